Background: an optimization exercise with open tools, aiming at small area, a short achievable clock period and few clock cycles per item. Do not read the settings as production practice.
The RTL was checked by simulation tests, not by an equivalence proof against the original design.
Order is by start time. A run may have started before the one above it ended, and the first run may already hold edits.
The series may have gaps, and a smaller design here may also do less where the tests do not look.

**flow/config.mk**
```make
export PLATFORM = sky130hd
export DESIGN_NAME = hanoivm_fsm
export DESIGN_NICKNAME = hanoivm_fsm
export VERILOG_FILES = /design/flow/design.v
export SDC_FILE = /design/flow/constraint.sdc
export NUM_CORES = 4
export LEC_CHECK = 0
export CAP_MARGIN = 20
export CORE_MARGIN = 2
export CORE_UTILIZATION = 30
export PLACE_DENSITY = 0.5
export SLEW_MARGIN = 20
```
**flow/constraint.sdc**
```tcl
create_clock -name core_clock -period 9.0 [get_ports {clk}]
set_input_delay 1.8000 -clock core_clock [delete_from_list [all_inputs] [get_ports {clk}]]
set_output_delay 1.8000 -clock core_clock [all_outputs]
set_load 0.01 [all_outputs]
```
**flow/design.v**
```verilog
module hanoivm_fsm(
    input clk,
    input rst,
    input [7:0] opcode_in,
    input [80:0] operand_in,
    input valid,
    output ready,
    output [80:0] result_out,
    output reg done
);
    localparam D = 15;
    reg [80:0] s [0:D-1];
    reg [80:0] last_top;
    reg [3:0]  sp;
    reg        sel_top;    
    reg        sel_last;   
    assign ready = 1'b1;
    wire is_push = valid && opcode_in == 8'h01;
    wire is_pop  = valid && opcode_in == 8'h02 && sp != 4'd0;
    wire is_add  = valid && opcode_in == 8'h03 && sp[3:1] != 3'd0;
    wire down    = is_pop || is_add;
    wire [80:0] sum = s[0] + s[1];
    always @(posedge clk or posedge rst) begin
        if (rst) begin
            sp <= 4'd0;
            done <= 1'b0;
        end else begin
            done <= valid;
            if (is_push)
                sp <= sp + 4'd1;
            else if (down)
                sp <= sp - 4'd1;
        end
    end
    always @(posedge clk) begin
        sel_top  <= is_push || is_add;
        sel_last <= is_pop;
        last_top <= s[0];
    end
    always @(posedge clk) begin
        if (is_push)
            s[0] <= operand_in;
        else if (is_add)
            s[0] <= sum;
        else if (is_pop)
            s[0] <= s[1];
    end
    genvar i;
    generate
        for (i = 1; i < D; i = i + 1) begin : g_shift
            always @(posedge clk) begin
                if (is_push)
                    s[i] <= s[i-1];
                else if (down && i < D-1)
                    s[i] <= s[(i < D-1) ? i+1 : i];
            end
        end
    endgenerate
    assign result_out = ({81{sel_top}} & s[0]) | ({81{sel_last}} & last_top);
endmodule
```
**flow/run.sh**
```bash
#!/bin/bash
# synth_recipe.tcl (not shown) runs the flow's synth.tcl, then flattens the netlist and writes it again
# the make line also repeats each setting of config.mk as NAME=value (left out here)
make -C /OpenROAD-flow-scripts/flow DESIGN_CONFIG=/design/flow/config.mk WORK_HOME=/design/flow/orfs CLKGATE_MAP_FILE= SYNTH_SCRIPT=/design/flow/synth_recipe.tcl finish
```
==> impl_metrics.yaml, run 1 <==
hold_path:
  holdCritStartpoint: "s[0][0]$_DFFE_PP_"
  hold_end: "last_top[0]$_DFF_P_"
  holdPathStages: 0
  hold_path.class: "flip-flop to flip-flop"
critical_path:
  r2r_setup_slack_ps: 3980
  worstReg2RegStart: "s[0][4]$_DFFE_PP_"
  path_class: "primary input to flip-flop"
  cp-end-kind: "flip-flop"
  crit_family: "buffers and inverters"
  reg2regPathDepth: 12
  crit_slowest_cell: "inv_2"
  crit_path_frequent_cell: "nor2_4"
  crit_chain: "clkdlybuf4s50_1 -> or4b_4 -> nor4_2 -> nand3b_1 -> inv_8 -> nor2_4 -> buf_4 -> inv_2 -> nor2_4 -> clkinvlp_4 -> buf_12"
  crit_fanout: 166
  crit_arrival_ps: 6870
  critPathRequiredTime_ps: 9390
  worstSetupStartpointType: "primary input"
  max_stage_delay_ps: 690
  path_buf_inv: 6
  r2r-end: "s[0][49]$_DFFE_PP_"
floorplan:
  ios: 175
  initial_core_util: 0.301
  rows: 161
  fp.dieH_um: 443
  fp.coreArea_sq_um: 192000
  die_w_um: 443
  die_area_sq_um: 197000
layout:
  num-nets-final: 5971
  fill_cells: 19500
  finalCoreUtilization: 0.347
  syn_to_final_growth_pct: 15.1
  layout-drive-gt1-share: 0.0471
detailed_routing:
  drtAntennaViolNets: 0
  drtIter0Drc: 3267
  drc: 0
  wire_per_inst_um: 16.2
  firstDrtPassIters: 6
  avgViaCountPerCell: 4.68
  wirelength_mm: 137
  via_count: 39500
placement:
  hpwl_mm: 84.9
  routabilityCongestion: 0.878
  port_buffers: 173
clock_tree:
  cts_buffer_depth: 3
  cts_made_buffers: 143
  clk_pin_slew_worst_paths_ps: 60
  cts_root_buf: "clkbuf_16"
  cts_sinks: 1303
  clk_latency_ps: 790
  cts_tree: "yes"
  post_cts_buffers: 0
  postCtsResizedCells: 0
  htree_levels: 4
  ctsHoldBuffers: 0
timing:
  worst_pin_slew_ps: 1280
  finalCritPeriodShare: 0.720
  setup_viol: 0
  clock.fmax_mhz: 154
  maxSlewHeadroom: 0.147
  min_period_ps: 6480
  worst_hold_slack_ps: 443
  hold_viol_final: 0
  slew_viol_final: 0
  tns_ps: 0
  clock_skew_ps: 31.2
  rsz0062_at_grt: "false"
status:
  outcome: "finished clean"
global_routing:
  grt_overflow: 0
  grt_pass1_wl_mm: 218
  grt_pass1_vias: 38900
  grt_max_degree: 229
  track_usage: 0.137
  antenna_found_initial: 3
synth:
  synth_edf_count: 1215
  synth_most_common_cell: "nand2_1"
  ys_seq_elements: 1303
  avgSynthCellArea_sq_um: 10.1
  yosysUniqueCellTypes: 73
  yosysTopAreaCell: "edfxtp_1"
  synth_top_area_frac: 0.630
  syn_inst: 5742
  ys_async_sr_fraction: 0.00384
  synth_fp_nets: 5918
  synth-main-ff-cell: "edfxtp_1"
  syn_area_sq_um: 57900
  yosys_warnings: 2
  ys_seq_area_frac: 0.661
  yosys-top-cells-area: "edfxtp_1, nand2_1, dfxtp_1"
  ys_top_cells_by_count: "nand2_1, edfxtp_1, clkbuf_1"
job:
  cap_violations: 0
## kinds of logic after synthesis
| family | count (synthesis) | share of synthesized area |
|---|---|---|
| buffers and inverters | 341 | 0.0227 |
| AOI/OAI and AO/OA | 523 | 0.0607 |
| and+or+nand+nor | 3410 | 0.225 |
| muxes | 1 | 0.000194 |
| DFF | 1303 | 0.661 |
| other | 1 | 0.0000647 |
| adders and majority gates | 84 | 0.0184 |
| xor gates and xnor gates | 79 | 0.0119 |
## registers in the layout (all words and copies together) (netlist names)
register / flops
done: 1
s: 1215
sp: 4
sel_last: 1
sel_top: 1
last_top: 81
## placed cells by master (no fill, tap or decap), types with 12 or more instances in the layout
cell type and instances:
nand2_1 3242, edfxtp_1 1215, clkdlybuf4s50_1 173, clkbuf_16 143, a21oi_1 129, o21ai_0 93, ha_1 82, a22o_1 81
dfxtp_1 81, nor2_1 59, a22oi_1 47, xnor2_1 42, a21o_1 40, xor2_1 37, buf_4 34, clkbuf_1 31
o22ai_1 29, clkinv_1 28, nand4_1 26, inv_1 25, o21bai_1 24, nor3_1 21, clkinv_2 19, nand3_1 16
buf_12 12
## per-stage QoR
stage / setup slack (ps) / cells / cell area (sq um)
6_report: 2520 / 8435 / 66700
5_1_grt: 2280 / 8435 / 66700
4_1_cts: 2610 / 8433 / 66700
3_5_place_dp: 1750 / 8175 / 62200
3_3_place_gp: 1770 / 8175 / 62200
2_1_floorplan: -9930 / 5742 / 58000
## worst register-to-register path, cell delays in order, from the launching register on
cell	delay (ps)
edfxtp_1	490
ha_1	420
a21o_1	220
a31o_2	200
o2111ai_1	170
a211oi_1	750
o21bai_1	270
o21ai_1	730
a21boi_0	310
o21ai_0	720
a21oi_1	200
xor2_1	170
o21ai_0	80
## metal layers
| layer | part of all wire | GRT usage |
|---|---|---|
| met1 | 0.47 | 0.188 |
| met2 | 0.46 | 0.217 |
| met3 | 0.035 | 0.0216 |
| met4 | 0.032 | 0.0514 |
| met5 | 0.000088 | 0 |
## worst max-delay path by stage
| stage | depth (start not counted) | endpoint | slack, ps | startpoint |
|---|---|---|---|---|
| 2_1_floorplan | 9 | s[10][0]$_DFFE_PP_ | -9930 | valid |
| 3_3_place_gp | 11 | s[10][76]$_DFFE_PP_ | 1770 | opcode_in[6] |
| 3_5_place_dp | 11 | s[10][76]$_DFFE_PP_ | 1750 | opcode_in[3] |
| 4_1_cts | 11 | s[3][69]$_DFFE_PP_ | 2610 | opcode_in[3] |
| 5_1_grt | 11 | s[12][76]$_DFFE_PP_ | 2280 | valid |
| 6_report | 11 | s[11][76]$_DFFE_PP_ | 2520 | opcode_in[6] |
## cell type report
type	instances	area, sq um	area share
clock buffer	180	3780	0.0566
multi-input combinational	4098	18400	0.276
tap	2526	3160	0.0474
inverter	29	123	0.00184
antenna	1	2.50	0.0000375
clock inverter	78	716	0.0107
sequential	1303	38300	0.574
timing repair buffer	220	2250	0.0338
Testbench counts, summed over its fixed seeds: cycles 2,400, items 2,400.
Power of run 1 is not shown: the default activity estimate is doubtful for this run.
==> inputs of run 2 (changes only) <==
==> flow/design.v (replaced) <==
module hanoivm_fsm(
    input clk,
    input rst,
    input [7:0] opcode_in,
    input [80:0] operand_in,
    input valid,
    output ready,
    output reg [80:0] result_out,
    output reg done
);
    localparam D = 15;
    reg [80:0] s [0:D-1];
    reg [3:0]  sp;
    reg        sp_nz;      
    reg        sp_ge2;     
    reg        v1;
    reg        op_push, op_pop, op_add;
    reg [80:0] operand_r;
    assign ready = 1'b1;
    always @(posedge clk or posedge rst) begin
        if (rst)
            v1 <= 1'b0;
        else
            v1 <= valid;
    end
    always @(posedge clk) begin
        op_push   <= opcode_in == 8'h01;
        op_pop    <= opcode_in == 8'h02;
        op_add    <= opcode_in == 8'h03;
        operand_r <= operand_in;
    end
    wire is_push = v1 && op_push;
    wire is_pop  = v1 && op_pop && sp_nz;
    wire is_add  = v1 && op_add && sp_ge2;
    wire down    = is_pop || is_add;
    wire hold    = !(is_push || down);
    wire [80:0] sum = s[0] + s[1];
    wire [3:0] sp_next = is_push ? sp + 4'd1 : down ? sp - 4'd1 : sp;
    always @(posedge clk or posedge rst) begin
        if (rst) begin
            sp <= 4'd0;
            sp_nz <= 1'b0;
            sp_ge2 <= 1'b0;
            done <= 1'b0;
        end else begin
            sp <= sp_next;
            sp_nz <= sp_next != 4'd0;
            sp_ge2 <= sp_next[3:1] != 3'd0;
            done <= v1;
        end
    end
    always @(posedge clk) begin
        result_out <= ({81{is_push}} & operand_r) | ({81{is_add}} & sum) |
                      ({81{is_pop}} & s[0]);
    end
    always @(posedge clk) begin
        s[0] <= ({81{is_push}} & operand_r) | ({81{is_add}} & sum) |
                ({81{is_pop}} & s[1]) | ({81{hold}} & s[0]);
    end
    genvar i;
    generate
        for (i = 1; i < D; i = i + 1) begin : g_shift
            always @(posedge clk) begin
                if (i < D-1)
                    s[i] <= ({81{is_push}} & s[i-1]) | ({81{down}} & s[(i < D-1) ? i+1 : i]) | ({81{hold}} & s[i]);
                else
                    s[i] <= ({81{is_push}} & s[i-1]) | ({81{!is_push}} & s[i]);
            end
        end
    endgenerate
endmodule
--- a/flow/config.mk
+++ b/flow/config.mk
@@ -8,5 +8,6 @@
 export CAP_MARGIN = 20
 export CORE_MARGIN = 2
-export CORE_UTILIZATION = 30
-export PLACE_DENSITY = 0.5
+export CORE_UTILIZATION = 50
+export PLACE_DENSITY = 0.6
+export SETUP_SLACK_MARGIN = 5
 export SLEW_MARGIN = 20
==> run 2 against run 1 <==
Via count up 9.6%. Utilization is 22 points higher. Critical endpoint is now result_out[66]$_DFF_P_. Final area shrank 8.4%. Register-to-register slack improved by 1200 ps. Clock skew fell by 5.2 ps. Still clean on timing, DRC and antenna. Global-route usage is 10 points higher.
==> impl_metrics.yaml, run 2 <==
status:
  outcome: "finished clean"
synth:
  syn_area_sq_um: 54100
  ys_seq_elements: 1388
  yosys_warnings: 2
  synth_fp_nets: 6374
  yosysUniqueCellTypes: 75
  synth_edf_count: 81
  ys_async_sr_fraction: 0.00576
  synth-main-ff-cell: "dfxtp_1"
  yosysTopAreaCell: "dfxtp_1"
  avgSynthCellArea_sq_um: 8.72
  syn_inst: 6199
  ys_seq_area_frac: 0.530
  yosys-top-cells-area: "dfxtp_1, nand2_1, a22oi_1"
  synth_top_area_frac: 0.481
  ys_top_cells_by_count: "nand2_1, dfxtp_1, a22oi_1"
  synth_most_common_cell: "nand2_1"
detailed_routing:
  wire_per_inst_um: 18.3
  firstDrtPassIters: 8
  drtAntennaViolNets: 0
  drc: 0
  wirelength_mm: 139
  via_count: 43300
  avgViaCountPerCell: 5.68
  drtIter0Drc: 5008
job:
  cap_violations: 0
critical_path:
  startpoint: "s[1][0]$_DFF_P_"
  worstSetupStartpointType: "flip-flop"
  crit_fanout: 5
  path_class: "flip-flop to flip-flop"
  critPathRequiredTime_ps: 9580
  cp-end-kind: "flip-flop"
  crit_arrival_ps: 4440
  reg2regPathDepth: 12
  r2r_setup_slack_ps: 5140
  r2r-end: "result_out[66]$_DFF_P_"
  worstReg2RegStart: "s[1][0]$_DFF_P_"
clock_tree:
  cts_sinks: 1388
  cts_tree: "yes"
  cts_made_buffers: 146
  htree_levels: 4
  clk_pin_slew_worst_paths_ps: 60
  clk_latency_ps: 750
  cts_buffer_depth: 3
  cts_root_buf: "clkbuf_16"
  post_cts_buffers: 0
placement:
  place_area_sq_um: 56200
  routabilityCongestion: 0.939
  hpwl_mm: 89.3
  port_buffers: 173
layout:
  num-nets-final: 6279
  fin_area_sq_um: 61100
  seqCellArea_sq_um: 28600
  syn_to_final_growth_pct: 12.9
  final_common_cell: "nand2_1"
  fill_cells: 9560
  multi_input_area_sq_um: 23600
  layout-drive-gt1-share: 0.0434
  layout_common_cells: "nand2_1, dfxtp_1, a22oi_1"
  reg_top3: "s: 1134 flops, operand_r: 81 flops, result_out: 81 flops"
  largest_register_ffs: 1134
  top_register: "s"
  num_antenna_cells: 0
global_routing:
  grt_overflow: 0
  grt_pass1_vias: 37200
  grt_max_degree: 255
  grt_pass1_wl_mm: 217
  track_usage: 0.239
  antenna_found_initial: 3
timing:
  maxSlewHeadroom: 0.236
  clock_skew_ps: 25.9
  tns_ps: 0
  min_period_ps: 3860
  clock.fmax_mhz: 259
  finalCritPeriodShare: 0.429
  rsz0062_at_grt: "false"
  slew_viol_final: 0
  setup_viol: 0
  hold_viol_final: 0
  worst_pin_slew_ps: 1150
hold_path:
  hold_end: "s[13][23]$_DFF_P_"
  hold_path.class: "flip-flop to flip-flop"
  holdPathStages: 2
floorplan:
  fp.coreArea_sq_um: 107000
  fp.dieH_um: 333
  initial_core_util: 0.504
  die_w_um: 333
  die_area_sq_um: 111000
  rows: 120
  ios: 175
-- run 2: changes by cell type in the layout (fill, tap and decap cells not counted), moves of 28 or more --
cell / delta
dfxtp_1: +1218
edfxtp_1: -1134
a22oi_1: +1041
nand2_1: -951
a22o_1: -60
a221o_1: +47
a222oi_1: +35
inv_1: +28
-- run 2: repair_timing --
item                                   4_1_cts  5_1_grt
hold buffers                                 0        0
setup endpoints to repair                  402      512
gates cloned                                 0        3
resized for setup                            7       13
endpoints found under the hold margin        0        0
-- run 2: cell type report --
type / count / area share
Timing Repair Buffer: 205 / 0.0362
Clock buffer: 226 / 0.0700
Multi-Input combinational cell: 4309 / 0.386
Sequential cell: 1388 / 0.469
Clock inverter: 37 / 0.00660
Tap cell: 1403 / 0.0287
Inverter: 54 / 0.00344
-- run 2: per-layer routing --
layer  vias to the layer above  routed length [um]  GRT usage  share of wire
met2                      1091               52800      0.301           0.38
met4                         2                2570     0.0638          0.018
met5                         -                  13          0       0.000093
met3                       202                8720     0.0382          0.063
li1                      21700                   -          -              -
met1                     20300               75100      0.404           0.54
-- run 2: worst max-delay path by stage --
stage                                   endpoint  slack, ps  cells past startpoint
after floorplan                s[13][76]$_DFF_P_       5040                      7
after global placement                 flip-flop       4590                      5
after detailed placement               flip-flop       4530                      5
after CTS                              flip-flop       5000                      5
after global routing            s[7][21]$_DFF_P_       5010                      7
final                     result_out[66]$_DFF_P_       5140                     12
-- run 2: through the flow --
stage	util	setup WS, ps	hold WS, ps	instances
after CTS	0.569	5000	450	7619
final	0.570	5140	447	7622
after floorplan	-	5040	430	6199
after global placement	0.525	4590	434	7356
after global routing	0.570	5010	466	7622
after detailed placement	0.525	4530	442	7356
-- run 2: critical path: stages, from the launching register on --
cell       delay (ps)
dfxtp_1           410
ha_1              230
inv_1              60
fa_1              400
and2b_1           240
o31ai_2           130
a2111o_1          460
a2111oi_4         480
o21ai_2           200
o21a_1            290
o21bai_2          250
xnor2_1           130
a221o_1           400
-- run 2: logic make-up (layout without fill, tap and decap cells) --
logic type      Yosys count  count (layout)  synth area share
compound gates         1637            1637             0.222
xor+xnor                 71              71            0.0115
fa+ha+maj                83              83            0.0193
buf+inv                 502             522            0.0351
flops                  1388            1388             0.530
mux                       6               6           0.00113
other cells               1               1         0.0000694
simple gates           2511            2511             0.181
Testbench counts for the RTL of run 2, summed over its fixed seeds: cycles 2,406, items 2,400.
Power of run 2 is not shown: the default activity estimate is doubtful for this run.
==> inputs of run 3 (changes only) <==
--- a/flow/config.mk
+++ b/flow/config.mk
@@ -8,6 +8,6 @@
 export CAP_MARGIN = 20
 export CORE_MARGIN = 2
-export CORE_UTILIZATION = 50
-export PLACE_DENSITY = 0.6
+export CORE_UTILIZATION = 30
+export PLACE_DENSITY = 0.5
 export SETUP_SLACK_MARGIN = 5
 export SLEW_MARGIN = 20
==> run 3 against run 2 <==
Maximum frequency barely moved. Non-clock buffer count fell by 2. Sequential share of layout area fell by 1.1 points. Sequential cell count did not move.
==> impl_metrics.yaml, run 3 <==
detailed_routing:
  wirelength_mm: 142
  avgViaCountPerCell: 5.06
  via_count: 43500
  drtIter0Drc: 4484
  wire_per_inst_um: 16.5
  drc: 0
  drtAntennaViolNets: 0
  firstDrtPassIters: 6
layout:
  fill_cells: 18100
  final_common_cell: "nand2_1"
  finalCoreUtilization: 0.350
  top_register: "s"
  layout_common_cells: "nand2_1, dfxtp_1, a22oi_1"
  num-nets-final: 6281
  stdcell_count: 8587
  syn_to_final_growth_pct: 15.7
  multi_input_area_sq_um: 23600
  layout-drive-gt1-share: 0.0469
  largest_register_ffs: 1134
  reg_top3: "s: 1134 flops, operand_r: 81 flops, result_out: 81 flops"
  seqCellArea_sq_um: 28600
floorplan:
  die_w_um: 429
  initial_core_util: 0.302
  die_area_sq_um: 184000
  fp.coreArea_sq_um: 179000
  rows: 155
  ios: 175
  fp.dieH_um: 429
synth:
  yosys-top-cells-area: "dfxtp_1, nand2_1, a22oi_1"
  ys_top_cells_by_count: "nand2_1, dfxtp_1, a22oi_1"
  synth_top_area_frac: 0.481
  syn_inst: 6199
  yosysUniqueCellTypes: 75
  synth_edf_count: 81
  syn_area_sq_um: 54100
  synth-main-ff-cell: "dfxtp_1"
  ys_seq_area_frac: 0.530
  synth_fp_nets: 6374
  ys_seq_elements: 1388
  avgSynthCellArea_sq_um: 8.72
  synth_most_common_cell: "nand2_1"
  yosys_warnings: 2
  yosysTopAreaCell: "dfxtp_1"
  ys_async_sr_fraction: 0.00576
timing:
  worst_pin_slew_ps: 1100
  clock.fmax_mhz: 259
  slew_viol_final: 0
  clock_skew_ps: 32.3
  min_period_ps: 3860
  rsz0062_at_grt: "true"
  finalCritPeriodShare: 0.429
  fin_ws_ps: 5140
  tns_ps: 0
  setup_viol: 0
  hold_viol_final: 0
  maxSlewHeadroom: 0.265
critical_path:
  reg2regPathDepth: 12
  cp-end-kind: "flip-flop"
  r2r_setup_slack_ps: 5140
  worstSetupStartpointType: "flip-flop"
  r2r-end: "result_out[54]$_DFF_P_"
  path_class: "flip-flop to flip-flop"
  critPathRequiredTime_ps: 9670
  crit_arrival_ps: 4530
  crit_fanout: 5
  worstReg2RegStart: "s[0][0]$_DFF_P_"
placement:
  placed_cells: 8308
  routabilityCongestion: 0.870
  hpwl_mm: 89.5
  post-place-ws_ps: 4790
  port_buffers: 173
clock_tree:
  clk_latency_ps: 790
  cts_sinks: 1388
  htree_levels: 4
  cts_buffer_depth: 3
  clk_pin_slew_worst_paths_ps: 60
  cts_root_buf: "clkbuf_16"
  cts_made_buffers: 150
  ctsHoldBuffers: 0
  cts_tree: "yes"
hold_path:
  hold_path.class: "flip-flop to flip-flop"
  hold_end: "s[13][13]$_DFF_P_"
  holdPathStages: 2
global_routing:
  grt_overflow: 0
  grt_pass1_wl_mm: 224
  grt_pass1_vias: 38400
  track_usage: 0.147
  grt_max_degree: 243
  antenna_found_initial: 2
status:
  outcome: "finished clean"
job:
  cap_violations: 0
==> run 3: cell counts after synthesis <==
Identical to the previous run, type by type.
==> run 3: logic make-up (layout without fill, tap and decap cells) <==
logic type,after synthesis,after routing,share of synthesized area
simple gates,2511,2511,0.181
flops,1388,1388,0.530
buf+inv,502,533,0.0351
xor+xnor,71,71,0.0115
compound gates,1637,1637,0.222
fa+ha+maj,83,83,0.0193
other cells,1,3,0.0000694
mux,6,6,0.00113
==> run 3: worst max path at each step <==
stage | startpoint | to | slack (ps) | cells past startpoint
6_report | s[0][0]$_DFF_P_ | result_out[54]$_DFF_P_ | 5140 | 12
5_1_grt | v1$_DFF_PP0_ | result_out[7]$_DFF_P_ | 4860 | 8
4_1_cts | v1$_DFF_PP0_ | s[13][74]$_DFF_P_ | 5010 | 6
3_5_place_dp | v1$_DFF_PP0_ | s[4][4]$_DFF_P_ | 4790 | 6
3_3_place_gp | v1$_DFF_PP0_ | s[1][2]$_DFF_P_ | 4810 | 6
2_1_floorplan | v1$_DFF_PP0_ | s[13][76]$_DFF_P_ | 5040 | 7
==> run 3: worst max-delay path, stage by stage (launching register included) <==
cell,delay (ps)
dfxtp_1,370
ha_1,210
inv_1,60
fa_1,390
and2b_1,230
o31ai_2,130
a2111o_1,490
a2111oi_4,550
o21ai_2,230
o21bai_1,390
a21boi_0,290
mux2i_1,290
nand2_1,90
==> run 3: through the flow <==
stage,cell area (sq um),hold slack (ps)
floorplan,54100,430
global placement,57400,436
detailed placement,57400,444
CTS,62400,447
global route,62500,456
finish,62500,442
==> run 3: metal layers <==
metal,track usage,up-vias,wire [um],share of wire
met2,0.210,837,59200,0.42
met3,0.0238,215,5730,0.040
met1,0.223,20700,73300,0.52
li1,-,21700,-,-
met5,0,-,0,0
met4,0.0472,0,3740,0.026
==> run 3: final cells by class <==
class | instances | area share
clock inverters | 58 | 0.0114
diodes | 2 | 0.0000800
clock buffers | 218 | 0.0683
inverters | 54 | 0.00344
flip-flops and latches | 1388 | 0.458
repair buffers | 203 | 0.0347
well taps | 2355 | 0.0471
multi-input cells | 4309 | 0.377
==> run 3: what timing repair did <==
action                     CTS  global route
cloned                       0             1
setup endpoints to repair  206           761
gates resized for setup      5            17
buffers inserted             0             0
Power of run 3 is not shown: the default activity estimate is doubtful for this run.
==> inputs of run 4 (changes only) <==
==> flow/design.v (replaced) <==
module hanoivm_fsm(
    input clk,
    input rst,
    input [7:0] opcode_in,
    input [80:0] operand_in,
    input valid,
    output ready,
    output reg [80:0] result_out,
    output reg done
);
    localparam D  = 15;
    localparam LO = 41;         
    localparam HI = 81 - LO;    
    reg [LO-1:0] sl [0:D-1];
    reg [HI-1:0] sh [0:D-1];
    reg [3:0]    sp;            
    reg          v2;
    reg          a_push, a_pop, a_add, a_down, a_hold;
    reg [80:0]   operand_r;
    reg          v3;
    reg          b_push, b_pop, b_add, b_down, b_hold;
    reg [HI-1:0] operand_h;
    reg          carry;
    reg [LO-1:0] result_l;
    assign ready = 1'b1;
    wire [3:0] sp_now = a_push ? sp + 4'd1 : a_down ? sp - 4'd1 : sp;
    wire       nz     = sp_now != 4'd0;
    wire       ge2    = sp_now[3:1] != 3'd0;
    wire c_push = valid && opcode_in == 8'h01;
    wire c_pop  = valid && opcode_in == 8'h02 && nz;
    wire c_add  = valid && opcode_in == 8'h03 && ge2;
    always @(posedge clk or posedge rst) begin
        if (rst) begin
            v2     <= 1'b0;
            a_push <= 1'b0;
            a_pop  <= 1'b0;
            a_add  <= 1'b0;
            a_down <= 1'b0;
            a_hold <= 1'b1;
            v3     <= 1'b0;
            b_push <= 1'b0;
            b_pop  <= 1'b0;
            b_add  <= 1'b0;
            b_down <= 1'b0;
            b_hold <= 1'b1;
            sp     <= 4'd0;
            done   <= 1'b0;
        end else begin
            v2     <= valid;
            a_push <= c_push;
            a_pop  <= c_pop;
            a_add  <= c_add;
            a_down <= c_pop || c_add;
            a_hold <= !(c_push || c_pop || c_add);
            v3     <= v2;
            b_push <= a_push;
            b_pop  <= a_pop;
            b_add  <= a_add;
            b_down <= a_down;
            b_hold <= a_hold;
            sp     <= sp_now;
            done   <= v3;
        end
    end
    always @(posedge clk) begin
        operand_r <= operand_in;
        operand_h <= operand_r[80:LO];
    end
    wire [LO:0] sum_l = {1'b0, sl[0]} + {1'b0, sl[1]};
    always @(posedge clk) begin
        carry    <= sum_l[LO];
        result_l <= ({LO{a_push}} & operand_r[LO-1:0]) | ({LO{a_add}} & sum_l[LO-1:0]) |
                    ({LO{a_pop}} & sl[0]);
        sl[0]    <= ({LO{a_push}} & operand_r[LO-1:0]) | ({LO{a_add}} & sum_l[LO-1:0]) |
                    ({LO{a_pop}} & sl[1]) | ({LO{a_hold}} & sl[0]);
    end
    wire [HI:0]   sum_hc = {sh[0], 1'b1} + {sh[1], carry};
    wire [HI-1:0] sum_h  = sum_hc[HI:1];
    always @(posedge clk) begin
        result_out <= {({HI{b_push}} & operand_h) | ({HI{b_add}} & sum_h) |
                       ({HI{b_pop}} & sh[0]),
                       result_l};
        sh[0]      <= ({HI{b_push}} & operand_h) | ({HI{b_add}} & sum_h) |
                      ({HI{b_pop}} & sh[1]) | ({HI{b_hold}} & sh[0]);
    end
    genvar i;
    generate
        for (i = 1; i < D; i = i + 1) begin : g_shift
            always @(posedge clk) begin
                if (i < D-1) begin
                    sl[i] <= ({LO{a_push}} & sl[i-1]) | ({LO{a_down}} & sl[(i < D-1) ? i+1 : i]) |
                             ({LO{a_hold}} & sl[i]);
                    sh[i] <= ({HI{b_push}} & sh[i-1]) | ({HI{b_down}} & sh[(i < D-1) ? i+1 : i]) |
                             ({HI{b_hold}} & sh[i]);
                end else begin
                    sl[i] <= ({LO{a_push}} & sl[i-1]) | ({LO{!a_push}} & sl[i]);
                    sh[i] <= ({HI{b_push}} & sh[i-1]) | ({HI{!b_push}} & sh[i]);
                end
            end
        end
    endgenerate
endmodule
==> flow/flow/run.sh (new file) <==
#!/bin/bash
set -euo pipefail
bash standard.sh SETUP_SLACK_MARGIN=6 TNS_END_PERCENT=30 \
  "BUFFER_PORTS_ARGS=-buffer_cell sky130_fd_sc_hd__buf_2" \
  "CTS_ARGS=-sink_clustering_enable -repair_clock_nets -dont_use_dummy_load -sink_clustering_size 25 -sink_clustering_max_diameter 120" \
  finish > standard.log 2>&1
==> flow/standard.sh (new file) <==
#!/bin/bash
# synth_recipe.tcl (not shown) runs the flow's synth.tcl, then flattens the netlist and writes it again
# the make line also repeats each setting of config.mk as NAME=value (left out here)
make -C /OpenROAD-flow-scripts/flow DESIGN_CONFIG=/design/flow/config.mk WORK_HOME=/design/flow/orfs CLKGATE_MAP_FILE= SYNTH_SCRIPT=/design/flow/synth_recipe.tcl "${@:-finish}"
--- a/flow/config.mk
+++ b/flow/config.mk
@@ -8,6 +8,6 @@
 export CAP_MARGIN = 20
 export CORE_MARGIN = 2
-export CORE_UTILIZATION = 30
-export PLACE_DENSITY = 0.5
+export CORE_UTILIZATION = 40
+export PLACE_DENSITY = 0.55
 export SETUP_SLACK_MARGIN = 5
 export SLEW_MARGIN = 20
removed: flow/run.sh
==> run 4 against run 3 <==
Maximum frequency rose by 23%. Global-route usage increased by 1.9 points. Worst setup slack better by 710 ps. Register-to-register slack better by 710 ps. Hold slack lost 140 ps. Non-clock buffer count is 22 higher. Critical path type unchanged. Largest cell class unchanged.
==> impl_metrics.yaml, run 4 <==
synth:
  synth-main-ff-cell: "dfxtp_1"
  ys_async_sr_fraction: 0.0115
  yosys_warnings: 3
  avgSynthCellArea_sq_um: 10.6
  ys_seq_area_frac: 0.571
  synth-compound-area-share: 0.261
  synth_top_area_frac: 0.518
  yosysUniqueCellTypes: 73
  synth-xor-area-share: 0.0123
  synthAdderAreaFrac: 0.0200
  synth_top_family_by_area: "compound AO/OA/AOI/OAI gates"
  synth_fp_nets: 5198
  ys_top_cells_by_count: "dfxtp_1, inv_1, a222oi_1"
  synth_most_common_cell: "dfxtp_1"
  synth_edf_count: 81
  yosysTopAreaCell: "dfxtp_1"
  syn_inst: 5022
  ys_seq_elements: 1476
  muxShareOfSynthArea: 0.000188
  syn_area_sq_um: 53300
  yosys.area_share.simple: 0.0270
  yosys-top-cells-area: "dfxtp_1, a222oi_1, inv_1"
floorplan:
  ios: 175
  fp.coreArea_sq_um: 132000
  fp.dieH_um: 369
  die_w_um: 369
  rows: 133
  die_area_sq_um: 136000
  initial_core_util: 0.404
timing:
  slew_viol_final: 0
  worst_pin_slew_ps: 1370
  tns_ps: 0
  min_period_ps: 3140
  clock_skew_ps: 69.0
  maxSlewHeadroom: 0.0847
  worst_hold_slack_ps: 298
  finalCritPeriodShare: 0.349
  setup_viol: 0
  hold_viol_final: 0
  clock.fmax_mhz: 318
  rsz0062_at_grt: "true"
detailed_routing:
  firstDrtPassIters: 15
  via_count: 38800
  drtIter0Drc: 7161
  avgViaCountPerCell: 5.83
  drc: 0
  wire_per_inst_um: 18.2
  drtAntennaViolNets: 0
  wirelength_mm: 121
layout:
  reg_top3: "sl: 574 flops, sh: 560 flops"
  largest_register_ffs: 574
  num-nets-final: 5070
  top_register: "sl"
  layout-drive-gt1-share: 0.0758
  num_antenna_cells: 0
  layout_common_cells: "dfxtp_1, inv_1, a222oi_1"
  final_common_cell: "dfxtp_1"
  fin_area_sq_um: 57500
  finalCoreUtilization: 0.436
  syn_to_final_growth_pct: 7.91
clock_tree:
  cts_sinks: 1476
  cts_buffer_depth: 3
  clk_pin_slew_worst_paths_ps: 100
  cts_tree: "yes"
  htree_levels: 3
  clk_latency_ps: 680
  cts_made_buffers: 69
  ctsHoldBuffers: 0
  cts_root_buf: "clkbuf_16"
critical_path:
  worstSetupStartpointType: "flip-flop"
  crit_arrival_ps: 3720
  cp-end-kind: "flip-flop"
  crit_fanout: 3
  path_class: "flip-flop to flip-flop"
  critPathRequiredTime_ps: 9580
placement:
  port_buffers: 173
  routabilityCongestion: 0.872
  hpwl_mm: 72.4
  place_area_sq_um: 55100
global_routing:
  track_usage: 0.166
  grt_pass1_wl_mm: 189
  grt_overflow: 0
  antenna_found_initial: 1
  grt_max_degree: 271
  grt_pass1_vias: 35000
hold_path:
  hold_path.class: "flip-flop to flip-flop"
job:
  cap_violations: 0
status:
  outcome: "finished clean"
==> run 4: changes by cell type in the layout (fill, tap and decap cells not counted), sizes merged, moves of 24 or more <==
cell | before | now
nand4 | 41 | 17
inv | 63 | 1106
clkinv | 37 | 0
clkbuf | 219 | 71
o21ai | 118 | 80
buf | 29 | 221
clkdlybuf4s50 | 173 | 0
a222oi | 35 | 1077
nor2 | 67 | 33
nand2 | 2291 | 195
dfxtp | 1299 | 1378
a22oi | 1088 | 58
==> run 4: cells by family (layout without fill, tap and decap cells) <==
logic type,after synthesis,count (layout)
other,1,1
DFF,1476,1476
AOI/OAI and AO/OA,1531,1531
and+or+nand+nor,324,324
xor gates and xnor gates,75,75
muxes,1,1
adders and majority gates,84,84
buffers and inverters,1530,1400
==> run 4: final cells by class <==
type,count,area (sq um)
fill,12600,74300
inverter,1106,4150
tap,1755,2200
timing repair buffer,225,1510
multi-input combinational,2016,17400
sequential,1476,30500
clock buffer,69,1730
==> run 4: through the flow <==
step / worst slack (ps) / cells
finish: 5860 / 6647
global route: 5790 / 6647
CTS: 5810 / 6635
detailed placement: 5450 / 6551
global placement: 5390 / 6551
floorplan: 6060 / 5022
==> run 4: timing repair <==
item,4_1_cts,5_1_grt
endpoints found under the hold margin,0,0
setup buffers,13,10
pin swaps,19,21
resized for setup,26,58
gates cloned,2,1
endpoints found under the setup margin,600,487
==> run 4: critical path, stage by stage, from the launching register on <==
cell,delay (ps)
dfxtp_4,410
fa_2,400
a21oi_2,120
nor2b_1,70
a311o_2,400
a211o_4,380
a21o_4,250
nand4_1,110
o211ai_1,140
a31oi_1,290
xnor2_1,140
a221o_1,290
==> run 4: worst paths after layout <==
check                                       from                    end  slack, ps  cells past startpoint
max                                carry$_DFF_P_      sh[0][33]$_DFF_P_       5860                     11
min                        operand_r[66]$_DFF_P_  operand_h[25]$_DFF_P_        300                      0
max reg2reg                        carry$_DFF_P_      sh[0][33]$_DFF_P_       5860                     11
min reg2reg                operand_r[66]$_DFF_P_  operand_h[25]$_DFF_P_        300                      0
max in group asynchronous                    rst       b_down$_DFF_PP0_       7080                      2
min in group asynchronous                    rst       a_push$_DFF_PP0_       1270                      2
==> run 4: layer usage <==
metal / share of wire / vias to the layer above / global-route usage
met2: 0.49 / 808 / 0.283
met5: 0.00011 / - / 0
met3: 0.040 / 144 / 0.0243
li1: - / 18800 / -
met4: 0.031 / 2 / 0.0544
met1: 0.44 / 19000 / 0.215
Testbench counts for the RTL of run 4, summed over its fixed seeds: cycles 2,412, items 2,400.
Power of run 4 is not shown: the default activity estimate is doubtful for this run.
==> inputs of run 5 (changes only) <==
==> flow/design.v (replaced) <==
module hanoivm_fsm(
    input clk,
    input rst,
    input [7:0] opcode_in,
    input [80:0] operand_in,
    input valid,
    output ready,
    output reg [80:0] result_out,
    output reg done
);
    localparam D  = 15;
    localparam LO = 41;         
    localparam HI = 81 - LO;    
    reg [LO-1:0] sl [0:D-1];
    reg [HI-1:0] sh [0:D-1];
    reg [3:0]    sp;
    reg          nz;            
    reg          ge2;           
    reg          v2;
    reg          b_push, b_pop, b_add, b_down, b_hold;
    reg [HI-1:0] operand_h;
    reg          carry;
    reg [LO-1:0] result_l;
    assign ready = 1'b1;
    wire a_push = valid && opcode_in == 8'h01;
    wire a_pop  = valid && opcode_in == 8'h02 && nz;
    wire a_add  = valid && opcode_in == 8'h03 && ge2;
    wire a_down = a_pop || a_add;
    wire a_hold = !(a_push || a_down);
    wire [3:0] sp_next = a_push ? sp + 4'd1 : a_down ? sp - 4'd1 : sp;
    always @(posedge clk or posedge rst) begin
        if (rst) begin
            sp     <= 4'd0;
            nz     <= 1'b0;
            ge2    <= 1'b0;
            v2     <= 1'b0;
            b_push <= 1'b0;
            b_pop  <= 1'b0;
            b_add  <= 1'b0;
            b_down <= 1'b0;
            b_hold <= 1'b1;
            done   <= 1'b0;
        end else begin
            sp     <= sp_next;
            nz     <= sp_next != 4'd0;
            ge2    <= sp_next[3:1] != 3'd0;
            v2     <= valid;
            b_push <= a_push;
            b_pop  <= a_pop;
            b_add  <= a_add;
            b_down <= a_down;
            b_hold <= a_hold;
            done   <= v2;
        end
    end
    wire [LO:0] sum_l = {1'b0, sl[0]} + {1'b0, sl[1]};
    always @(posedge clk) begin
        operand_h <= operand_in[80:LO];
        carry     <= sum_l[LO];
        result_l  <= ({LO{a_push}} & operand_in[LO-1:0]) | ({LO{a_add}} & sum_l[LO-1:0]) |
                     ({LO{a_pop}} & sl[0]);
        sl[0]     <= ({LO{a_push}} & operand_in[LO-1:0]) | ({LO{a_add}} & sum_l[LO-1:0]) |
                     ({LO{a_pop}} & sl[1]) | ({LO{a_hold}} & sl[0]);
    end
    wire [HI:0]   sum_hc = {sh[0], 1'b1} + {sh[1], carry};
    wire [HI-1:0] sum_h  = sum_hc[HI:1];
    always @(posedge clk) begin
        result_out <= {({HI{b_push}} & operand_h) | ({HI{b_add}} & sum_h) |
                       ({HI{b_pop}} & sh[0]),
                       result_l};
        sh[0]      <= ({HI{b_push}} & operand_h) | ({HI{b_add}} & sum_h) |
                      ({HI{b_pop}} & sh[1]) | ({HI{b_hold}} & sh[0]);
    end
    genvar i;
    generate
        for (i = 1; i < D; i = i + 1) begin : g_shift
            always @(posedge clk) begin
                if (i < D-1) begin
                    sl[i] <= ({LO{a_push}} & sl[i-1]) | ({LO{a_down}} & sl[(i < D-1) ? i+1 : i]) |
                             ({LO{a_hold}} & sl[i]);
                    sh[i] <= ({HI{b_push}} & sh[i-1]) | ({HI{b_down}} & sh[(i < D-1) ? i+1 : i]) |
                             ({HI{b_hold}} & sh[i]);
                end else begin
                    sl[i] <= ({LO{a_push}} & sl[i-1]) | ({LO{!a_push}} & sl[i]);
                    sh[i] <= ({HI{b_push}} & sh[i-1]) | ({HI{!b_push}} & sh[i]);
                end
            end
        end
    endgenerate
endmodule
--- a/flow/config.mk
+++ b/flow/config.mk
@@ -7,7 +7,9 @@
 export LEC_CHECK = 0
 export CAP_MARGIN = 20
+export CELL_PAD_IN_SITES_DETAIL_PLACEMENT = 1
+export CELL_PAD_IN_SITES_GLOBAL_PLACEMENT = 1
 export CORE_MARGIN = 2
-export CORE_UTILIZATION = 40
-export PLACE_DENSITY = 0.55
+export CORE_UTILIZATION = 35
+export PLACE_DENSITY = 0.5
 export SETUP_SLACK_MARGIN = 5
 export SLEW_MARGIN = 20
==> run 5 against run 4 <==
Count of clock-buffer cells in the layout fell by 8. Global-route usage rose by 3.2 points. Sequential share of layout area fell by 7.5 points. Critical path type is now primary input to flip-flop. Critical endpoint is now sl[11][16]$_DFF_P_. Largest cell class unchanged.
==> impl_metrics.yaml, run 5 <==
clock_tree:
  htree_levels: 2
  clk_latency_ps: 730
  cts_root_buf: "clkbuf_16"
  cts_sinks: 1391
  clk_pin_slew_worst_paths_ps: 110
  cts_made_buffers: 61
  ctsHoldBuffers: 0
  cts_tree: "yes"
  cts_buffer_depth: 3
global_routing:
  grt_pass1_vias: 40400
  grt_overflow: 0
  antenna_found_initial: 2
  grt_pass1_wl_mm: 243
  track_usage: 0.198
  grt_max_degree: 231
synth:
  synth_top_area_frac: 0.495
  yosysUniqueCellTypes: 80
  yosys_warnings: 3
  synth_fp_nets: 5677
  syn_area_sq_um: 52400
  syn_inst: 5501
  ys_async_sr_fraction: 0.00935
  avgSynthCellArea_sq_um: 9.53
  ys_top_cells_by_count: "dfxtp_1, nand2_1, a22oi_1"
  yosysTopAreaCell: "dfxtp_1"
  ys_seq_area_frac: 0.548
  synth-main-ff-cell: "dfxtp_1"
  yosys-top-cells-area: "dfxtp_1, a222oi_1, nand2_1"
  synth_edf_count: 81
  synth_most_common_cell: "dfxtp_1"
  ys_seq_elements: 1391
timing:
  tns_ps: 0
  clock.fmax_mhz: 285
  worst_hold_slack_ps: 328
  maxSlewHeadroom: 0.222
  slew_viol_final: 0
  rsz0062_at_grt: "true"
  hold_viol_final: 0
  setup_viol: 0
  fin_ws_ps: 5490
  worst_pin_slew_ps: 1170
  clock_skew_ps: 21.6
  finalCritPeriodShare: 0.390
  min_period_ps: 3510
layout:
  layout_common_cells: "dfxtp_1, nand2_1, inv_1"
  num-nets-final: 5797
  stdcell_count: 7563
  top_register: "sl"
  num_antenna_cells: 0
  syn_to_final_growth_pct: 20.5
  reg_top3: "sl: 574 flops, sh: 560 flops, result_out: 81 flops"
  largest_register_ffs: 574
  final_common_cell: "dfxtp_1"
  layout-drive-gt1-share: 0.150
placement:
  post-place-ws_ps: 3290
  port_buffers: 173
  routabilityCongestion: 0.781
  placed_cells: 7217
  hpwl_mm: 83.9
critical_path:
  crit_fanout: 7
  path_class: "primary input to flip-flop"
  cp-end-kind: "flip-flop"
  critPathRequiredTime_ps: 9670
  reg2regPathDepth: 13
  crit_arrival_ps: 4180
  worstSetupStartpointType: "primary input"
floorplan:
  ios: 175
  fp.dieH_um: 391
  die_area_sq_um: 153000
  rows: 142
  fp.coreArea_sq_um: 149000
  initial_core_util: 0.351
  die_w_um: 391
hold_path:
  holdPathStages: 0
  hold_path.class: "flip-flop to flip-flop"
detailed_routing:
  drtIter0Drc: 4967
  drtAntennaViolNets: 0
  wirelength_mm: 171
  wire_per_inst_um: 22.6
  avgViaCountPerCell: 5.65
  drc: 0
  via_count: 42700
  firstDrtPassIters: 12
status:
  outcome: "finished clean"
job:
  cap_violations: 0
==> run 5: changes by cell type after synthesis, sizes merged, moves of 60 or more <==
cell / previous run / this run
nand2: 195 / 1277
a222oi: 1077 / 538
clkbuf: 390 / 330
dfxtp: 1378 / 1297
inv: 1106 / 560
buf: 34 / 100
a22oi: 58 / 607
==> run 5: worst paths after layout <==
kind                       slack, ps                      to                 start
min                              330  result_out[25]$_DFF_P_  result_l[25]$_DFF_P_
min reg2reg                      330  result_out[25]$_DFF_P_  result_l[25]$_DFF_P_
max reg2reg                     5870    result_l[32]$_DFF_P_      sl[1][0]$_DFF_P_
max                             5490      sl[11][16]$_DFF_P_          opcode_in[4]
min in group asynchronous       1230            v2$_DFF_PP0_                   rst
max in group asynchronous       7170        b_down$_DFF_PP0_                   rst
==> run 5: cell families (layout without fill, tap and decap cells) <==
logic type	Yosys count	count (layout)	share of synthesized area
buf+inv	991	1107	0.0724
fa+ha+maj	84	84	0.0203
simple gates	1413	1415	0.106
flops	1391	1391	0.548
other cells	1	1	0.0000715
xor+xnor	72	72	0.0120
compound gates	1546	1546	0.241
mux	3	3	0.000596
==> run 5: cell type report <==
type	instances	area (sq um)
repair buffers	478	6970
multi-input cells	3121	21200
clock buffers	61	1530
repair inverters	7	119
inverters	561	2140
fillers	16400	86100
flip-flops and latches	1391	28800
well taps	1944	2430
==> run 5: what timing repair did <==
action | 4_1_cts | 5_1_grt
buffers inserted | 64 | 60
gates cloned | 84 | 76
pin swaps | 123 | 133
endpoints found under the setup margin | 875 | 840
gates resized for setup | 204 | 357
==> run 5: routing by layer <==
metal  vias to the layer above  part of all wire  GRT usage
met5                         -                 0          0
met4                         0             0.021     0.0477
met3                       164             0.031     0.0196
met2                       700              0.47      0.318
met1                     21600              0.48      0.284
li1                      20300                 -          -
==> run 5: stage by stage <==
step / util / area [sq um]
after floorplan: - / 52600
after global placement: 0.365 / 54500
after detailed placement: 0.365 / 54500
after CTS: 0.401 / 59800
after global routing: 0.423 / 63200
final: 0.423 / 63200
==> run 5: critical path, cell delays in order <==
cell and delay, ps:
buf_6 90, or4b_4 540, nor4_4 160, buf_6 160, nand3b_1 150, bufinv_16 250
buf_8 110, buf_16 150, buf_12 130, buf_12 120, buf_8 110, buf_12 100
buf_16 110, a22oi_2 70, nand2_1 100
Testbench counts for the RTL of run 5, summed over its fixed seeds: cycles 2,406, items 2,400.
Power of run 5 is not shown: the default activity estimate is doubtful for this run.
==> inputs of run 6 (changes only) <==
==> flow/design.v (replaced) <==
module hanoivm_fsm(
    input clk,
    input rst,
    input [7:0] opcode_in,
    input [80:0] operand_in,
    input valid,
    output ready,
    output reg [80:0] result_out,
    output reg done
);
    localparam D  = 15;
    localparam LO = 41;         
    localparam HI = 81 - LO;    
    reg [LO-1:0] sl [0:D-1];
    reg [HI-1:0] sh [0:D-1];
    reg [3:0]    sp;            
    reg          ph;            
    reg          v2;
    reg          a_push, a_pop, a_add, a_down, a_hold;
    reg [80:0]   operand_r;
    reg          v3;
    reg          b_push, b_pop, b_add, b_down, b_hold;
    reg [HI-1:0] operand_h;
    reg          carry;
    reg [LO-1:0] result_l;
    assign ready = 1'b1;
    wire [3:0] sp_now = a_push ? sp + 4'd1 : a_down ? sp - 4'd1 : sp;
    wire       nz     = sp_now != 4'd0;
    wire       ge2    = sp_now[3:1] != 3'd0;
    wire c_push = valid && opcode_in == 8'h01;
    wire c_pop  = valid && opcode_in == 8'h02 && nz;
    wire c_add  = valid && opcode_in == 8'h03 && ge2;
    always @(posedge clk or posedge rst) begin
        if (rst) begin
            ph     <= 1'b0;
            v2     <= 1'b0;
            a_push <= 1'b0;
            a_pop  <= 1'b0;
            a_add  <= 1'b0;
            a_down <= 1'b0;
            a_hold <= 1'b1;
            v3     <= 1'b0;
            b_push <= 1'b0;
            b_pop  <= 1'b0;
            b_add  <= 1'b0;
            b_down <= 1'b0;
            b_hold <= 1'b1;
            sp     <= 4'd0;
            done   <= 1'b0;
        end else begin
            ph     <= !ph;
            v2     <= valid;
            a_push <= c_push;
            a_pop  <= c_pop;
            a_add  <= c_add;
            a_down <= c_pop || c_add;
            a_hold <= !(c_push || c_pop || c_add);
            v3     <= v2;
            b_push <= a_push;
            b_pop  <= a_pop;
            b_add  <= a_add;
            b_down <= a_down;
            b_hold <= a_hold;
            sp     <= sp_now;
            done   <= v3;
        end
    end
    always @(posedge clk) begin
        operand_r <= operand_in;
        operand_h <= operand_r[80:LO];
    end
    wire [LO:0]   sum_l = {1'b0, sl[0]} + {1'b0, sl[1]} + {{LO{1'b0}}, ph};
    wire [LO-1:0] op_l  = operand_r[LO-1:0] ^ {LO{ph}};
    always @(posedge clk) begin
        carry    <= sum_l[LO];
        result_l <= ({LO{a_push}} & operand_r[LO-1:0]) |
                    ((({LO{a_add}} & sum_l[LO-1:0]) | ({LO{a_pop}} & sl[0])) ^ {LO{ph & a_down}});
        sl[0]    <= ~(({LO{a_push}} & op_l) | ({LO{a_add}} & sum_l[LO-1:0]) |
                      ({LO{a_pop}} & sl[1]) | ({LO{a_hold}} & sl[0]));
    end
    wire [HI:0]   sum_hc = {sh[0], 1'b1} + {sh[1], !carry};
    wire [HI-1:0] sum_h  = sum_hc[HI:1];
    wire [HI-1:0] op_h   = operand_h ^ {HI{ph}};
    always @(posedge clk) begin
        result_out <= {({HI{b_push}} & operand_h) |
                       ((({HI{b_add}} & sum_h) | ({HI{b_pop}} & sh[0])) ^ {HI{ph & b_down}}),
                       result_l};
        sh[0]      <= ~(({HI{b_push}} & op_h) | ({HI{b_add}} & sum_h) |
                        ({HI{b_pop}} & sh[1]) | ({HI{b_hold}} & sh[0]));
    end
    genvar i;
    generate
        for (i = 1; i < D; i = i + 1) begin : g_shift
            always @(posedge clk) begin
                if (i < D-1) begin
                    sl[i] <= ~(({LO{a_push}} & sl[i-1]) | ({LO{a_down}} & sl[(i < D-1) ? i+1 : i]) |
                               ({LO{a_hold}} & sl[i]));
                    sh[i] <= ~(({HI{b_push}} & sh[i-1]) | ({HI{b_down}} & sh[(i < D-1) ? i+1 : i]) |
                               ({HI{b_hold}} & sh[i]));
                end else begin
                    sl[i] <= ~(({LO{a_push}} & sl[i-1]) | ({LO{!a_push}} & sl[i]));
                    sh[i] <= ~(({HI{b_push}} & sh[i-1]) | ({HI{!b_push}} & sh[i]));
                end
            end
        end
    endgenerate
endmodule
==> flow/config.mk (replaced) <==
export PLATFORM = sky130hd
export DESIGN_NAME = hanoivm_fsm
export DESIGN_NICKNAME = hanoivm_fsm
export VERILOG_FILES = /design/flow/design.v
export SDC_FILE = /design/flow/constraint.sdc
export NUM_CORES = 4
export LEC_CHECK = 0
export CAP_MARGIN = 20
export CORE_MARGIN = 2
export CORE_UTILIZATION = 40
export PLACE_DENSITY = 0.55
export SETUP_SLACK_MARGIN = 5
export SLEW_MARGIN = 20
==> run 6 against run 5 <==
Maximum frequency up 8.4%. Synthesized cell count down 20%. Count of clock-buffer cells in the layout up 8. Critical path depth down 2. Critical path type is now flip-flop to flip-flop.
==> impl_metrics.yaml, run 6 <==
layout:
  final_common_cell: "dfxtp_1"
  top_register: "sl"
  stdcell_count: 5904
  reg_top3: "sl: 615 flops, sh: 600 flops"
  syn_to_final_growth_pct: 8.71
  fill_cells: 12100
  seqCellArea_sq_um: 29700
  layout_common_cells: "dfxtp_1, a222oi_1, nand2_1"
  largest_register_ffs: 615
  layout-drive-gt1-share: 0.110
  num_antenna_cells: 0
  finalCoreUtilization: 0.440
  num-nets-final: 4420
  multi_input_area_sq_um: 20800
timing:
  finalCritPeriodShare: 0.360
  hold_viol_final: 0
  setup_viol: 0
  min_period_ps: 3240
  clock.fmax_mhz: 309
  slew_viol_final: 0
  worst_pin_slew_ps: 1140
  tns_ps: 0
  worst_hold_slack_ps: 311
  maxSlewHeadroom: 0.237
  rsz0062_at_grt: "true"
  clock_skew_ps: 64.1
floorplan:
  die_w_um: 364
  die_area_sq_um: 132000
  fp.dieH_um: 364
  fp.coreArea_sq_um: 128000
  rows: 131
  ios: 175
  initial_core_util: 0.404
synth:
  synth_top_area_frac: 0.565
  synth_fp_nets: 4576
  ys_top_cells_by_count: "dfxtp_1, a222oi_1, clkbuf_1"
  ys_async_sr_fraction: 0.0122
  synth_most_common_cell: "dfxtp_1"
  ys_seq_elements: 1477
  yosys_warnings: 3
  synth_edf_count: 0
  yosysUniqueCellTypes: 74
  syn_inst: 4400
  yosys-top-cells-area: "dfxtp_1, a222oi_1, clkbuf_1"
  yosysTopAreaCell: "dfxtp_1"
  ys_seq_area_frac: 0.574
  synth-main-ff-cell: "dfxtp_1"
  syn_area_sq_um: 51700
  avgSynthCellArea_sq_um: 11.7
hold_path:
  hold_path.class: "flip-flop to flip-flop"
job:
  cap_violations: 0
global_routing:
  track_usage: 0.171
  grt_pass1_wl_mm: 188
  use_met3: 0.0217
  grt.met2_usage: 0.208
  grt_overflow: 0
  top_usage_layer: "met1"
  grtUsageMet1: 0.300
  grt_pass1_vias: 32300
  grt_max_degree: 261
  antenna_found_initial: 2
placement:
  placed_cells: 5790
  routabilityCongestion: 0.862
  hpwl_mm: 71.3
  port_buffers: 173
clock_tree:
  cts_buffer_depth: 3
  ctsHoldBuffers: 0
  cts_sinks: 1477
  cts_tree: "yes"
  cts_root_buf: "clkbuf_16"
  clk_latency_ps: 680
  cts_made_buffers: 69
  htree_levels: 3
  clk_pin_slew_worst_paths_ps: 100
status:
  outcome: "finished clean"
detailed_routing:
  drtIter0Drc: 10000
  wire_per_inst_um: 20.7
  via_count: 38200
  firstDrtPassIters: 22
  avgViaCountPerCell: 6.48
  wirelength_mm: 122
  drtAntennaViolNets: 0
  drc: 0
critical_path:
  cp-end-kind: "flip-flop"
  crit_fanout: 3
  crit_arrival_ps: 3770
  worstSetupStartpointType: "flip-flop"
  path_class: "flip-flop to flip-flop"
  critPathRequiredTime_ps: 9540
run 6: cell types whose count changed after synthesis, sizes merged, moves of 105 or more:
cell    delta
a222oi   +593
a22oi    -569
clkbuf   +105
dfxtp    +162
inv      -531
nand2   -1025
run 6: kinds of logic after synthesis:
group                    count (synthesis)  synth area share
AO/OA/AOI/OAI                         1571             0.275
flip-flops                            1477             0.574
buffers and inverters                  505            0.0367
AND/OR/NAND/NOR                        471            0.0425
XOR/XNOR                               203            0.0344
multiplexers                            88            0.0170
adder cells (fa/ha/maj)                 84            0.0208
other                                    1         0.0000725
run 6: timing repair:
item                                    in CTS  in global routing
endpoints found under the setup margin     786                774
pin swaps                                   70                 44
gates resized for setup                    113                 62
setup buffers                               30                 12
cloned                                       0                  3
run 6: metrics by stage:
step                      area, sq um  setup slack [ps]
after floorplan                 51800              5870
after global placement          53300              5000
after detailed placement        53300              4890
after CTS                       55700              5740
after global routing            56200              5640
final                           56200              5760
run 6: final cells by class:
| class | instances | share of cell area |
|---|---|---|
| timing repair buffer | 248 | 0.0308 |
| clock buffer | 69 | 0.0307 |
| inverter | 30 | 0.00200 |
| tap | 1662 | 0.0370 |
| sequential | 1477 | 0.529 |
| multi-input combinational | 2418 | 0.370 |
run 6: critical path, cell delays in order (launching register included):
cell and delay (ps):
dfrtp_4 500, fa_2 370, buf_6 140, a211oi_4 270
o21ai_2 140, a211o_1 360, a32oi_2 230, nand3_1 130
and3_1 210, or2_1 250, mux2i_1 170, o21ai_1 90
xnor2_1 200, nand2_1 80
run 6: path summary, 6_finish.rpt:
path / start / endpoint / slack, ps / cells past startpoint
min reg2reg: result_l[30]$_DFF_P_ / result_out[30]$_DFF_P_ / 310 / 0
min: result_l[30]$_DFF_P_ / result_out[30]$_DFF_P_ / 310 / 0
min in group asynchronous: rst / a_down$_DFF_PP0_ / 1220 / 2
max in group asynchronous: rst / ph$_DFF_PP0_ / 7280 / 2
max: ph$_DFF_PP0_ / result_l[39]$_DFF_P_ / 5760 / 13
max reg2reg: ph$_DFF_PP0_ / result_l[39]$_DFF_P_ / 5760 / 13
run 6: metal layers:
layer / vias to the layer above / part of all wire
li1: 18000 / -
met1: 18700 / 0.54
met2: 1411 / 0.38
met3: 106 / 0.070
met4: 0 / 0.014
met5: - / 0
Testbench counts for the RTL of run 6, summed over its fixed seeds: cycles 2,412, items 2,400.
Power of run 6 is not shown: the default activity estimate is doubtful for this run.
==> inputs of run 7 (changes only) <==
--- a/flow/design.v
+++ b/flow/design.v
@@ -23,5 +23,5 @@
     reg [HI-1:0] operand_h;
     reg          carry;
-    reg [LO-1:0] result_l;
+    reg [LO-1:0] result_l;      
     assign ready = 1'b1;
     wire [3:0] sp_now = a_push ? sp + 4'd1 : a_down ? sp - 4'd1 : sp;
@@ -70,10 +70,11 @@
         operand_h <= operand_r[80:LO];
     end
-    wire [LO:0]   sum_l = {1'b0, sl[0]} + {1'b0, sl[1]} + {{LO{1'b0}}, ph};
-    wire [LO-1:0] op_l  = operand_r[LO-1:0] ^ {LO{ph}};
+    wire [LO+1:0] sum_lc = {1'b0, sl[0], 1'b1} + {1'b0, sl[1], ph};
+    wire [LO:0]   sum_l  = sum_lc[LO+1:1];
+    wire [LO-1:0] op_l   = operand_r[LO-1:0] ^ {LO{ph}};
     always @(posedge clk) begin
         carry    <= sum_l[LO];
-        result_l <= ({LO{a_push}} & operand_r[LO-1:0]) |
-                    ((({LO{a_add}} & sum_l[LO-1:0]) | ({LO{a_pop}} & sl[0])) ^ {LO{ph & a_down}});
+        result_l <= ({LO{a_push}} & op_l) | ({LO{a_add}} & sum_l[LO-1:0]) |
+                    ({LO{a_pop}} & sl[0]) | {LO{a_hold & ph}};
         sl[0]    <= ~(({LO{a_push}} & op_l) | ({LO{a_add}} & sum_l[LO-1:0]) |
                       ({LO{a_pop}} & sl[1]) | ({LO{a_hold}} & sl[0]));
@@ -85,5 +86,5 @@
         result_out <= {({HI{b_push}} & operand_h) |
                        ((({HI{b_add}} & sum_h) | ({HI{b_pop}} & sh[0])) ^ {HI{ph & b_down}}),
-                       result_l};
+                       result_l ^ {LO{!ph}}};
         sh[0]      <= ~(({HI{b_push}} & op_h) | ({HI{b_add}} & sum_h) |
                         ({HI{b_pop}} & sh[1]) | ({HI{b_hold}} & sh[0]));
==> run 7 against run 6 <==
Still clean. Register-to-register slack improved by 190 ps. Worst setup slack improved by 190 ps. Non-clock buffer count decreased by 15. Global-route usage decreased by 0.91 points. Critical path depth decreased by 2. Die area increased by 0.49%. Synthesized area increased by 0.49%. Maximum frequency increased by 6.1%. Final area increased by 0.22%. Sequential share of layout area about the same.
==> impl_metrics.yaml, run 7 <==
layout:
  num-nets-final: 4348
  num_antenna_cells: 0
  top_register: "sl"
  layout-drive-gt1-share: 0.118
  syn_to_final_growth_pct: 8.41
  layout_common_cells: "dfxtp_1, a222oi_1, nand2_1"
  reg_top3: "sl: 615 flops, sh: 600 flops"
  fill_cells: 12300
  final_common_cell: "dfxtp_1"
  largest_register_ffs: 615
  stdcell_count: 5912
synth:
  synth-main-ff-cell: "dfxtp_1"
  syn_area_sq_um: 52000
  yosysUniqueCellTypes: 87
  synth_most_common_cell: "dfxtp_1"
  avgSynthCellArea_sq_um: 12.0
  ys_async_sr_fraction: 0.0122
  syn_inst: 4347
  ys_seq_elements: 1477
  synth_fp_nets: 4523
  yosys_warnings: 3
  ys_top_cells_by_count: "dfxtp_1, a222oi_1, clkbuf_1"
  synth_edf_count: 0
  yosys-top-cells-area: "dfxtp_1, a222oi_1, clkbuf_1"
  yosysTopAreaCell: "dfxtp_1"
  ys_seq_area_frac: 0.571
  synth_top_area_frac: 0.562
critical_path:
  worstReg2RegStart: "ph$_DFF_PP0_"
  r2r_setup_slack_ps: 5950
  crit_family: "compound AO/OA/AOI/OAI gates"
  r2r-end: "result_l[39]$_DFF_P_"
  reg2regPathDepth: 11
  cp_num_cells: 11
  crit_chain: "fa_2 -> a21o_1 -> a21oi_2 -> o211ai_1 -> a31oi_2 -> o21ai_4 -> a31oi_4 -> o21ai_1 -> a221o_1 -> xor2_1 -> a221o_1"
  crit_arrival_ps: 3630
  crit_path_frequent_cell: "a221o_1"
  cp-end-kind: "flip-flop"
  path_buf_inv: 0
  max_stage_delay_ps: 530
  path_class: "flip-flop to flip-flop"
  critPathRequiredTime_ps: 9570
  worstSetupStartpointType: "flip-flop"
  crit_fanout: 3
  crit_slowest_cell: "dfrtp_4"
clock_tree:
  clk_latency_ps: 680
  clk_pin_slew_worst_paths_ps: 100
  cts_sinks: 1477
  cts_buffer_depth: 3
  cts_made_buffers: 69
  htree_levels: 3
  cts_root_buf: "clkbuf_16"
  cts_tree: "yes"
floorplan:
  die_area_sq_um: 133000
  fp.coreArea_sq_um: 129000
  rows: 132
  fp.dieH_um: 364
  initial_core_util: 0.402
  die_w_um: 364
  ios: 175
timing:
  tns_ps: 0
  maxSlewHeadroom: 0.270
  clock.fmax_mhz: 328
  slew_viol_final: 0
  setup_viol: 0
  min_period_ps: 3050
  hold_viol_final: 0
  clock_skew_ps: 64.7
  finalCritPeriodShare: 0.339
  worst_pin_slew_ps: 1090
  rsz0062_at_grt: "true"
detailed_routing:
  avgViaCountPerCell: 6.34
  wirelength_mm: 115
  drtIter0Drc: 8397
  drtAntennaViolNets: 0
  via_count: 37500
  drc: 0
  wire_per_inst_um: 19.5
  firstDrtPassIters: 17
global_routing:
  grt_overflow: 0
  grt_pass1_vias: 33500
  antenna_found_initial: 0
  track_usage: 0.162
  grt_max_degree: 251
  grt_pass1_wl_mm: 181
hold_path:
  hold_path.class: "flip-flop to flip-flop"
  holdCritStartpoint: "operand_r[45]$_DFF_P_"
  holdPathStages: 0
  hold_end: "operand_h[4]$_DFF_P_"
status:
  outcome: "finished clean"
placement:
  port_buffers: 173
  hpwl_mm: 66.0
  routabilityCongestion: 0.871
  placed_cells: 5814
job:
  cap_violations: 0
run 7: worst max path at each step:
| stage | from | to | slack, ps |
|---|---|---|---|
| global route | ph$_DFF_PP0_ | result_l[39]$_DFF_P_ | 5860 |
| detailed placement | ph$_DFF_PP0_ | result_l[39]$_DFF_P_ | 5370 |
| floorplan | opcode_in[4] | a_hold$_DFF_PP1_ | 5930 |
| global placement | ph$_DFF_PP0_ | result_l[39]$_DFF_P_ | 5390 |
| finish | ph$_DFF_PP0_ | result_l[39]$_DFF_P_ | 5950 |
| CTS | ph$_DFF_PP0_ | result_l[39]$_DFF_P_ | 5850 |
run 7: cell type report:
class                           instances  area (sq um)  share of cell area
Clock buffer                           69          1730              0.0307
Timing Repair Buffer                  233          1570              0.0278
Tap cell                             1742          2180              0.0387
Multi-Input combinational cell       2367         21000               0.372
Inverter                               24          90.1             0.00160
Sequential cell                      1477         29800               0.529
run 7: timing repair:
item | 4_1_cts | 5_1_grt
hold endpoints to repair | 0 | 0
hold buffers | 0 | 0
gates cloned | 0 | 2
setup buffers | 9 | 18
gates resized for setup | 30 | 181
pin swaps | 12 | 42
setup endpoints to repair | 433 | 551
run 7: layer usage:
layer  share of wire  global-route usage  vias up
met5               0                   0        -
met2            0.47               0.259      883
li1                -                   -    17800
met3           0.041              0.0213      116
met4           0.020              0.0395        0
met1            0.47               0.230    18700
run 7: metrics by stage:
stage               setup slack [ps]  hold slack [ps]   util  cell area [sq um]
finish                          5950              315  0.436              56300
global placement                5390              311  0.414              53500
global route                    5860              334  0.436              56300
CTS                             5850              310  0.429              55400
floorplan                       5930              310      -              52000
detailed placement              5370              312  0.414              53500
run 7: cells by family after synthesis:
kind of cell             count (synthesis)  share of synthesized area
multiplexers                            92                     0.0177
other                                    1                  0.0000722
AND/OR/NAND/NOR                        408                     0.0380
XOR/XNOR                               223                     0.0376
buffers and inverters                  503                     0.0382
AO/OA/AOI/OAI                         1559                      0.277
flip-flops                            1477                      0.571
adder cells (fa/ha/maj)                 84                     0.0205
Testbench counts for the RTL of run 7, summed over its fixed seeds: cycles 2,412, items 2,400.
Power of run 7 is not shown: the default activity estimate is doubtful for this run.
==> inputs of run 8 (changes only) <==
--- a/flow/design.v
+++ b/flow/design.v
@@ -16,4 +16,5 @@
     reg [3:0]    sp;            
     reg          ph;            
+    reg          ph_c;          
     reg          v2;
     reg          a_push, a_pop, a_add, a_down, a_hold;
@@ -67,8 +68,9 @@
     end
     always @(posedge clk) begin
+        ph_c      <= !ph;
         operand_r <= operand_in;
         operand_h <= operand_r[80:LO];
     end
-    wire [LO+1:0] sum_lc = {1'b0, sl[0], 1'b1} + {1'b0, sl[1], ph};
+    wire [LO+1:0] sum_lc = {1'b0, sl[0], 1'b1} + {1'b0, sl[1], ph_c};
     wire [LO:0]   sum_l  = sum_lc[LO+1:1];
     wire [LO-1:0] op_l   = operand_r[LO-1:0] ^ {LO{ph}};
==> run 8 against run 7 <==
Still clean on timing, DRC and antenna. Hold slack improved by 6.3 ps. Synthesized area increased by 0.36%. Critical path type unchanged. Non-clock buffer count decreased by 17. Global-route usage increased by 1.3 points. Clock skew decreased by 21 ps. Worst setup slack improved by 8.8 ps. Utilization decreased by 0.43 points. Wire length increased by 7.9%. Count of clock-buffer cells in the layout unchanged.
==> impl_metrics.yaml, run 8 <==
detailed_routing:
  via_count: 38500
  drtIter0Drc: 7188
  wire_per_inst_um: 20.9
  avgViaCountPerCell: 6.45
  wirelength_mm: 125
  firstDrtPassIters: 15
  drc: 0
  drtAntennaViolNets: 0
critical_path:
  max_stage_delay_ps: 390
  crit_slowest_cell: "or3_4"
  crit_arrival_ps: 3590
  crit_fanout: 5
  path_class: "flip-flop to flip-flop"
  cp-end-kind: "flip-flop"
  worstSetupStartpointType: "flip-flop"
  crit_chain: "ha_1 -> nor2b_1 -> o31ai_4 -> a21oi_2 -> o2111ai_2 -> a211oi_2 -> or3_4 -> a311o_1 -> o211ai_2 -> mux2_1"
  critPathRequiredTime_ps: 9550
global_routing:
  grt_pass1_wl_mm: 193
  top_usage_layer: "met2"
  grt_overflow: 0
  grt_max_degree: 263
  grt_pass1_vias: 35400
  use_met3: 0.0192
  grt.met2_usage: 0.315
  track_usage: 0.174
  grtUsageMet1: 0.215
  antenna_found_initial: 2
synth:
  synth-main-ff-cell: "dfxtp_1"
  ys_top_cells_by_count: "dfxtp_1, a222oi_1, clkbuf_1"
  ys_seq_elements: 1478
  synth_fp_nets: 4591
  yosys-top-cells-area: "dfxtp_1, a222oi_1, clkbuf_1"
  yosysUniqueCellTypes: 88
  avgSynthCellArea_sq_um: 11.8
  yosys_warnings: 3
  synth_most_common_cell: "dfxtp_1"
  ys_async_sr_fraction: 0.0122
  ys_seq_area_frac: 0.569
  syn_area_sq_um: 52100
  synth_edf_count: 0
  yosysTopAreaCell: "dfxtp_1"
  synth_top_area_frac: 0.561
  syn_inst: 4415
floorplan:
  fp.dieH_um: 365
  die_w_um: 365
  die_area_sq_um: 133000
  rows: 132
  ios: 175
  fp.coreArea_sq_um: 129000
  initial_core_util: 0.403
clock_tree:
  cts_buffer_depth: 3
  cts_root_buf: "clkbuf_16"
  clk_latency_ps: 680
  cts_tree: "yes"
  cts_made_buffers: 69
  htree_levels: 3
  clk_pin_slew_worst_paths_ps: 100
  cts_sinks: 1478
  ctsHoldBuffers: 0
layout:
  top_register: "sl"
  finalCoreUtilization: 0.432
  num_antenna_cells: 0
  syn_to_final_growth_pct: 7.23
  layout_common_cells: "dfxtp_1, a222oi_1, nand2_1"
  reg_top3: "sl: 615 flops, sh: 600 flops"
  largest_register_ffs: 615
  fill_cells: 12300
  num-nets-final: 4407
  final_common_cell: "dfxtp_1"
  layout-drive-gt1-share: 0.0873
placement:
  routabilityCongestion: 0.871
  port_buffers: 173
  hpwl_mm: 76.4
timing:
  finalCritPeriodShare: 0.338
  setup_viol: 0
  slew_viol_final: 0
  hold_viol_final: 0
  clock.fmax_mhz: 329
  rsz0062_at_grt: "true"
  maxSlewHeadroom: 0.225
  min_period_ps: 3040
  clock_skew_ps: 43.9
  worst_pin_slew_ps: 1160
  tns_ps: 0
job:
  cap_violations: 0
hold_path:
  hold_path.class: "flip-flop to flip-flop"
status:
  outcome: "finished clean"
-- run 8: cell count changes in the layout (fill, tap and decap cells not counted), sizes merged, moves of 11 or more --
cell and delta:
nand2 +11, a21o -19, buf -16, mux2i +12
a21oi +16, xnor2 -12, and3 -14, a22o -25
nor2 +25, a211oi +14, o21ai +26
-- run 8: cell families after synthesis --
family | count (synthesis) | synth area share
simple gates | 448 | 0.0416
fa+ha+maj | 84 | 0.0204
other cells | 1 | 0.0000719
buf+inv | 499 | 0.0361
flops | 1478 | 0.569
compound gates | 1594 | 0.278
mux | 105 | 0.0202
xor+xnor | 206 | 0.0346
-- run 8: repair_timing --
item | CTS | global route
setup endpoints to repair | 179 | 608
buffers inserted | 3 | 2
gates resized for setup | 38 | 29
gates cloned | 0 | 1
pin swaps | 5 | 6
-- run 8: worst max-delay path: cells and delay by family (launching register included) --
family,cells,cell delay (ps)
AND/OR/NAND/NOR,2,560
flip-flops,1,350
multiplexers,1,330
adder cells (fa/ha/maj),1,280
AO/OA/AOI/OAI,6,1400
-- run 8: area by class of cell --
| class | count | area, sq um | area share |
|---|---|---|---|
| inverters | 28 | 105 | 0.00188 |
| well taps | 1742 | 2180 | 0.0390 |
| repair buffers | 216 | 1380 | 0.0246 |
| clock buffers | 69 | 1730 | 0.0309 |
| flip-flops and latches | 1478 | 29700 | 0.532 |
| multi-input cells | 2438 | 20800 | 0.372 |
-- run 8: path summary, 6_finish.rpt --
path	from	cells after the start	slack [ps]	to
max in group asynchronous	rst	2	6910	ph$_DFF_PP0_
min in group asynchronous	rst	2	1350	b_down$_DFF_PP0_
worst min register to register	operand_r[62]$_DFF_P_	0	320	operand_h[21]$_DFF_P_
worst max register to register	sh[0][0]$_DFF_P_	10	5960	result_out[79]$_DFF_P_
worst min-delay path	operand_r[62]$_DFF_P_	0	320	operand_h[21]$_DFF_P_
worst max-delay path	sh[0][0]$_DFF_P_	10	5960	result_out[79]$_DFF_P_
-- run 8: per-stage QoR --
| stage | hold WS (ps) | area [sq um] | worst slack [ps] | cells |
|---|---|---|---|---|
| after detailed placement | 312 | 53800 | 5600 | 5896 |
| after CTS | 324 | 55800 | 5920 | 5968 |
| after global routing | 327 | 55900 | 5830 | 5971 |
| after floorplan | 310 | 52200 | 5850 | 4415 |
| after global placement | 312 | 53800 | 5680 | 5896 |
| final | 321 | 55900 | 5960 | 5971 |
-- run 8: metal layers --
metal / up-vias / wire [um]
met2: 826 / 64300
met3: 163 / 4140
met4: 4 / 3710
met5: - / 27
met1: 19400 / 52400
li1: 18100 / -
Testbench counts for the RTL of run 8, summed over its fixed seeds: cycles 2,412, items 2,400.
Power of run 8 is not shown: the default activity estimate is doubtful for this run.
==> inputs of run 9 (changes only) <==
==> flow/flow/run.sh (replaced) <==
#!/bin/bash
set -euo pipefail
bash standard.sh SETUP_SLACK_MARGIN=6.3 TNS_END_PERCENT=50 \
  "BUFFER_PORTS_ARGS=-buffer_cell sky130_fd_sc_hd__buf_2" \
  "CTS_ARGS=-sink_clustering_enable -repair_clock_nets -dont_use_dummy_load -sink_clustering_size 25 -sink_clustering_max_diameter 120" \
  finish > standard.log 2>&1
==> run 9 against run 8 <==
Non-clock buffer count up 64. Wire length up 2.8%. Clock skew up 3.9 ps. Synthesized cell count unchanged. Largest cell class unchanged. Hold slack worse by 1.2 ps. Final cell count up 1.1%. Critical path type is now flip-flop to output pin. Critical endpoint is now done. Still clean on timing, DRC and antenna. Sequential cell count unchanged. Highest routed layer unchanged. Utilization up 1.6 points. Sequential share of layout area down 1.6 points.
==> impl_metrics.yaml, run 9 <==
status:
  outcome: "finished clean"
critical_path:
  max_stage_delay_ps: 400
  critPathRequiredTime_ps: 7200
  worstSetupStartpointType: "flip-flop"
  crit_slowest_cell: "dfrtp_1"
  path_class: "flip-flop to output pin"
  cp-end-kind: "output pin"
  crit_fanout: 1
  path_buf_inv: 1
  crit_chain: "buf_2"
  crit_family: "flip-flops"
  crit_arrival_ps: 1190
layout:
  top_register: "sl"
  reg_top3: "sl: 615 flops, sh: 600 flops"
  layout_common_cells: "dfxtp_1, a222oi_1, nand2_1"
  final_common_cell: "dfxtp_1"
  layout-drive-gt1-share: 0.150
  syn_to_final_growth_pct: 11.2
  fill_cells: 12100
  num_antenna_cells: 0
  num-nets-final: 4471
  largest_register_ffs: 615
synth:
  yosysUniqueCellTypes: 88
  synth_fp_nets: 4591
  yosysTopAreaCell: "dfxtp_1"
  ys_seq_area_frac: 0.569
  synth_most_common_cell: "dfxtp_1"
  ys_async_sr_fraction: 0.0122
  avgSynthCellArea_sq_um: 11.8
  synth_top_area_frac: 0.561
  syn_inst: 4415
  synth_edf_count: 0
  syn_area_sq_um: 52100
  yosys_warnings: 3
  synth-main-ff-cell: "dfxtp_1"
  ys_top_cells_by_count: "dfxtp_1, a222oi_1, clkbuf_1"
  yosys-top-cells-area: "dfxtp_1, a222oi_1, clkbuf_1"
  ys_seq_elements: 1478
timing:
  clock.fmax_mhz: 334
  tns_ps: 0
  setup_viol: 0
  finalCritPeriodShare: 0.332
  worst_pin_slew_ps: 1280
  clock_skew_ps: 47.8
  maxSlewHeadroom: 0.146
  slew_viol_final: 0
  hold_viol_final: 0
  min_period_ps: 2990
  rsz0062_at_grt: "true"
global_routing:
  grt_overflow: 0
  grt_pass1_vias: 36000
  antenna_found_initial: 1
  grt_pass1_wl_mm: 197
  track_usage: 0.178
  grt_max_degree: 250
floorplan:
  rows: 132
  fp.coreArea_sq_um: 129000
  initial_core_util: 0.403
  die_area_sq_um: 133000
  fp.dieH_um: 365
  die_w_um: 365
  ios: 175
detailed_routing:
  wire_per_inst_um: 21.2
  avgViaCountPerCell: 6.49
  via_count: 39200
  firstDrtPassIters: 13
  drtIter0Drc: 7491
  wirelength_mm: 128
  drtAntennaViolNets: 0
  drc: 0
job:
  cap_violations: 0
placement:
  hpwl_mm: 76.4
  port_buffers: 173
  routabilityCongestion: 0.871
clock_tree:
  cts_made_buffers: 69
  cts_root_buf: "clkbuf_16"
  cts_buffer_depth: 3
  cts_sinks: 1478
  ctsHoldBuffers: 0
  htree_levels: 3
  clk_latency_ps: 680
  cts_tree: "yes"
  clk_pin_slew_worst_paths_ps: 100
hold_path:
  hold_path.class: "flip-flop to flip-flop"
run 9: cell counts after synthesis:
No cell type changed its count.
run 9: cell families after synthesis:
group           count (synthesis)  share of synthesized area
compound gates               1594                      0.278
xor+xnor                      206                     0.0346
fa+ha+maj                      84                     0.0204
buf+inv                       499                     0.0361
flops                        1478                      0.569
mux                           105                     0.0202
other cells                     1                  0.0000719
simple gates                  448                     0.0416
run 9: final cells by class:
cell class              count  area (sq um)  share of cell area
flip-flops and latches   1478         29900               0.515
inverters                  28           105             0.00181
well taps                1742          2180              0.0376
repair buffers            280          2310              0.0398
clock buffers              69          1730              0.0298
multi-input cells        2438         21800               0.376
run 9: worst paths after layout:
| kind | start | to | slack, ps | depth (start not counted) |
|---|---|---|---|---|
| min in group asynchronous | rst | b_down$_DFF_PP0_ | 1330 | 2 |
| max reg2reg | sh[0][0]$_DFF_P_ | result_out[68]$_DFF_P_ | 6090 | 13 |
| max in group asynchronous | rst | ph$_DFF_PP0_ | 6930 | 2 |
| min reg2reg | operand_r[62]$_DFF_P_ | operand_h[21]$_DFF_P_ | 320 | 0 |
| max | done$_DFF_PP0_ | done | 6010 | 1 |
| min | operand_r[62]$_DFF_P_ | operand_h[21]$_DFF_P_ | 320 | 0 |
run 9: what timing repair did:
item / 4_1_cts / 5_1_grt
gates cloned: 3 / 2
setup endpoints to repair: 863 / 556
gates resized for setup: 252 / 186
pin swaps: 62 / 84
endpoints found under the hold margin: 0 / 0
buffers inserted: 39 / 26
run 9: through the flow:
step                      std cells  hold slack (ps)  instance area [sq um]  setup WS, ps  utilization
final                          6035              320                  58000          6010        0.448
after global routing           6035              327                  58000          5950        0.448
after global placement         5896              312                  53800          5680        0.416
after detailed placement       5896              312                  53800          5600        0.416
after CTS                      6007              324                  57000          5960        0.440
after floorplan                4415              310                  52200          5850            -
run 9: per-layer routing:
metal | vias to the layer above | global-route usage | share of wire
met5 | - | 0 | 0.00010
met4 | 2 | 0.0597 | 0.032
met3 | 189 | 0.0187 | 0.038
met2 | 922 | 0.323 | 0.51
met1 | 19800 | 0.220 | 0.42
li1 | 18300 | - | -
Power of run 9 is not shown: the default activity estimate is doubtful for this run.

re-timing with driven ports:
How much do the figures lean on ideal ports? The routed layouts below were timed once more, with nothing changed but the port constraints.
Step 1, drivers: a clkbuf_16 drives clk and a buf_2 each remaining input, both assumed.
Step 2 moves the port delays by t, midway between the first and last clock arrival at a register: inputs arrive t later, outputs are due t later. That takes back most of the time a late clock gives input paths.
a / b / c = no drivers / after step 1 / after step 2; a / b = the first two.
| run | t (ns) | setup slack, ns | worst setup path at the end | worst register clock-pin slew, ns |
|---|---|---|---|---|
| run 1 | 0.851 | 2.524 / 2.568 / 1.716 | input to register | 0.07 / 0.07 |
| run 2 | 0.812 | 5.143 / 5.143 / 5.143 | register to register | 0.07 / 0.07 |
| run 3 | 0.852 | 5.143 / 5.143 / 5.143 | register to register | 0.07 / 0.07 |
| run 4 | 0.740 | 5.858 / 5.843 / 5.858 | register to register | 0.11 / 0.11 |
| run 5 | 0.797 | 5.488 / 5.527 / 4.730 | input to register | 0.11 / 0.11 |
| run 6 | 0.715 | 5.761 / 5.761 / 5.702 | input to register | 0.11 / 0.11 |
| run 7 | 0.727 | 5.948 / 5.948 / 5.745 | input to register | 0.10 / 0.10 |
| run 8 | 0.726 | 5.957 / 5.938 / 5.717 | input to register | 0.11 / 0.11 |
| run 9 | 0.729 | 6.008 / 5.933 / 5.716 | input to register | 0.11 / 0.11 |
After both steps setup and hold are still met in every run listed. The setup slack of run 1, which loses most, moves by +0.044 ns with the drivers and by -0.808 ns with both steps.
